This is an optimization exercise on Yosys and OpenROAD, whose aim is small area, not a production implementation. Where RTL was checked, it was by simulation tests only, not by an equivalence proof against the original. Order is by start time. A run may have started before the one above it ended, and the first run may already hold edits. The series may have gaps, and a smaller design here may also do less where the tests do not look. For runs 1 to 3, only the layout was checked, not whether the RTL still works. The clock cells of runs 5 to 10 come from the design's own scripts or RTL, not from TritonCTS. The clock input has no modelled driver; a real chip could not lean on it and would need a root buffer or a full tree.

### flow/flow/run.sh
#!/bin/bash
set -euo pipefail
here=$PWD
rm -rf scripts_local
cp -r "$FLOW_HOME/scripts" scripts_local
cp flow/abc_area.script scripts_local/abc_area.script
export SCRIPTS_DIR=$here/scripts_local
export BUFFER_PORTS_ARGS="-buffer_cell sky130_fd_sc_hd__buf_1"
bash standard.sh > standard_flow.log 2>&1
### flow/flow/abc_area.script
strash
ifraig
scorr
dc2
strash
&get -n
&st
&dch
&nf -a -R 1000
&put
mfs3 -a
### flow/standard.sh
#!/bin/bash
# synth_recipe.tcl (not shown) runs the flow's synth.tcl, then flattens the netlist and writes it again
# the make line also repeats each setting of config.mk as NAME=value (left out here)
make -C /OpenROAD-flow-scripts/flow DESIGN_CONFIG=/design/flow/config.mk WORK_HOME=/design/flow/orfs CLKGATE_MAP_FILE= SYNTH_SCRIPT=/design/flow/synth_recipe.tcl "${@:-finish}"
### flow/config.mk
export PLATFORM = sky130hd
export DESIGN_NAME = i2c_control
export DESIGN_NICKNAME = i2c_control
export VERILOG_FILES = /design/flow/design.v
export SDC_FILE = /design/flow/constraint.sdc
export NUM_CORES = 4
export LEC_CHECK = 0
export ABC_AREA = 1
export CAP_MARGIN = 20
export CORE_MARGIN = 2
export CORE_UTILIZATION = 40
export SLEW_MARGIN = 20
### flow/constraint.sdc
create_clock -name core_clock -period 10.0 [get_ports {Clk}]
set_input_delay 2.0000 -clock core_clock [delete_from_list [all_inputs] [get_ports {Clk}]]
set_output_delay 2.0000 -clock core_clock [all_outputs]
set_load 0.01 [all_outputs]
### flow/design.v
module i2c_bit_shift(
	Clk,
	ld,
	tick,
	pre,
	post
);
	input Clk;
	input ld;
	output tick;
	output pre;
	output post;
	reg [4:0] D;
	assign tick = (D == 5'b11111);
	assign pre = (D == 5'b01111);
	assign post = (D == 5'b11110);
	always @(posedge Clk)
		if (ld)
			D <= 5'b01111;
		else
			D <= {D[3:0], D[4] ^ D[2]};
endmodule
module i2c_control(
	Clk,
	Rst_n,
	wrreg_req,
	rdreg_req,
	addr,
	addr_mode,
	wrdata,
	rddata,
	device_id,
	RW_Done,
	ack,
	i2c_sclk,
	i2c_sdat_i,
	i2c_sdat_pull
);
	input Clk;
	input Rst_n;
	input wrreg_req;
	input rdreg_req;
	input [15:0]addr;
	input addr_mode;
	input [7:0]wrdata;
	output reg[7:0]rddata;
	input [7:0]device_id;
	output RW_Done;
	output reg ack;
	output reg i2c_sclk;
	input i2c_sdat_i;
	output reg i2c_sdat_pull;
	localparam
		IDLE = 3'd0,
		B0   = 3'd1,    
		B1   = 3'd2,    
		B2   = 3'd3,    
		B3   = 3'd4,    
		B4   = 3'd5,    
		FIN  = 3'd6;
	localparam
		S_ACK = 4'd0,
		S_STO = 4'd1,
		S_GAP = 4'd2,
		S_STA = 4'd7,
		S_D1  = 4'd8;
	reg [2:0] b;
	reg rd;
	reg [3:0] s;
	reg [1:0] q;
	reg [7:0] sr;
	wire tick, pre, post;
	wire idle = (b == IDLE);
	wire fin = (b == FIN);
	wire act = !idle && !fin;
	wire start_ok = idle || (fin && tick);
	wire req = wrreg_req || rdreg_req;
	wire start = start_ok && req;
	wire dslot = s[3];
	wire gap = !s[3] && s[1] && !s[0];
	wire s_sta = !s[3] && s[2];
	wire s_sto = !s[3] && !s[1] && s[0];
	wire s_ack = !s[3] && !s[1] && !s[0];
	wire isB0 = (b == B0);
	wire isB1 = (b == B1);
	wire isB2 = (b == B2);
	wire isB3 = (b == B3);
	wire isB4 = (b == B4);
	wire has_sta = isB0 || (isB3 && rd);
	wire has_sto = (isB3 && !rd) || isB4;
	wire t = tick && !gap;             
	wire slot_end = t && q[1] && q[0];
	wire gap_end = tick && gap && act;
	wire gap1 = act && gap && post;    
	wire gap2 = gap && pre;            
	assign RW_Done = fin && tick;
	i2c_bit_shift i2c_bit_shift(
		.Clk(Clk),
		.ld(start || gap1),
		.tick(tick),
		.pre(pre),
		.post(post)
	);
	always @(posedge Clk or negedge Rst_n)
	if (!Rst_n) begin
		b <= IDLE;
		s <= S_GAP;
		q <= 2'd0;
	end
	else begin
		if (start_ok)
			b <= req ? B0 : IDLE;
		else if (gap1)
			case (b)
				B0: b <= B1;
				B1: b <= addr_mode ? B2 : B3;
				B2: b <= B3;
				B3: b <= rd ? B4 : FIN;
				default: b <= FIN;
			endcase
		q[0] <= q[0] ^ t;
		q[1] <= q[1] ^ (t && q[0]);
		if (gap_end)
			s <= has_sta ? S_STA : S_D1;
		else if (slot_end && s_ack && !has_sto)
			s <= S_GAP;
		else if (slot_end)
			s <= s + 4'd1;
	end
	always @(posedge Clk)
		if (start)
			rd <= !wrreg_req;
	wire ld_dev = gap2 && has_sta;
	wire ld_hi  = gap2 && ((isB1 && addr_mode) || (isB2 && !addr_mode));
	wire ld_lo  = gap2 && ((isB1 && !addr_mode) || (isB2 && addr_mode));
	wire ld_wr  = gap2 && isB3 && !rd;
	wire shift  = t && q[1] && !q[0] && (dslot || (s_ack && !isB4));
	wire hold   = !gap2 && !shift;
	wire sh_in  = (dslot && !isB4) ? sr[7] : i2c_sdat_i;
	wire [7:0] dev = device_id | {7'd0, isB3};
	always @(posedge Clk)
		sr <= ({8{ld_dev}} & dev) | ({8{ld_hi}} & addr[15:8]) | ({8{ld_lo}} & addr[7:0]) |
		      ({8{ld_wr}} & wrdata) | ({8{shift}} & {sr[6:0], sh_in}) | ({8{hold}} & sr);
	always @(posedge Clk or negedge Rst_n)
	if (!Rst_n) begin
		i2c_sclk <= 1'b1;
		i2c_sdat_pull <= 1'b0;
		ack <= 1'b0;
		rddata <= 8'd0;
	end
	else begin
		if (t && q[0])
			i2c_sclk <= !q[1] || s_sto;
		if (gap1)
			i2c_sdat_pull <= !sr[1] && !has_sto;
		else if (t && !q[0] && dslot && !q[1] && !isB4)
			i2c_sdat_pull <= !sr[7];
		else if (t && !q[0] && !dslot && (s_sta || s_sto))
			i2c_sdat_pull <= q[1] ? s_sta : s_sto;
		else if (t && !q[0] && !q[1] && s_ack)
			i2c_sdat_pull <= 1'b0;
		if (start_ok)
			ack <= 1'b0;
		else if (gap1 && !isB4)
			ack <= ack | sr[0];
		if (fin && gap2 && rd)
			rddata <= sr;
	end
endmodule
==> results of run 1 <==
## through the flow
step	std cells	worst slack, ns	hold WS (ns)	instance area (µm²)
detailed placement	278	6.32	0.470	1910
CTS	286	6.59	0.486	2020
finish	286	6.53	0.483	2020
global route	286	6.39	0.508	2020
floorplan	176	6.72	0.430	1640
global placement	277	6.31	0.467	1900
## cells in the mapped netlist (2+ instances only)
cell | instances | share of area [%]
sky130_fd_sc_hd__a21oi_1 | 7 | 2.1
sky130_fd_sc_hd__a222oi_1 | 8 | 4.9
sky130_fd_sc_hd__a22oi_1 | 7 | 3.2
sky130_fd_sc_hd__a31oi_1 | 3 | 1.1
sky130_fd_sc_hd__clkinv_1 | 8 | 1.8
sky130_fd_sc_hd__dfrtp_1 | 18 | 27
sky130_fd_sc_hd__dfstp_2 | 2 | 3.2
sky130_fd_sc_hd__dfxtp_1 | 13 | 16
sky130_fd_sc_hd__ha_1 | 3 | 2.3
sky130_fd_sc_hd__mux2_1 | 9 | 6.2
sky130_fd_sc_hd__nand2_1 | 23 | 5.3
sky130_fd_sc_hd__nand3_1 | 10 | 3.0
sky130_fd_sc_hd__nand3b_1 | 2 | 0.91
sky130_fd_sc_hd__nor2_1 | 18 | 4.1
sky130_fd_sc_hd__nor3_1 | 9 | 2.7
sky130_fd_sc_hd__nor3b_1 | 3 | 1.4
sky130_fd_sc_hd__o21ai_0 | 12 | 3.7
sky130_fd_sc_hd__or2_0 | 2 | 0.76
sky130_fd_sc_hd__or3_1 | 4 | 1.5
## layer usage
metal	GRT usage, %	up-vias	wire length, µm
met1	24.7	737	1880
met2	27.5	35	1880
met5	0	-	0
met3	4.77	8	155
met4	4.00	0	50
li1	-	783	-
## area by class of cell
| class | count | area [µm²] | area share [%] |
|---|---|---|---|
| inverters | 8 | 30.0 | 1.48 |
| well taps | 50 | 62.6 | 3.09 |
| flip-flops and latches | 34 | 793 | 39.2 |
| multi-input cells | 134 | 818 | 40.4 |
| repair buffers | 52 | 210 | 10.4 |
| clock buffers | 8 | 110 | 5.44 |
## cell usage in the layout, fill, tap and decap left out, drive strengths merged, types with 4 or more instances in the layout
cell type and n:
o21ai 12, mux2 9, a222oi 8, clkbuf 8, nor3 9, nand3 10, nand2 23, nor2 18
dfrtp 18, or3 4, buf 52, dfxtp 13, a21oi 7, a22oi 7, clkinv 8
## cells by family after synthesis
group | synth area share, %
and+or+nand+nor | 22.1
AOI/OAI and AO/OA | 18.2
DFF | 48.3
muxes | 6.17
buffers and inverters | 1.83
adders and majority gates | 2.29
xor gates and xnor gates | 1.07
## registers in the layout (all words and copies together) (netlist names)
register / cells
i2c_bit_shift.D: 5
rddata: 8
s: 4
b: 3
i2c_sdat_pull: 1
sr: 8
i2c_sclk: 1
rd: 1
q: 2
ack: 1
## worst register-to-register path: stages (launching register included)
cell and delay (ns):
sky130_fd_sc_hd__dfstp_2 0.58, sky130_fd_sc_hd__nand2_1 0.09, sky130_fd_sc_hd__or3_1 0.46, sky130_fd_sc_hd__nor3_1 0.79, sky130_fd_sc_hd__a22oi_1 0.20, sky130_fd_sc_hd__nand2_1 0.10, sky130_fd_sc_hd__a221o_1 0.10
## final timing paths
check	slack, ns	to
worst max-delay path	6.53	sr[0]
worst min-delay path	0.48	rddata[1]
worst max register to register	7.63	sr[0]
worst min register to register	0.48	rddata[1]
max in group asynchronous	7.91	rddata[3]
min in group asynchronous	1.63	s[2]
==> metrics.yaml, run 1 <==
cts_resized: 0
cts-root-buf: "sky130_fd_sc_hd__clkbuf_8"
clock_transition_at_the_registers_of_the_reported_paths_ns: 0.07
cts.sink_count: 34
critical_path_peak_fanout: 8
layout_worst_path_cycle_share_pct: 34.7
crit_buf_inv: 1
post_drt_wl_per_cell_um: 13.9
grt_remaining_overflow: 0
postSynthNetCount: 217
fin_tns_setup_ns: 0
critical-path-top-cell-by-count: "sky130_fd_sc_hd__nand2_1"
clockBufferDepth: 2
die_area_mm2: 0.00463
synth_edf_count: 1
crit-reg2reg-launch: "s[1]"
drive_above_1_share_pct: 5.51
initial_core_util_pct: 41.3
num_antenna_cells: 0
initial_antenna_violation_count: 0
vias: 1563
worst_slew_pin_slew_ns: 0.929
drtIter0Drc: 136
ys_dominant_reg_cell: "sky130_fd_sc_hd__dfrtp_1"
cts_max_level: 2
firstDrtPassIters: 7
ys_async_sr_fraction_pct: 58.8
critical_path.startpoint: "addr_mode"
crit_slowest_cell: "sky130_fd_sc_hd__nor3_1"
crit_path_cell_trace: "buf_1 -> nand2_1 -> nor3_1 -> a31oi_1 -> nand2_1 -> nor3_1 -> a22oi_1 -> nand2_1 -> a221o_1"
grt_max_degree: 14
dieHeight_um: 68.1
route.detailed.vias_per_inst: 5.47
fin_nets: 276
critical-path-max-stage-delay_ns: 0.77
global_route_wire_length_before_repair_um: 6150
via_count_of_the_first_global_routing_pass: 1345
postCtsSetupBuffers: 0
timing.reg2reg.worst_path_depth: 6
route.final.wire_length_um: 3970
worst-endpoint-arrival_ns: 3.70
syn_inst: 176
die_width_um: 68.1
drc: 0
worst_setup_path_start_kind: "primary input"
required_ns: 10.22
dp_hpwl_um: 3090
finClkSkew_ns: 0.00315
post_synth_instance_area_mm2: 0.00164
hold_class: "reg -> reg"
finalWeightedCongestion: 0.847
grt_util_all_layers_pct: 17.7
synthDistinctLibCells: 34
result_of_the_run: "complete, no violations"
placement_rows: 23
layout.core_utilization_pct: 51.0
yosysWarningCount: 2
worst_slew_margin_rel_pct: 37.6
final.fill_count: 383
rsz0062_at_grt: "false"
hp-start: "rddata[1]"
critical-path-top-delay-family: "simple AND/OR/NAND/NOR gates"
cap_violations: 0
final.min_clock_period_ns: 3.47
worst_setup_path_end_kind: "register"
boundaryPins: 50
synthToLayoutAreaGrowth_pct: 23.3
cts_inserted_buffers: 5
synth.avg_cell_area_um2: 9.33
cts-hold-fix-buffers: 0
report.final.setup_viol: 0
timing.fmax_mhz: 288
insertion_delay_ns: 0.28
drv_slew: 0
clock_tree_from_tritoncts: "yes"
coreArea_mm2: 0.00397
count_of_port_buffers_added_during_placement: 49
hold-path-cell-count: 1
ant_nets: 0
synth_seq_cells: 34
critical_setup_path_class: "in -> reg"
final-hold-violation-count: 0
yosysSeqAreaShare_pct: 48.3
worstSetupPathDepth: 9
Power of run 1 is not shown: the default activity estimate is doubtful for this run.
==> run 2: changes to the inputs <==
==> flow/design.v (replaced) <==
module i2c_bit_shift(
	Clk,
	ld,
	tick,
	pre,
	post
);
	input Clk;
	input ld;
	output tick;
	output pre;
	output post;
	reg [4:0] D;
	assign tick = (D == 5'b11111);
	assign pre = (D == 5'b01111);
	assign post = (D == 5'b11110);
	always @(posedge Clk)
		if (ld)
			D <= 5'b01111;
		else
			D <= {D[3:0], D[4] ^ D[2]};
endmodule
module i2c_control(
	Clk,
	Rst_n,
	wrreg_req,
	rdreg_req,
	addr,
	addr_mode,
	wrdata,
	rddata,
	device_id,
	RW_Done,
	ack,
	i2c_sclk,
	i2c_sdat_i,
	i2c_sdat_pull
);
	input Clk;
	input Rst_n;
	input wrreg_req;
	input rdreg_req;
	input [15:0]addr;
	input addr_mode;
	input [7:0]wrdata;
	output reg[7:0]rddata;
	input [7:0]device_id;
	output RW_Done;
	output reg ack;
	output i2c_sclk;
	input i2c_sdat_i;
	output reg i2c_sdat_pull;
	reg [2:0] b;
	reg rd;
	reg [3:0] s;
	reg [1:0] q;
	reg [7:0] sr;
	wire tick, pre, post;
	wire idle = (!b[2] && !b[1] && !b[0]);
	wire fin = (b[2] && b[1]);
	wire act = (!b[2] && b[1]) || (b[2] && !b[1]) || (b[0]);
	wire start_ok = idle || (fin && tick);
	wire req = wrreg_req || rdreg_req;
	wire start = start_ok && req;
	wire dslot = s[3];
	wire gap = !s[3] && ((!s[2] && s[1]));
	wire gaph = !s[3] && ((s[1] && !s[0]));
	wire gapl = !s[3] && ((!s[2] && s[1] && s[0]));
	wire s_sta = !s[3] && ((s[2]));
	wire s_sto = !s[3] && ((!s[1] && s[0]));
	wire s_ack = !s[3] && ((!s[1] && !s[0]));
	wire isB0 = (!b[2] && !b[1] && b[0]);
	wire isB4 = (b[2] && b[0]);
	wire has_sta = (!b[2] && !b[1] && b[0]) || (b[2] && !b[1] && !b[0] && rd);
	wire has_sto = (b[2] && !b[1] && !rd) || (b[2] && b[0]);
	wire wr_last = (b[2] && !b[1] && !b[0] && !rd);
	wire dev_or1 = (b[2] && !b[1] && !b[0]);
	wire capture = (b[2] && b[1] && rd);
	wire addr_hi = (!b[2] && b[1] && !b[0] && addr_mode) || (b[1] && b[0] && !addr_mode);
	wire addr_lo = (!b[2] && b[1] && !b[0] && !addr_mode) || (b[1] && b[0] && addr_mode);
	wire q0 = (!q[1] && !q[0]);
	wire q2 = (q[1] && !q[0]);
	wire q3 = (q[1] && q[0]);
	wire q_odd = (q[0]);
	wire q_hi = (q[1]);
	wire t = tick && !gap;             
	wire slot_end = t && q3;
	wire gap_end = tick && gap && act;
	wire gap1 = act && gap && post;    
	wire gap2 = gap && pre;            
	assign RW_Done = fin && tick;
	assign i2c_sclk = q_hi || gaph || (isB0 && s_sta);
	i2c_bit_shift i2c_bit_shift(
		.Clk(Clk),
		.ld(start || gap1),
		.tick(tick),
		.pre(pre),
		.post(post)
	);
	always @(posedge Clk or negedge Rst_n)
	if (!Rst_n) begin
		b <= 3'd0;
		s <= 4'd2;
		q <= 2'd0;
	end
	else begin
		if (start_ok)
			b <= req ? 3'd1 : 3'd0;
		else if (gap1)
			case (b)
				3'd1: b <= 3'd2;
				3'd2: b <= addr_mode ? 3'd3 : 3'd4;
				3'd3: b <= 3'd4;
				3'd4: b <= rd ? 3'd5 : 3'd6;
				default: b <= 3'd6;
			endcase
		if (t) begin
			q[1] <= (!q[1] && q[0]) || (q[1] && !q[0]);
			q[0] <= (!q[0]);
		end
		if (gap_end)
			s <= has_sta ? 4'd7 : 4'd8;
		else if (slot_end) begin
			if (dslot)
				s <= (s[2:0] == 3'd7) ? 4'd0 : {1'b1, s[2:0] + 3'd1};
			else if (s_ack)
				s <= has_sto ? 4'd1 : 4'd3;
			else if (s_sto)
				s <= 4'd2;
			else
				s <= 4'd8;
		end
	end
	always @(posedge Clk)
		if (start)
			rd <= !wrreg_req;
	wire ld_dev = gap2 && has_sta;
	wire ld_hi  = gap2 && addr_hi;
	wire ld_lo  = gap2 && addr_lo;
	wire ld_wr  = gap2 && wr_last;
	wire shift  = t && q2 && (dslot || (s_ack && !isB4));
	wire hold   = !gap2 && !shift;
	wire sh_in  = (dslot && !isB4) ? sr[7] : i2c_sdat_i;
	wire [7:0] dev = device_id | {7'd0, dev_or1};
	always @(posedge Clk)
		sr <= ({8{ld_dev}} & dev) | ({8{ld_hi}} & addr[15:8]) | ({8{ld_lo}} & addr[7:0]) |
		      ({8{ld_wr}} & wrdata) | ({8{shift}} & {sr[6:0], sh_in}) | ({8{hold}} & sr);
	always @(posedge Clk or negedge Rst_n)
	if (!Rst_n) begin
		i2c_sdat_pull <= 1'b0;
		ack <= 1'b0;
		rddata <= 8'd0;
	end
	else begin
		if (gapl && post)
			i2c_sdat_pull <= !sr[1];
		else if (t && q0 && dslot)
			i2c_sdat_pull <= !sr[7] && !isB4;
		else if (t && !q_odd && !dslot)
			i2c_sdat_pull <= q_hi ? s_sta : s_sto;
		if (start_ok)
			ack <= 1'b0;
		else if (gap1 && !isB4)
			ack <= ack | sr[0];
		if (capture && gap2)
			rddata <= sr;
	end
endmodule
==> flow/flow/run.sh (replaced) <==
#!/bin/bash
# Own layout flow: the standard flow (standard.sh), with these changes:
#  - the port buffers are buf_1 cells;
#  - clock tree synthesis uses clkbuf_4 cells, large sink clusters and no
#    dummy loads.
# make's output goes to standard_flow.log; ORFS keeps each step's log
# under orfs/logs.
set -euo pipefail
here=$PWD
rm -rf scripts_local
cp -r "$FLOW_HOME/scripts" scripts_local
cp flow/abc_area.script scripts_local/abc_area.script
export SCRIPTS_DIR=$here/scripts_local
export BUFFER_PORTS_ARGS="-buffer_cell sky130_fd_sc_hd__buf_1"
export CTS_ARGS="-sink_clustering_enable -repair_clock_nets -dont_use_dummy_load -root_buf sky130_fd_sc_hd__clkbuf_4 -buf_list sky130_fd_sc_hd__clkbuf_4 -sink_clustering_size 40 -sink_clustering_max_diameter 200"
bash standard.sh > standard_flow.log 2>&1
--- a/flow/config.mk
+++ b/flow/config.mk
@@ -8,5 +8,5 @@
 export ABC_AREA = 1
 export CAP_MARGIN = 20
 export CORE_MARGIN = 2
-export CORE_UTILIZATION = 40
+export CORE_UTILIZATION = 70
 export SLEW_MARGIN = 20
==> run 2 against run 1 <==
Effect of this change: still clean on timing, DRC and antenna; hold slack worse by 0.0049 ns; setup slack worse by 0.30 ns; count of clock-buffer cells in the layout down 3; register-to-register slack worse by 0.78 ns; clock skew up 0.0098 ns; via count up 9.4%; cell count down 6.3%; wire length up 7.0%; sequential share of layout area down 1.0 points; area after synthesis up 6.6%; fmax down 8.0%; flip-flop and latch count down 1; critical endpoint is now i2c_sclk.
==> metrics.yaml, run 2 <==
firstDrtPassIters: 7  # unchanged
critical-path-max-stage-delay_ns: 0.55  # -0.22 ns
clockBufferDepth: 2  # unchanged
synth_seq_cells: 33  # -2.9%
boundaryPins: 50  # unchanged
insertion_delay_ns: 0.33  # +0.05 ns
drv_slew: 0  # unchanged
worst_slew_pin_slew_ns: 0.992  # +0.0634 ns
route.detailed.vias_per_inst: 6.38  # +17%
synth_top_cells_by_area: "sky130_fd_sc_hd__dfrtp_1, sky130_fd_sc_hd__dfxtp_1, sky130_fd_sc_hd__a222oi_1"
yosys-mux-area-fraction_pct: 5.15  # -1.0 points
worstSetupPathDepth: 5  # -4
drc: 0  # unchanged
rsz0062_at_grt: "false"
worst-endpoint-arrival_ns: 1.77  # -1.93 ns
worst_slew_margin_rel_pct: 33.4  # -4.2 points
vias: 1710  # +9.4%
synthToLayoutAreaGrowth_pct: 14.9
critical_setup_path_class: "reg -> out"
yosysSeqAreaShare_pct: 43.8  # -4.5 points
layout_worst_path_cycle_share_pct: 37.7  # +3.0 points
report.final.setup_viol: 0  # unchanged
synthSimpleGateAreaFrac_pct: 15.9  # -6.2 points
ys_dominant_reg_cell: "sky130_fd_sc_hd__dfrtp_1"
cap_violations: 0  # unchanged
fin_nets: 290  # +5.1%
yosys.area_share.adder_pct: 8.58  # +6.3 points
required_ns: 8.00  # -2.22 ns
post_synth_instance_area_mm2: 0.00175  # +6.6%
crit_path_cell_trace: "clkinv_1 -> ha_1 -> a31oi_1 -> o21ai_0 -> buf_1"
multi_input_area_um2: 927  # +13%
yosysWarningCount: 2  # unchanged
clock_tree_from_tritoncts: "yes"
timing.fmax_mhz: 265  # -8.0%
cts-root-buf: "sky130_fd_sc_hd__clkbuf_4"
drive_above_1_share_pct: 2.94  # -2.6 points
synth.most_common_cell: "sky130_fd_sc_hd__nand2_1"
setup_ws_ns: 6.23  # -0.300 ns
cts_max_level: 2  # unchanged
post_drt_wl_per_cell_um: 15.9  # +14%
place_worst_setup_slack_ns: 6.04  # -0.281 ns
die_area_mm2: 0.00292  # -37%
cts_resized: 0  # unchanged
hold-path-cell-count: 1  # unchanged
cts-hold-fix-buffers: 0  # unchanged
area_fraction_in_compound_gates_after_synthesis_pct: 22.4  # +4.2 points
worst_setup_path_end_kind: "primary output"
drtIter0Drc: 145  # +6.6%
crit_slowest_cell: "sky130_fd_sc_hd__dfrtp_1"
coreArea_mm2: 0.00243  # -39%
yosys.area_share.xor_xnor_pct: 1.00  # -0.066 points
syn_inst: 184  # +4.5%
num_antenna_cells: 0  # unchanged
layout_top_registers: "rddata: 8 flops, sr: 8 flops, i2c_bit_shift.D: 5 flops"
register_area_um2: 767  # -3.3%
synth_top_family_by_area: "compound AO/OA/AOI/OAI gates"
worst_setup_path_start_kind: "register"
layout_common_cells: "sky130_fd_sc_hd__buf_1, sky130_fd_sc_hd__nand2_1, sky130_fd_sc_hd__dfrtp_1"
cts_inserted_buffers: 5  # unchanged
post-synth-top-area-cell: "sky130_fd_sc_hd__dfrtp_1"
route.final.wire_length_um: 4250  # +7.0%
crit_buf_inv: 2  # +1
finalWeightedCongestion: 0.908  # +7.2%
via_count_of_the_first_global_routing_pass: 1562  # +16%
critical_path_peak_fanout: 10  # +2
synthDistinctLibCells: 31  # -8.8%
final.fill_count: 159  # -58%
dieHeight_um: 54.0  # -21%
final-hold-violation-count: 0  # unchanged
synth.avg_cell_area_um2: 9.51  # +2.0%
initial_core_util_pct: 72.0  # +31 points
ant_nets: 0  # unchanged
grt_remaining_overflow: 0  # unchanged
dp_hpwl_um: 3200  # +3.5%
initial_antenna_violation_count: 0  # unchanged
ys_async_sr_fraction_pct: 57.6  # -1.2 points
final_common_cell: "sky130_fd_sc_hd__buf_1"
postCtsSetupBuffers: 0  # unchanged
finClkSkew_ns: 0.0130  # +0.00981 ns
count_of_port_buffers_added_during_placement: 49  # unchanged
ys_top_cells_by_count: "sky130_fd_sc_hd__nand2_1, sky130_fd_sc_hd__dfrtp_1, sky130_fd_sc_hd__a222oi_1, sky130_fd_sc_hd__clkinv_1, sky130_fd_sc_hd__nor2_1"
final.min_clock_period_ns: 3.77  # +0.300 ns
postSynthNetCount: 234  # +7.8%
placement_rows: 18  # -22%
grt_util_all_layers_pct: 31.2  # +13 points
grt_max_degree: 20  # +6
hold_class: "reg -> reg"
fin_tns_setup_ns: 0  # unchanged
timing.reg2reg.worst_path_depth: 7  # +1
synth_edf_count: 1  # unchanged
clock_transition_at_the_registers_of_the_reported_paths_ns: 0.09  # +0.02 ns
result_of_the_run: "complete, no violations"
global_route_wire_length_before_repair_um: 6540  # +6.4%
die_width_um: 54.0  # -21%
cts.sink_count: 33  # -2.9%
critical-path-top-delay-family: "flip-flops"
synthDominantCellAreaShare_pct: 25.7  # -1.7 points
[run 2: changes by cell type after synthesis, sizes merged, moves of 5 or more]
cell | before | now
ha | 3 | 12
clkinv | 8 | 15
a22oi | 7 | 2
o21ai | 12 | 6
a222oi | 8 | 15
nand3 | 10 | 4
nor3 | 9 | 4
[run 2: worst register-to-register path: cells and delay by family (launching register included)]
family	cells	cell delay (ns)
AO/OA/AOI/OAI	3	1.62
AND/OR/NAND/NOR	3	0.73
flip-flops	1	0.58
buffers and inverters	1	0.12
[run 2: logic make-up (layout without fill, tap and decap cells)]
kind of cell,Yosys count,in the layout
flip-flops,33,33
buffers and inverters,15,69
adder cells (fa/ha/maj),12,12
multiplexers,8,8
AND/OR/NAND/NOR,62,62
XOR/XNOR,2,2
AO/OA/AOI/OAI,52,52
[run 2: through the flow]
stage                     hold WS [ns]  instances  cell area, µm²  utilization [%]
after floorplan                  0.440        184            1750                -
after global placement           0.451        263            1970             81.1
after detailed placement         0.456        263            1970             81.1
after CTS                        0.483        268            2010             82.6
after global routing             0.513        268            2010             82.7
final                            0.478        268            2010             82.7
[run 2: cell type report]
| cell class | count | area share (%) |
|---|---|---|
| well taps | 30 | 1.87 |
| multi-input cells | 136 | 46.1 |
| repair buffers | 49 | 9.21 |
| inverters | 15 | 2.80 |
| clock buffers | 5 | 1.87 |
| flip-flops and latches | 33 | 38.1 |
[run 2: per-layer routing]
metal | wire length (µm) | vias to the layer above | GRT usage, %
met4 | 34 | 0 | 12.9
met2 | 2120 | 103 | 49.2
met1 | 1710 | 798 | 39.8
met5 | 0 | - | 0
li1 | - | 801 | -
met3 | 386 | 8 | 9.17
[run 2: final timing paths]
kind                                          from                  to  slack, ns
worst max register to register                s[1]               sr[1]       6.85
min in group asynchronous                    Rst_n           rddata[7]       1.60
max in group asynchronous                    Rst_n                s[1]       8.05
worst min-delay path            i2c_bit_shift.D[0]  i2c_bit_shift.D[1]       0.48
worst min register to register  i2c_bit_shift.D[0]  i2c_bit_shift.D[1]       0.48
worst max-delay path                          b[2]            i2c_sclk       6.23
Power of run 2 is not shown: the default activity estimate is doubtful for this run.
==> run 3: changes to the inputs <==
==> flow/flow/run.sh (replaced) <==
#!/bin/bash
set -euo pipefail
here=$PWD
rm -rf scripts_local
cp -r "$FLOW_HOME/scripts" scripts_local
cp flow/abc_area.script scripts_local/abc_area.script
export SCRIPTS_DIR=$here/scripts_local
export BUFFER_PORTS_ARGS="-buffer_cell sky130_fd_sc_hd__buf_1"
bash standard.sh > standard_flow.log 2>&1
==> run 3 against run 2 <==
Effect of this change: synthesized cell count unchanged; global-route usage is 0.23 points higher; critical path type unchanged; highest routed layer unchanged; cell count grew 1.1%; non-clock buffer count did not move; critical path depth is the same; still clean on timing, DRC and antenna.
==> metrics.yaml, run 3 <==
result_of_the_run: "complete, no violations"
worst_slew_pin_slew_ns: 0.988  # -0.00459 ns
die_area_mm2: 0.00292  # unchanged
final.min_clock_period_ns: 3.79  # +0.0224 ns
insertion_delay_ns: 0.34  # about the same
report.final.setup_viol: 0  # unchanged
yosysWarningCount: 2  # unchanged
drv_slew: 0  # unchanged
ys_async_sr_fraction_pct: 57.6  # unchanged
cts_resized: 0  # unchanged
cts_inserted_buffers: 5  # unchanged
final_common_cell: "sky130_fd_sc_hd__buf_1"
clockBufferDepth: 2  # unchanged
drtIter0Drc: 113  # -22%
count_of_port_buffers_added_during_placement: 49  # unchanged
drc: 0  # unchanged
dp_hpwl_um: 3200  # unchanged
synth_seq_cells: 33  # unchanged
cts-hold-fix-buffers: 0  # unchanged
syn_inst: 184  # unchanged
fin_nets: 290  # unchanged
yosysSeqAreaShare_pct: 43.8  # unchanged
dieHeight_um: 54.0  # unchanged
synth.most_common_cell: "sky130_fd_sc_hd__nand2_1"
vias: 1754  # +2.6%
required_ns: 8.00  # about the same
worst_setup_path_start_kind: "register"
postSynthNetCount: 234  # unchanged
final-hold-violation-count: 0  # unchanged
hold_class: "reg -> reg"
grt_util_all_layers_pct: 31.4  # +0.23 points
synthToLayoutAreaGrowth_pct: 15.6
worst_setup_path_end_kind: "primary output"
route.detailed.vias_per_inst: 6.47  # +1.4%
layout_common_cells: "sky130_fd_sc_hd__buf_1, sky130_fd_sc_hd__nand2_1, sky130_fd_sc_hd__dfrtp_1"
crit_buf_inv: 2  # unchanged
timing.critical_path.to: "i2c_sclk"
worstSetupPathDepth: 5  # unchanged
synth_top_cells_by_area: "sky130_fd_sc_hd__dfrtp_1, sky130_fd_sc_hd__dfxtp_1, sky130_fd_sc_hd__a222oi_1"
via_count_of_the_first_global_routing_pass: 1533  # -1.9%
multi_input_area_um2: 927  # unchanged
grt_remaining_overflow: 0  # unchanged
initial_antenna_violation_count: 0  # unchanged
clock_tree_from_tritoncts: "yes"
drive_above_1_share_pct: 3.32  # +0.38 points
die_width_um: 54.0  # unchanged
grt_max_degree: 20  # unchanged
critical-path-max-stage-delay_ns: 0.55  # about the same
route.final.wire_length_um: 4230  # -0.52%
worst-endpoint-arrival_ns: 1.79  # +0.02 ns
crit-reg2reg-launch: "s[1]"
ant_nets: 0  # unchanged
post-synth-top-area-cell: "sky130_fd_sc_hd__dfrtp_1"
firstDrtPassIters: 8  # +1
critical_setup_path_class: "reg -> out"
boundaryPins: 50  # unchanged
clock_transition_at_the_registers_of_the_reported_paths_ns: 0.10  # about the same
finClkSkew_ns: 0.00349  # -0.00946 ns
final.fill_count: 158  # -0.63%
critical_path_peak_fanout: 10  # unchanged
post_drt_wl_per_cell_um: 15.6  # -1.6%
worst_slew_margin_rel_pct: 33.8  # +0.31 points
hold-path-cell-count: 1  # unchanged
ys_top_cells_by_count: "sky130_fd_sc_hd__nand2_1, sky130_fd_sc_hd__dfrtp_1, sky130_fd_sc_hd__a222oi_1, sky130_fd_sc_hd__clkinv_1, sky130_fd_sc_hd__nor2_1"
crit_path_cell_trace: "clkinv_1 -> ha_1 -> a31oi_1 -> o21ai_0 -> buf_1"
synth.avg_cell_area_um2: 9.51  # unchanged
num_antenna_cells: 0  # unchanged
register_to_register_path_setup_slack_ns: 6.84  # about the same
critical-path-top-delay-family: "flip-flops"
cts.sink_count: 33  # unchanged
synthDistinctLibCells: 31  # unchanged
synthDominantCellAreaShare_pct: 25.7  # unchanged
register_area_um2: 767  # unchanged
layout_worst_path_cycle_share_pct: 37.9  # +0.22 points
global_route_wire_length_before_repair_um: 6560  # +0.31%
ys_dominant_reg_cell: "sky130_fd_sc_hd__dfrtp_1"
cts-root-buf: "sky130_fd_sc_hd__clkbuf_4"
rsz0062_at_grt: "false"
timing.reg2reg.worst_path_depth: 7  # unchanged
initial_core_util_pct: 72.0  # unchanged
coreArea_mm2: 0.00243  # unchanged
cts_max_level: 2  # unchanged
finalWeightedCongestion: 0.908  # unchanged
fin_tns_setup_ns: 0  # unchanged
critical_path.startpoint: "b[2]"
post_synth_instance_area_mm2: 0.00175  # unchanged
placement_rows: 18  # unchanged
crit_slowest_cell: "sky130_fd_sc_hd__dfrtp_1"
timing.fmax_mhz: 264  # -0.59%
layout_top_registers: "rddata: 8 flops, sr: 8 flops, i2c_bit_shift.D: 5 flops"
synth_edf_count: 1  # unchanged
cap_violations: 0  # unchanged
critical_path.reg2reg.endpoint: "sr[1]"
postCtsSetupBuffers: 0  # unchanged
==> run 3: cell counts after synthesis <==
Identical to the previous run, type by type.
==> run 3: worst min path at each step <==
stage	end	slack, ns	startpoint
2_1_floorplan	i2c_bit_shift.D[1]	0.44	i2c_bit_shift.D[0]
3_3_place_gp	i2c_bit_shift.D[1]	0.45	i2c_bit_shift.D[0]
3_5_place_dp	i2c_bit_shift.D[1]	0.46	i2c_bit_shift.D[0]
4_1_cts	i2c_bit_shift.D[1]	0.48	i2c_bit_shift.D[0]
5_1_grt	i2c_bit_shift.D[1]	0.51	i2c_bit_shift.D[0]
6_report	i2c_bit_shift.D[1]	0.48	i2c_bit_shift.D[0]
==> run 3: cell type report <==
| type | count | area share [%] |
|---|---|---|
| multi-input cells | 136 | 45.8 |
| flip-flops and latches | 33 | 37.9 |
| repair buffers | 49 | 9.15 |
| inverters | 15 | 2.78 |
| clock buffers | 7 | 2.23 |
| well taps | 30 | 1.86 |
| clock inverters | 1 | 0.247 |
==> run 3: worst register-to-register path, cell delays in order, from the launching register on <==
cell                       delay (ns)
sky130_fd_sc_hd__dfstp_2         0.58
sky130_fd_sc_hd__clkinv_1        0.12
sky130_fd_sc_hd__nor3_1          0.40
sky130_fd_sc_hd__nand3_1         0.24
sky130_fd_sc_hd__a211oi_1        0.82
sky130_fd_sc_hd__a211oi_1        0.35
sky130_fd_sc_hd__a222oi_1        0.45
sky130_fd_sc_hd__nand2_1         0.08
==> run 3: metrics by stage <==
step	setup slack, ns	hold slack (ns)	cells	cell area, µm²	util (%)
6_report	6.21	0.480	271	2020	83.2
5_1_grt	6.07	0.515	271	2020	83.2
4_1_cts	6.22	0.485	271	2020	83.1
3_5_place_dp	6.04	0.456	263	1970	81.1
3_3_place_gp	6.12	0.451	263	1970	81.1
2_1_floorplan	6.50	0.440	184	1750	-
==> run 3: cell families after synthesis <==
kind of cell	Yosys count	synth area share, %
buffers and inverters	15	3.22
XOR/XNOR	2	1.00
AND/OR/NAND/NOR	62	15.9
flip-flops	33	43.8
multiplexers	8	5.15
adder cells (fa/ha/maj)	12	8.58
AO/OA/AOI/OAI	52	22.4
==> run 3: metal layers <==
layer,routed length (µm),vias to the layer above,global-route usage (%)
met1,1770,829,40.9
li1,-,809,-
met4,65,0,15.8
met2,2060,104,49.2
met3,335,12,6.67
met5,0,-,0
Power of run 3 is not shown: the default activity estimate is doubtful for this run.
==> run 4: changes to the inputs <==
--- a/flow/design.v
+++ b/flow/design.v
@@ -69,15 +69,16 @@
 	wire s_sta = !s[3] && ((s[2]));
 	wire s_sto = !s[3] && ((!s[1] && s[0]));
 	wire s_ack = !s[3] && ((!s[1] && !s[0]));
-	wire isB0 = (!b[2] && !b[1] && b[0]);
+	wire isB0 = (!b[2] && !b[1]);
 	wire isB4 = (b[2] && b[0]);
-	wire has_sta = (!b[2] && !b[1] && b[0]) || (b[2] && !b[1] && !b[0] && rd);
-	wire has_sto = (b[2] && !b[1] && !rd) || (b[2] && b[0]);
-	wire wr_last = (b[2] && !b[1] && !b[0] && !rd);
-	wire dev_or1 = (b[2] && !b[1] && !b[0]);
+	wire has_sta = (!b[2] && !b[1]) || (b[2] && !b[0] && rd);
+	wire has_sto = (b[2] && b[0]) || (b[2] && !rd);
+	wire sel_dev = (!b[2] && !b[1]) || (b[2] && rd);
+	wire wr_last = (b[2] && !rd);
+	wire dev_or1 = (b[2]);
 	wire capture = (b[2] && b[1] && rd);
-	wire addr_hi = (!b[2] && b[1] && !b[0] && addr_mode) || (b[1] && b[0] && !addr_mode);
-	wire addr_lo = (!b[2] && b[1] && !b[0] && !addr_mode) || (b[1] && b[0] && addr_mode);
+	wire addr_hi = (!b[2] && !b[0] && addr_mode) || (b[1] && b[0] && !addr_mode);
+	wire addr_lo = (!b[2] && !b[0] && !addr_mode) || (b[1] && b[0] && addr_mode);
 	wire q0 = (!q[1] && !q[0]);
 	wire q2 = (q[1] && !q[0]);
 	wire q3 = (q[1] && q[0]);
@@ -85,14 +86,14 @@
 	wire q_hi = (q[1]);
 	wire t = tick && !gap;             
 	wire slot_end = t && q3;
-	wire gap_end = tick && gap && act;
+	wire gap_end = tick && gap && act;    
 	wire gap1 = act && gap && post;    
 	wire gap2 = gap && pre;            
 	assign RW_Done = fin && tick;
 	assign i2c_sclk = q_hi || gaph || (isB0 && s_sta);
 	i2c_bit_shift i2c_bit_shift(
 		.Clk(Clk),
-		.ld(start || gap1),
+		.ld(start_ok || gap1),
 		.tick(tick),
 		.pre(pre),
 		.post(post)
@@ -134,7 +135,7 @@
 	always @(posedge Clk)
 		if (start)
 			rd <= !wrreg_req;
-	wire ld_dev = gap2 && has_sta;
+	wire ld_dev = gap2 && sel_dev;
 	wire ld_hi  = gap2 && addr_hi;
 	wire ld_lo  = gap2 && addr_lo;
 	wire ld_wr  = gap2 && wr_last;
==> flow/flow/run.sh (replaced) <==
#!/bin/bash
# Own layout flow: the standard flow (standard.sh), with these changes:
#  - the port buffers are buf_1 cells;
#  - clock tree synthesis uses clkbuf_4 cells, large sink clusters and no
#    dummy loads.
# make's output goes to standard_flow.log; ORFS keeps each step's log
# under orfs/logs.
set -euo pipefail
here=$PWD
rm -rf scripts_local
cp -r "$FLOW_HOME/scripts" scripts_local
cp flow/abc_area.script scripts_local/abc_area.script
export SCRIPTS_DIR=$here/scripts_local
export BUFFER_PORTS_ARGS="-buffer_cell sky130_fd_sc_hd__buf_1"
export CTS_ARGS="-sink_clustering_enable -repair_clock_nets -dont_use_dummy_load -root_buf sky130_fd_sc_hd__clkbuf_4 -buf_list sky130_fd_sc_hd__clkbuf_4 -sink_clustering_size 40 -sink_clustering_max_diameter 200"
bash standard.sh ADDER_MAP_FILE= finish > standard_flow.log 2>&1
==> flow/flow/abc_area.script (replaced) <==
strash
ifraig
dc2
strash
&get -n
&st
&dch
&nf -a -R 1000
&put
--- a/flow/config.mk
+++ b/flow/config.mk
@@ -8,5 +8,5 @@
 export ABC_AREA = 1
 export CAP_MARGIN = 20
 export CORE_MARGIN = 2
-export CORE_UTILIZATION = 70
+export CORE_UTILIZATION = 45
 export SLEW_MARGIN = 20
==> run 4 against run 3 <==
Effect of this change: wire length fell by 8.5%; non-clock buffer count unchanged; first-iteration DRC count rose by 53%; cell area shrank 8.5%; flip-flop and latch count did not move; synthesized cell count decreased by 12%; fmax up 8.9%; global-route usage down 11 points; sequential share of layout area up 3.5 points.
==> metrics.yaml, run 4 <==
multi_input_area_um2: 785  # -15%
timing.reg2reg.worst_path_depth: 7  # unchanged
final_common_cell: "sky130_fd_sc_hd__buf_1"
synth.avg_cell_area_um2: 9.69  # +1.9%
cap_violations: 0  # unchanged
ys_dominant_reg_cell: "sky130_fd_sc_hd__dfrtp_1"
synthSimpleGateAreaFrac_pct: 20.2  # +4.3 points
clock_tree_from_tritoncts: "yes"
crit_path_cell_trace: "clkinv_1 -> a31oi_1 -> o21ai_0 -> buf_1"
synthToLayoutAreaGrowth_pct: 17.8
ys_top_cells_by_count: "sky130_fd_sc_hd__nand2_1, sky130_fd_sc_hd__dfrtp_1, sky130_fd_sc_hd__nor2_1, sky130_fd_sc_hd__a222oi_1, sky130_fd_sc_hd__dfxtp_1"
layout_worst_path_cycle_share_pct: 34.8  # -3.1 points
route.final.wire_length_um: 3870  # -8.5%
die_width_um: 63.1  # +17%
synthDominantCellAreaShare_pct: 28.7  # +3.0 points
worst_slew_pin_slew_ns: 1.01  # +0.0184 ns
final_area_mm2: 0.00185  # -8.5%
firstDrtPassIters: 6  # -2
count_of_port_buffers_added_during_placement: 49  # unchanged
dp_hpwl_um: 2950  # -7.7%
hold_class: "reg -> reg"
layout.core_utilization_pct: 55.5  # -28 points
post-synth-top-area-cell: "sky130_fd_sc_hd__dfrtp_1"
cts_inserted_buffers: 5  # unchanged
worst_setup_path_end_kind: "primary output"
ys_async_sr_fraction_pct: 57.6  # unchanged
postCtsSetupBuffers: 0  # unchanged
syn_inst: 162  # -12%
cts-hold-fix-buffers: 0  # unchanged
coreArea_mm2: 0.00334  # +37%
area_fraction_in_compound_gates_after_synthesis_pct: 22.4  # about the same
hold-path-cell-count: 1  # unchanged
rsz0062_at_grt: "false"
fin_nets: 256  # -12%
grt_util_all_layers_pct: 20.3  # -11 points
crit_slowest_cell: "sky130_fd_sc_hd__dfrtp_1"
critical_path_peak_fanout: 10  # unchanged
critical_setup_path_class: "reg -> out"
layout_common_cells: "sky130_fd_sc_hd__buf_1, sky130_fd_sc_hd__nand2_1, sky130_fd_sc_hd__dfrtp_1"
yosys.area_share.adder_pct: 0  # -8.6 points
critical-path-max-stage-delay_ns: 0.52  # -0.03 ns
num_antenna_cells: 0  # unchanged
finClkSkew_ns: 0.00898  # +0.00549 ns
drc: 0  # unchanged
worst_slew_margin_rel_pct: 32.8  # -0.97 points
yosysWarningCount: 2  # unchanged
vias: 1524  # -13%
synth_seq_cells: 33  # unchanged
postSynthNetCount: 200  # -15%
clockBufferDepth: 2  # unchanged
drtIter0Drc: 173  # +53%
ant_nets: 0  # unchanged
boundaryPins: 50  # unchanged
insertion_delay_ns: 0.32  # -0.02 ns
synth_top_cells_by_area: "sky130_fd_sc_hd__dfrtp_1, sky130_fd_sc_hd__dfxtp_1, sky130_fd_sc_hd__a222oi_1"
route.detailed.vias_per_inst: 5.82  # -10%
worst-endpoint-arrival_ns: 1.48  # -0.31 ns
grt_max_degree: 20  # unchanged
result_of_the_run: "complete, no violations"
grt_remaining_overflow: 0  # unchanged
placedInstanceArea_mm2: 0.00181  # -8.1%
initial_antenna_violation_count: 0  # unchanged
cts_max_level: 2  # unchanged
fin_tns_setup_ns: 0  # unchanged
worst_setup_path_start_kind: "register"
cts-root-buf: "sky130_fd_sc_hd__clkbuf_4"
cts_resized: 0  # unchanged
die_area_mm2: 0.00398  # +36%
post_synth_instance_area_mm2: 0.00157  # -10%
yosysSeqAreaShare_pct: 48.8  # +5.0 points
layout_top_registers: "rddata: 8 flops, sr: 8 flops, i2c_bit_shift.D: 5 flops"
initial_core_util_pct: 47.1  # -25 points
cts.sink_count: 33  # unchanged
timing.fmax_mhz: 287  # +8.9%
synth.most_common_cell: "sky130_fd_sc_hd__nand2_1"
drive_above_1_share_pct: 3.24  # -0.079 points
synth_edf_count: 1  # unchanged
dieHeight_um: 63.1  # +17%
placement_rows: 21  # +3
final_worst_hold_slack_ns: 0.493  # +0.0127 ns
clock_transition_at_the_registers_of_the_reported_paths_ns: 0.09  # about the same
yosys-mux-area-fraction_pct: 5.74  # +0.59 points
yosys.area_share.xor_xnor_pct: 1.67  # +0.67 points
final.min_clock_period_ns: 3.48  # -0.310 ns
post_drt_wl_per_cell_um: 14.8  # -5.4%
drv_slew: 0  # unchanged
global_route_wire_length_before_repair_um: 6380  # -2.7%
report.final.setup_viol: 0  # unchanged
synthDistinctLibCells: 34  # +9.7%
finalWeightedCongestion: 0.832  # -8.4%
register_to_register_path_setup_slack_ns: 7.50  # +0.66 ns
final-hold-violation-count: 0  # unchanged
final.fill_count: 338  # +110%
required_ns: 8.00  # about the same
register_area_um2: 767  # unchanged
synth_top_family_by_area: "compound AO/OA/AOI/OAI gates"
via_count_of_the_first_global_routing_pass: 1384  # -9.7%
## run 4: changes by cell type after synthesis, moves of 4 or more
| cell | before | now |
|---|---|---|
| sky130_fd_sc_hd__o22a_1 | 0 | 4 |
| sky130_fd_sc_hd__clkinv_1 | 15 | 5 |
| sky130_fd_sc_hd__nand2_1 | 25 | 21 |
| sky130_fd_sc_hd__and3_1 | 4 | 0 |
| sky130_fd_sc_hd__ha_1 | 12 | 0 |
| sky130_fd_sc_hd__a221oi_1 | 4 | 0 |
## run 4: per-layer routing
layer / global-route usage, % / wire length (µm) / share of wire (%)
met2: 32.2 / 1870 / 48
met3: 5.36 / 220 / 5.7
met1: 26.9 / 1730 / 45
met5: 0 / 0 / 0
met4: 6.67 / 42 / 1.1
## run 4: final timing paths
| check | from | to |
|---|---|---|
| min in group asynchronous | Rst_n | rddata[7] |
| max in group asynchronous | Rst_n | s[1] |
| setup / recovery | s[3] | i2c_sclk |
| hold / removal | rddata[1] | rddata[1] |
| hold reg to reg | rddata[1] | rddata[1] |
| setup reg to reg | s[3] | sr[3] |
## run 4: critical path: cells and delay by family (launching register included)
kind / cells / cell delay [ns]
AO/OA/AOI/OAI: 2 / 0.28
buffers and inverters: 2 / 0.37
flip-flops: 1 / 0.52
## run 4: cell type report
cell class / count / area share, %
clock buffers: 5 / 2.03
inverters: 5 / 1.01
multi-input cells: 124 / 42.4
flip-flops and latches: 33 / 41.4
well taps: 46 / 3.11
repair buffers: 49 / 10.0
## run 4: logic make-up (layout without fill, tap and decap cells)
group,Yosys count,count (layout)
buffers and inverters,5,59
AOI/OAI and AO/OA,45,45
xor gates and xnor gates,3,3
muxes,8,8
DFF,33,33
and+or+nand+nor,68,68
## run 4: through the flow
stage	instances	setup WS, ns
after detailed placement	257	6.53
final	262	6.52
after global routing	262	6.34
after CTS	262	6.51
after floorplan	162	7.06
after global placement	257	6.62
Power of run 4 is not shown: the default activity estimate is doubtful for this run.
==> run 5: changes to the inputs <==
==> flow/flow/run.sh (replaced) <==
#!/bin/bash
# Own layout flow: the standard flow (standard.sh), with these changes:
#  - the port buffers are buf_1 cells;
#  - the clock tree is two clkbuf_8 cells driven by the clock port, each
#    driving half of the registers (flow/manual_cts.tcl, in place of
#    clock_tree_synthesis in the CTS step; the rest of the step, with its
#    legalisation and timing repair, is unchanged).
# make's output goes to standard_flow.log; ORFS keeps each step's log
# under orfs/logs.
set -euo pipefail
here=$PWD
rm -rf scripts_local
cp -r "$FLOW_HOME/scripts" scripts_local
cp flow/abc_area.script scripts_local/abc_area.script
sed -i "s|^log_cmd clock_tree_synthesis {\*}\$cts_args|source $here/flow/manual_cts.tcl|" scripts_local/cts.tcl
grep -q "manual_cts.tcl" scripts_local/cts.tcl
export SCRIPTS_DIR=$here/scripts_local
export BUFFER_PORTS_ARGS="-buffer_cell sky130_fd_sc_hd__buf_1"
export MCTS_CELL=sky130_fd_sc_hd__clkbuf_8
export MCTS_GROUPS=2
bash standard.sh ADDER_MAP_FILE= finish > standard_flow.log 2>&1
==> flow/flow/manual_cts.tcl (new file) <==
# Clock tree made by hand: the clock port drives $ncts clock buffers
# ($::env(MCTS_CELL)), each placed at the centre of a group of registers
# and driving that group. Groups come from splitting the registers by
# position (k-d split on x, then y).
set mcts_cell $::env(MCTS_CELL)
set mcts_groups $::env(MCTS_GROUPS)
set block [ord::get_db_block]
set clk_net [$block findNet Clk]
set sinks {}
foreach it [$clk_net getITerms] {
  set bb [[$it getInst] getBBox]
  lappend sinks [list $it [expr {([$bb xMin] + [$bb xMax]) / 2}] [expr {([$bb yMin] + [$bb yMax]) / 2}]]
}
proc mcts_split { sinks n axis } {
  if { $n <= 1 } { return [list $sinks] }
  set idx [expr { $axis == 0 ? 1 : 2 }]
  set sorted [lsort -integer -index $idx $sinks]
  set n1 [expr { $n / 2 }]
  set k [expr { ([llength $sorted] * $n1) / $n }]
  set a [lrange $sorted 0 [expr { $k - 1 }]]
  set b [lrange $sorted $k end]
  return [concat [mcts_split $a $n1 [expr {1 - $axis}]] [mcts_split $b [expr { $n - $n1 }] [expr {1 - $axis}]]]
}
set master [[ord::get_db] findMaster $mcts_cell]
set gi 0
foreach group [mcts_split $sinks $mcts_groups 0] {
  set sx 0; set sy 0
  foreach s $group { set sx [expr { $sx + [lindex $s 1] }]; set sy [expr { $sy + [lindex $s 2] }] }
  set x [expr { $sx / [llength $group] }]
  set y [expr { $sy / [llength $group] }]
  set inst [odb::dbInst_create $block $master "clkbuf_m_$gi"]
  set net [odb::dbNet_create $block "clknet_m_$gi"]
  $net setSigType CLOCK
  foreach s $group { set it [lindex $s 0]; $it disconnect; $it connect $net }
  [$inst findITerm A] connect $clk_net
  [$inst findITerm X] connect $net
  $inst setLocation $x $y
  $inst setPlacementStatus PLACED
  puts "manual CTS: $mcts_cell clkbuf_m_$gi drives [llength $group] registers"
  incr gi
}
==> run 5 against run 4 <==
Effect of this change: clock skew decreased by 0.0050 ns; critical path depth unchanged; area after synthesis unchanged; register-to-register slack about the same; hold slack improved by 0.0023 ns; fmax increased by 4.7%; cell count decreased by 1.1%; critical endpoint unchanged; setup slack improved by 0.16 ns; still clean on timing, DRC and antenna; flip-flop and latch count unchanged; cell area decreased by 0.54%; die area unchanged; via count decreased by 0.26%; highest routed layer unchanged.
==> metrics.yaml, run 5 <==
result_of_the_run: "complete, no violations"
dieHeight_um: 63.1  # unchanged
layout_worst_path_cycle_share_pct: 33.3  # -1.6 points
hold_class: "reg -> reg"
critical_path.startpoint: "s[3]"
ys_dominant_reg_cell: "sky130_fd_sc_hd__dfrtp_1"
drtIter0Drc: 149  # -14%
worst_slew_pin_slew_ns: 1.02  # +0.0120 ns
drc: 0  # unchanged
firstDrtPassIters: 7  # +1
placement_rows: 21  # unchanged
worst_setup_path_start_kind: "register"
synthToLayoutAreaGrowth_pct: 17.2
grt_util_all_layers_pct: 18.7  # -1.6 points
route.detailed.vias_per_inst: 5.87  # +0.89%
clock_transition_at_the_registers_of_the_reported_paths_ns: 0.10  # about the same
ant_nets: 0  # unchanged
worst_setup_path_end_kind: "primary output"
layout_top_registers: "rddata: 8 flops, sr: 8 flops, i2c_bit_shift.D: 5 flops"
ys_top_cells_by_count: "sky130_fd_sc_hd__nand2_1, sky130_fd_sc_hd__dfrtp_1, sky130_fd_sc_hd__nor2_1, sky130_fd_sc_hd__a222oi_1, sky130_fd_sc_hd__dfxtp_1"
placedInstanceArea_mm2: 0.00181  # unchanged
required_ns: 8.00  # about the same
synth_top_cells_by_area: "sky130_fd_sc_hd__dfrtp_1, sky130_fd_sc_hd__dfxtp_1, sky130_fd_sc_hd__a222oi_1"
synth.most_common_cell: "sky130_fd_sc_hd__nand2_1"
synthDistinctLibCells: 34  # unchanged
cts-hold-fix-buffers: 0  # unchanged
crit-reg2reg-launch: "s[3]"
global_route_wire_length_before_repair_um: 6310  # -1.2%
grt_remaining_overflow: 0  # unchanged
yosysSeqAreaShare_pct: 48.8  # unchanged
report.final.setup_viol: 0  # unchanged
final-hold-violation-count: 0  # unchanged
vias: 1520  # -0.26%
critical_path_peak_fanout: 10  # unchanged
synth_seq_cells: 33  # unchanged
post_drt_wl_per_cell_um: 14.8  # about the same
ys_async_sr_fraction_pct: 57.6  # unchanged
worst-endpoint-arrival_ns: 1.33  # -0.15 ns
final_worst_hold_slack_ns: 0.495  # +0.00232 ns
boundaryPins: 50  # unchanged
fin_tns_setup_ns: 0  # unchanged
postSynthNetCount: 200  # unchanged
die_width_um: 63.1  # unchanged
num_antenna_cells: 0  # unchanged
drv_slew: 0  # unchanged
layout_common_cells: "sky130_fd_sc_hd__buf_1, sky130_fd_sc_hd__nand2_1, sky130_fd_sc_hd__dfrtp_1"
worst_slew_margin_rel_pct: 32.0  # -0.80 points
syn_inst: 162  # unchanged
post-synth-top-area-cell: "sky130_fd_sc_hd__dfrtp_1"
insertion_delay_ns: 0.16  # -0.16 ns
timing.fmax_mhz: 301  # +4.7%
finalWeightedCongestion: 0.832  # unchanged
route.final.wire_length_um: 3830  # -1.1%
final_area_mm2: 0.00184  # -0.54%
synthDominantCellAreaShare_pct: 28.7  # unchanged
drive_above_1_share_pct: 1.88  # -1.4 points
count_of_port_buffers_added_during_placement: 49  # unchanged
synth_edf_count: 1  # unchanged
initial_antenna_violation_count: 0  # unchanged
postCtsSetupBuffers: 0  # unchanged
yosysWarningCount: 2  # unchanged
initial_core_util_pct: 47.1  # unchanged
layout.core_utilization_pct: 55.2  # -0.30 points
coreArea_mm2: 0.00334  # unchanged
fin_nets: 253  # -1.2%
grt_max_degree: 20  # unchanged
cts_resized: 0  # unchanged
via_count_of_the_first_global_routing_pass: 1362  # -1.6%
post_synth_instance_area_mm2: 0.00157  # unchanged
final.min_clock_period_ns: 3.33  # -0.157 ns
cap_violations: 0  # unchanged
rsz0062_at_grt: "false"
die_area_mm2: 0.00398  # unchanged
final_common_cell: "sky130_fd_sc_hd__buf_1"
synth.avg_cell_area_um2: 9.69  # unchanged
hp-start: "rddata[1]"
finClkSkew_ns: 0.00402  # -0.00496 ns
critical_setup_path_class: "reg -> out"
dp_hpwl_um: 2950  # unchanged
-- run 5: critical path, cell delays in order, from the launching register on --
cell,delay [ns]
sky130_fd_sc_hd__dfrtp_1,0.52
sky130_fd_sc_hd__clkinv_1,0.22
sky130_fd_sc_hd__a31oi_1,0.19
sky130_fd_sc_hd__o21ai_0,0.10
sky130_fd_sc_hd__buf_1,0.14
-- run 5: path summary, 6_finish.rpt --
| kind | endpoint | slack, ns | depth (start not counted) |
|---|---|---|---|
| max | i2c_sclk | 6.67 | 4 |
| min | rddata[1] | 0.50 | 1 |
| max reg2reg | sr[0] | 7.51 | 7 |
| min reg2reg | rddata[1] | 0.50 | 1 |
| max in group asynchronous | s[1] | 7.86 | 1 |
| min in group asynchronous | s[2] | 1.79 | 1 |
-- run 5: per-stage QoR --
step | setup WS [ns] | std cells
after floorplan | 7.06 | 162
after global placement | 6.62 | 257
after detailed placement | 6.53 | 257
after CTS | 6.55 | 259
after global routing | 6.50 | 259
final | 6.67 | 259
-- run 5: layer usage --
| layer | up-vias | wire length [µm] | track usage (%) |
|---|---|---|---|
| li1 | 728 | - | - |
| met1 | 735 | 1740 | 26.7 |
| met2 | 48 | 1860 | 32.4 |
| met3 | 9 | 177 | 1.07 |
| met4 | 0 | 48 | 1.94 |
| met5 | - | 0 | 0 |
-- run 5: area by class of cell --
cell class / count / area, µm²
Buffer: 2 / 27.5
Fill cell: 337 / 1500
Inverter: 5 / 18.8
Multi-Input combinational cell: 124 / 785
Sequential cell: 33 / 767
Tap cell: 46 / 57.6
Timing Repair Buffer: 49 / 185
-- run 5: cells by family after synthesis --
family                 after synthesis  share of synthesized area, %
XOR/XNOR                             3                          1.67
multiplexers                         8                          5.74
AND/OR/NAND/NOR                     68                          20.2
flip-flops                          33                          48.8
AO/OA/AOI/OAI                       45                          22.4
buffers and inverters                5                          1.20
Power of run 5 is not shown: the default activity estimate is doubtful for this run.
==> run 6: changes to the inputs <==
--- a/flow/design.v
+++ b/flow/design.v
@@ -56,9 +56,9 @@
 	reg [1:0] q;
 	reg [7:0] sr;
 	wire tick, pre, post;
-	wire idle = (!b[2] && !b[1] && !b[0]);
-	wire fin = (b[2] && b[1]);
-	wire act = (!b[2] && b[1]) || (b[2] && !b[1]) || (b[0]);
+	wire idle = (b[2] && b[1] && !b[0]);
+	wire fin = (b[2] && !b[1] && b[0]);
+	wire act = (!b[2]) || (!b[1] && !b[0]) || (b[1] && b[0]);
 	wire start_ok = idle || (fin && tick);
 	wire req = wrreg_req || rdreg_req;
 	wire start = start_ok && req;
@@ -69,16 +69,16 @@
 	wire s_sta = !s[3] && ((s[2]));
 	wire s_sto = !s[3] && ((!s[1] && s[0]));
 	wire s_ack = !s[3] && ((!s[1] && !s[0]));
-	wire isB0 = (!b[2] && !b[1]);
-	wire isB4 = (b[2] && b[0]);
-	wire has_sta = (!b[2] && !b[1]) || (b[2] && !b[0] && rd);
-	wire has_sto = (b[2] && b[0]) || (b[2] && !rd);
-	wire sel_dev = (!b[2] && !b[1]) || (b[2] && rd);
-	wire wr_last = (b[2] && !rd);
-	wire dev_or1 = (b[2]);
-	wire capture = (b[2] && b[1] && rd);
-	wire addr_hi = (!b[2] && !b[0] && addr_mode) || (b[1] && b[0] && !addr_mode);
-	wire addr_lo = (!b[2] && !b[0] && !addr_mode) || (b[1] && b[0] && addr_mode);
+	wire isB0 = (b[2] && !b[1]);
+	wire isB4 = (b[2] && b[1]);
+	wire has_sta = (!b[2] && b[0] && rd) || (b[2] && !b[1]);
+	wire has_sto = (b[2] && b[1]) || (b[0] && !rd);
+	wire sel_dev = (b[2]) || (b[0] && rd);
+	wire wr_last = (b[0] && !rd);
+	wire dev_or1 = (!b[2]);
+	wire capture = (b[2] && !b[1] && b[0] && rd);
+	wire addr_hi = (!b[2] && !b[1] && !b[0] && !addr_mode) || (b[1] && addr_mode);
+	wire addr_lo = (!b[2] && !b[1] && !b[0] && addr_mode) || (b[1] && !addr_mode);
 	wire q0 = (!q[1] && !q[0]);
 	wire q2 = (q[1] && !q[0]);
 	wire q3 = (q[1] && q[0]);
@@ -86,8 +86,8 @@
 	wire q_hi = (q[1]);
 	wire t = tick && !gap;             
 	wire slot_end = t && q3;
-	wire gap_end = tick && gap && act;    
-	wire gap1 = act && gap && post;    
+	wire gap_end = tick && gap && !fin;    
+	wire gap1 = gap && post;    
 	wire gap2 = gap && pre;            
 	assign RW_Done = fin && tick;
 	assign i2c_sclk = q_hi || gaph || (isB0 && s_sta);
@@ -100,20 +100,20 @@
 	);
 	always @(posedge Clk or negedge Rst_n)
 	if (!Rst_n) begin
-		b <= 3'd0;
+		b <= 3'd6;
 		s <= 4'd2;
 		q <= 2'd0;
 	end
 	else begin
 		if (start_ok)
-			b <= req ? 3'd1 : 3'd0;
+			b <= req ? 3'd4 : 3'd6;
 		else if (gap1)
 			case (b)
-				3'd1: b <= 3'd2;
-				3'd2: b <= addr_mode ? 3'd3 : 3'd4;
-				3'd3: b <= 3'd4;
-				3'd4: b <= rd ? 3'd5 : 3'd6;
-				default: b <= 3'd6;
+				3'd4: b <= 3'd2;
+				3'd2: b <= addr_mode ? 3'd0 : 3'd1;
+				3'd0: b <= 3'd1;
+				3'd1: b <= rd ? 3'd7 : 3'd5;
+				default: b <= 3'd5;
 			endcase
 		if (t) begin
 			q[1] <= (!q[1] && q[0]) || (q[1] && !q[0]);
@@ -163,7 +163,7 @@
 			ack <= 1'b0;
 		else if (gap1 && !isB4)
 			ack <= ack | sr[0];
-		if (capture && gap2)
+		if (capture && pre)
 			rddata <= sr;
 	end
 endmodule
==> run 6 against run 5 <==
Effect of this change: setup slack got worse by 0.054 ns; synthesized cell count decreased by 1.9%; global-route usage grew 0.57 points.
==> metrics.yaml, run 6 <==
vias: 1478  # -2.8%
hold_class: "reg -> reg"
dp_hpwl_um: 2900  # -2.0%
yosys.area_share.xor_xnor_pct: 1.69  # +0.019 points
yosysSeqAreaShare_pct: 49.6  # +0.71 points
critical_setup_path_class: "reg -> out"
cap_violations: 0  # unchanged
route.detailed.vias_per_inst: 5.75  # -2.0%
grt_remaining_overflow: 0  # unchanged
result_of_the_run: "complete, no violations"
yosysWarningCount: 2  # unchanged
initial_core_util_pct: 46.5  # -0.52 points
crit_path_cell_trace: "nand2_1 -> nor3_1 -> buf_1"
die_width_um: 62.7  # -0.52%
ant_nets: 0  # unchanged
synthDominantCellAreaShare_pct: 25.8  # -2.9 points
clock_transition_at_the_registers_of_the_reported_paths_ns: 0.10  # about the same
ys_dominant_reg_cell: "sky130_fd_sc_hd__dfrtp_1"
layout_worst_path_cycle_share_pct: 33.8  # +0.54 points
firstDrtPassIters: 6  # -1
multi_input_area_um2: 768  # -2.1%
synth.avg_cell_area_um2: 9.77  # +0.75%
ys_top_cells_by_count: "sky130_fd_sc_hd__nand2_1, sky130_fd_sc_hd__nor2_1, sky130_fd_sc_hd__dfrtp_1, sky130_fd_sc_hd__a222oi_1, sky130_fd_sc_hd__dfxtp_1"
layout_top_registers: "rddata: 8 flops, sr: 8 flops, i2c_bit_shift.D: 5 flops"
fin_nets: 251  # -0.79%
final-instance-count-excl-fill: 257  # -0.77%
synthDistinctLibCells: 38  # +12%
drc: 0  # unchanged
crit_slowest_cell: "sky130_fd_sc_hd__dfstp_2"
timing.fmax_mhz: 296  # -1.6%
synth_top_cells_by_area: "sky130_fd_sc_hd__dfrtp_1, sky130_fd_sc_hd__dfxtp_1, sky130_fd_sc_hd__a222oi_1"
area_fraction_in_compound_gates_after_synthesis_pct: 21.9  # -0.47 points
insertion_delay_ns: 0.16  # about the same
final.fill_count: 356  # +5.6%
postSynthNetCount: 197  # -1.5%
route.final.wire_length_um: 3920  # +2.5%
initial_antenna_violation_count: 0  # unchanged
required_ns: 8.00  # about the same
post-synth-top-area-cell: "sky130_fd_sc_hd__dfrtp_1"
cts-hold-fix-buffers: 0  # unchanged
cts_resized: 0  # unchanged
yosys.area_share.adder_pct: 0  # unchanged
post_drt_wl_per_cell_um: 15.3  # +3.3%
register_area_um2: 769  # +0.33%
final-hold-violation-count: 0  # unchanged
worst-endpoint-arrival_ns: 1.38  # +0.05 ns
num_antenna_cells: 0  # unchanged
critical-path-max-stage-delay_ns: 0.65  # +0.13 ns
syn_inst: 159  # -1.9%
synth_top_family_by_area: "compound AO/OA/AOI/OAI gates"
count_of_port_buffers_added_during_placement: 49  # unchanged
ys_async_sr_fraction_pct: 57.6  # unchanged
fin_tns_setup_ns: 0  # unchanged
finalWeightedCongestion: 0.846  # +1.6%
rsz0062_at_grt: "false"
dieHeight_um: 62.7  # -0.52%
final.min_clock_period_ns: 3.38  # +0.0543 ns
layout.core_utilization_pct: 54.9  # -0.30 points
worst_slew_pin_slew_ns: 0.645  # -0.373 ns
worst_setup_path_end_kind: "primary output"
grt_max_degree: 20  # unchanged
critical_path_peak_fanout: 11  # +1
post_synth_instance_area_mm2: 0.00155  # -1.1%
crit_buf_inv: 1  # -1
synthSimpleGateAreaFrac_pct: 20.1  # -0.095 points
via_count_of_the_first_global_routing_pass: 1282  # -5.9%
die_area_mm2: 0.00394  # -1.0%
synth_edf_count: 1  # unchanged
yosys-mux-area-fraction_pct: 5.80  # +0.065 points
worst_slew_margin_rel_pct: 56.9  # +25 points
drv_slew: 0  # unchanged
drive_above_1_share_pct: 3.32  # +1.4 points
placement_rows: 21  # unchanged
finClkSkew_ns: 0.0102  # +0.00620 ns
grt_util_all_layers_pct: 19.3  # +0.57 points
report.final.setup_viol: 0  # unchanged
synth_seq_cells: 33  # unchanged
final_common_cell: "sky130_fd_sc_hd__buf_1"
critical-path-top-delay-family: "flip-flops"
boundaryPins: 50  # unchanged
postCtsSetupBuffers: 0  # unchanged
placed_cells_incl_taps: 255  # -0.78%
synthToLayoutAreaGrowth_pct: 17.9
drtIter0Drc: 196  # +32%
worst_setup_path_start_kind: "register"
layout_common_cells: "sky130_fd_sc_hd__buf_1, sky130_fd_sc_hd__nand2_1, sky130_fd_sc_hd__nor2_1"
synth.most_common_cell: "sky130_fd_sc_hd__nand2_1"
coreArea_mm2: 0.00334  # unchanged
global_route_wire_length_before_repair_um: 6230  # -1.2%
==> run 6: per-stage QoR <==
| step | instance area (µm²) | hold WS [ns] | setup slack [ns] |
|---|---|---|---|
| 2_1_floorplan | 1550 | 0.431 | 6.94 |
| 3_3_place_gp | 1800 | 0.465 | 6.83 |
| 3_5_place_dp | 1800 | 0.474 | 6.81 |
| 4_1_cts | 1830 | 0.474 | 6.80 |
| 5_1_grt | 1830 | 0.512 | 6.49 |
| 6_report | 1830 | 0.493 | 6.62 |
==> run 6: per-layer routing <==
metal	global-route usage, %	vias up	wire length (µm)
met1	28.2	702	1840
met5	0	-	0
met2	32.4	41	1890
li1	-	731	-
met3	1.80	4	171
met4	1.67	0	19
==> run 6: worst register-to-register path: cells and delay by family (launching register included) <==
| kind | cells | cell delay, ns |
|---|---|---|
| buffers and inverters | 1 | 0.21 |
| AND/OR/NAND/NOR | 4 | 0.74 |
| AO/OA/AOI/OAI | 3 | 1.03 |
| flip-flops | 1 | 0.49 |
==> run 6: path summary, 6_finish.rpt <==
path | startpoint | endpoint | slack (ns) | depth (start not counted)
min reg2reg | rddata[3] | rddata[3] | 0.49 | 1
max reg2reg | s[3] | sr[1] | 7.42 | 8
min in group asynchronous | Rst_n | i2c_sdat_pull | 1.79 | 1
max | b[2] | RW_Done | 6.62 | 3
min | rddata[3] | rddata[3] | 0.49 | 1
max in group asynchronous | Rst_n | b[1] | 7.84 | 1
==> run 6: logic make-up after synthesis <==
kind of cell / Yosys count
AOI/OAI and AO/OA: 43
xor gates and xnor gates: 3
buffers and inverters: 4
DFF: 33
muxes: 8
and+or+nand+nor: 68
==> run 6: cell type report <==
| cell class | count | share of cell area [%] |
|---|---|---|
| Multi-Input combinational cell | 122 | 42.0 |
| Buffer | 2 | 1.50 |
| Sequential cell | 33 | 42.0 |
| Tap cell | 46 | 3.14 |
| Inverter | 4 | 0.820 |
| Timing Repair Buffer | 50 | 10.5 |
Power of run 6 is not shown: the default activity estimate is doubtful for this run.
==> run 7: changes to the inputs <==
--- a/flow/config.mk
+++ b/flow/config.mk
@@ -6,7 +6,7 @@
 export NUM_CORES = 4
 export LEC_CHECK = 0
 export ABC_AREA = 1
-export CAP_MARGIN = 20
+export CAP_MARGIN = 0
 export CORE_MARGIN = 2
 export CORE_UTILIZATION = 45
-export SLEW_MARGIN = 20
+export SLEW_MARGIN = 0
==> run 7 against run 6 <==
Effect of this change: sequential share of layout area is essentially flat; first-iteration DRC count unchanged; setup slack about the same; area after synthesis unchanged; die area unchanged; critical path depth unchanged; largest cell class unchanged; register-to-register slack better by 0.02 ns; synthesized cell count unchanged; utilization is essentially flat.
==> metrics.yaml, run 7 <==
yosys.area_share.adder_pct: 0  # unchanged
synthSimpleGateAreaFrac_pct: 20.1  # unchanged
register_to_register_path_setup_slack_ns: 7.44  # +0.02 ns
drive_above_1_share_pct: 2.84  # -0.47 points
drv_slew: 0  # unchanged
crit_buf_inv: 1  # unchanged
route.detailed.vias_per_inst: 5.75  # unchanged
critical_path_peak_fanout: 11  # unchanged
synthDistinctLibCells: 38  # unchanged
vias: 1478  # unchanged
synth_top_family_by_area: "compound AO/OA/AOI/OAI gates"
synth_seq_cells: 33  # unchanged
ys_dominant_reg_cell: "sky130_fd_sc_hd__dfrtp_1"
grt_remaining_overflow: 0  # unchanged
num_antenna_cells: 0  # unchanged
area_fraction_in_compound_gates_after_synthesis_pct: 21.9  # unchanged
ys_top_cells_by_count: "sky130_fd_sc_hd__nand2_1, sky130_fd_sc_hd__nor2_1, sky130_fd_sc_hd__dfrtp_1, sky130_fd_sc_hd__a222oi_1, sky130_fd_sc_hd__dfxtp_1"
crit-reg2reg-launch: "s[3]"
finClkSkew_ns: 0.0100  # -0.000209 ns
setup_ws_ns: 6.62  # -0.0000200 ns
synth_top_cells_by_area: "sky130_fd_sc_hd__dfrtp_1, sky130_fd_sc_hd__dfxtp_1, sky130_fd_sc_hd__a222oi_1"
hold_class: "reg -> reg"
route.final.wire_length_um: 3900  # -0.59%
post_drt_wl_per_cell_um: 15.2  # -0.59%
final.min_clock_period_ns: 3.38  # +0.0000200 ns
crit_path_cell_trace: "nand2_1 -> nor3_1 -> buf_1"
insertion_delay_ns: 0.16  # about the same
yosys.area_share.xor_xnor_pct: 1.69  # unchanged
worst_slew_margin_rel_pct: 27.7  # -29 points
place_worst_setup_slack_ns: 6.81  # unchanged
post_synth_instance_area_mm2: 0.00155  # unchanged
synthDominantCellAreaShare_pct: 25.8  # unchanged
dieHeight_um: 62.7  # unchanged
cap_violations: 0  # unchanged
final-hold-violation-count: 0  # unchanged
worst_slew_pin_slew_ns: 1.08  # +0.440 ns
multi_input_area_um2: 768  # unchanged
grt_util_all_layers_pct: 19.3  # unchanged
result_of_the_run: "complete, no violations"
cts-hold-fix-buffers: 0  # unchanged
firstDrtPassIters: 5  # -1
final-instance-count-excl-fill: 257  # unchanged
dp_hpwl_um: 2900  # unchanged
synth.avg_cell_area_um2: 9.77  # unchanged
cts_resized: 0  # unchanged
placement_rows: 21  # unchanged
register_area_um2: 769  # unchanged
timing.reg2reg.worst_path_depth: 8  # unchanged
drtIter0Drc: 196  # unchanged
initial_antenna_violation_count: 0  # unchanged
yosys-mux-area-fraction_pct: 5.80  # unchanged
worst_setup_path_start_kind: "register"
drc: 0  # unchanged
fin_nets: 251  # unchanged
final.fill_count: 357  # +0.28%
layout_common_cells: "sky130_fd_sc_hd__buf_1, sky130_fd_sc_hd__nand2_1, sky130_fd_sc_hd__nor2_1"
syn_inst: 159  # unchanged
timing.fmax_mhz: 296  # about the same
rsz0062_at_grt: "false"
hp-start: "rddata[3]"
grt_max_degree: 20  # unchanged
report.final.setup_viol: 0  # unchanged
die_area_mm2: 0.00394  # unchanged
critical_path.reg2reg.endpoint: "sr[3]"
critical-path-max-stage-delay_ns: 0.65  # about the same
layout_top_registers: "rddata: 8 flops, sr: 8 flops, i2c_bit_shift.D: 5 flops"
via_count_of_the_first_global_routing_pass: 1282  # unchanged
yosysWarningCount: 2  # unchanged
layout_worst_path_cycle_share_pct: 33.8  # about the same
fin_tns_setup_ns: 0  # unchanged
postSynthNetCount: 197  # unchanged
ant_nets: 0  # unchanged
initial_core_util_pct: 46.5  # unchanged
placed_cells_incl_taps: 255  # unchanged
coreArea_mm2: 0.00334  # unchanged
crit_slowest_cell: "sky130_fd_sc_hd__dfstp_2"
final_common_cell: "sky130_fd_sc_hd__buf_1"
die_width_um: 62.7  # unchanged
yosysSeqAreaShare_pct: 49.6  # unchanged
synthToLayoutAreaGrowth_pct: 17.8  # about the same
boundaryPins: 50  # unchanged
hold-path-cell-count: 1  # unchanged
count_of_port_buffers_added_during_placement: 49  # unchanged
critical_setup_path_class: "reg -> out"
synth_edf_count: 1  # unchanged
required_ns: 8.00  # about the same
worst_setup_path_end_kind: "primary output"
finalWeightedCongestion: 0.846  # unchanged
critical-path-top-delay-family: "flip-flops"
layout.core_utilization_pct: 54.8  # about the same
post-synth-top-area-cell: "sky130_fd_sc_hd__dfrtp_1"
ys_async_sr_fraction_pct: 57.6  # unchanged
worst-endpoint-arrival_ns: 1.38  # about the same
hold-path-endpoint: "rddata[3]"
global_route_wire_length_before_repair_um: 6230  # unchanged
clock_transition_at_the_registers_of_the_reported_paths_ns: 0.10  # about the same
postCtsSetupBuffers: 0  # unchanged
synth.most_common_cell: "sky130_fd_sc_hd__nand2_1"
run 7: cell counts after synthesis:
Identical to the previous run, type by type.
run 7: worst max path at each step:
stage / startpoint / end / slack (ns) / cells past startpoint
2_1_floorplan: b[2] / RW_Done / 6.94 / 2
3_3_place_gp: b[2] / RW_Done / 6.83 / 3
3_5_place_dp: b[2] / RW_Done / 6.81 / 3
4_1_cts: b[2] / RW_Done / 6.80 / 3
5_1_grt: b[2] / RW_Done / 6.49 / 3
6_report: b[2] / RW_Done / 6.62 / 3
run 7: final cells by class:
type	instances	area share (%)
Multi-Input combinational cell	122	42.0
Buffer	2	1.50
Timing Repair Buffer	50	10.5
Sequential cell	33	42.1
Tap cell	46	3.15
Inverter	4	0.821
run 7: worst reg2reg max path, cell delays in order (launching register included):
cell                       delay, ns
sky130_fd_sc_hd__dfrtp_1        0.49
sky130_fd_sc_hd__clkinv_1       0.21
sky130_fd_sc_hd__nand2_1        0.20
sky130_fd_sc_hd__nor2_1         0.10
sky130_fd_sc_hd__nor3_1         0.34
sky130_fd_sc_hd__o211a_1        0.40
sky130_fd_sc_hd__a21oi_1        0.22
sky130_fd_sc_hd__a222oi_1       0.40
sky130_fd_sc_hd__nand2_1        0.09
run 7: kinds of logic after synthesis:
| family | Yosys count |
|---|---|
| AO/OA/AOI/OAI | 43 |
| buffers and inverters | 4 |
| XOR/XNOR | 3 |
| flip-flops | 33 |
| multiplexers | 8 |
| AND/OR/NAND/NOR | 68 |
run 7: metal layers:
metal  share of wire, %  vias up  GRT usage, %
li1                   -      732             -
met1                 46      701          28.2
met2                 49       41          32.4
met3                4.8        4          1.80
met4               0.49        0          1.67
met5                  0        -             0
run 7: stage by stage:
| stage | hold slack, ns | area [µm²] |
|---|---|---|
| after floorplan | 0.431 | 1550 |
| after global placement | 0.465 | 1800 |
| after detailed placement | 0.474 | 1800 |
| after CTS | 0.474 | 1830 |
| after global routing | 0.512 | 1830 |
| final | 0.493 | 1830 |
Power of run 7 is not shown: the default activity estimate is doubtful for this run.
==> run 8: changes to the inputs <==
--- a/flow/config.mk
+++ b/flow/config.mk
@@ -9,4 +9,5 @@
 export CAP_MARGIN = 0
 export CORE_MARGIN = 2
 export CORE_UTILIZATION = 45
+export GPL_TIMING_DRIVEN = 0
 export SLEW_MARGIN = 0
==> run 8 against run 7 <==
Effect of this change: still clean; synthesized cell count unchanged; sequential share of layout area up 0.17 points; first-iteration DRC count down 8.2%; via count up 0.27%; cell count down 0.39%; global-route usage down 0.28 points; setup slack worse by 0.029 ns; hold slack worse by 0.0030 ns; cell area down 0.41%; fmax down 0.85%; area after synthesis unchanged; wire length down 2.6%; critical path type unchanged; critical endpoint unchanged; largest cell class unchanged.
==> metrics.yaml, run 8 <==
cts-hold-fix-buffers: 0  # unchanged
critical_setup_path_class: "reg -> out"
register_area_um2: 769  # unchanged
hold-path-endpoint: "i2c_bit_shift.D[1]"
syn_inst: 159  # unchanged
initial_antenna_violation_count: 0  # unchanged
synth_seq_cells: 33  # unchanged
ys_async_sr_fraction_pct: 57.6  # unchanged
ant_nets: 0  # unchanged
hold-path-cell-count: 1  # unchanged
hold_class: "reg -> reg"
cap_violations: 0  # unchanged
drc: 0  # unchanged
crit_slowest_cell: "sky130_fd_sc_hd__dfstp_2"
via_count_of_the_first_global_routing_pass: 1245  # -2.9%
drtIter0Drc: 180  # -8.2%
coreArea_mm2: 0.00334  # unchanged
timing.reg2reg.worst_path_depth: 6  # -2
final.fill_count: 331  # -7.3%
grt_remaining_overflow: 0  # unchanged
synthToLayoutAreaGrowth_pct: 17.3
rsz0062_at_grt: "false"
post-synth-top-area-cell: "sky130_fd_sc_hd__dfrtp_1"
dieHeight_um: 62.7  # unchanged
route.final.wire_length_um: 3800  # -2.6%
drv_slew: 0  # unchanged
synthDominantCellAreaShare_pct: 25.8  # unchanged
critical_path_peak_fanout: 11  # unchanged
yosysSeqAreaShare_pct: 49.6  # unchanged
postCtsSetupBuffers: 0  # unchanged
multi_input_area_um2: 768  # unchanged
fin_nets: 250  # -0.40%
worst_setup_path_start_kind: "register"
hp-start: "i2c_bit_shift.D[0]"
firstDrtPassIters: 7  # +2
synth.most_common_cell: "sky130_fd_sc_hd__nand2_1"
worst_slew_pin_slew_ns: 1.16  # +0.0796 ns
post_drt_wl_per_cell_um: 14.8  # -2.2%
global_route_wire_length_before_repair_um: 6200  # -0.55%
ys_top_cells_by_count: "sky130_fd_sc_hd__nand2_1, sky130_fd_sc_hd__nor2_1, sky130_fd_sc_hd__dfrtp_1, sky130_fd_sc_hd__a222oi_1, sky130_fd_sc_hd__dfxtp_1"
grt_util_all_layers_pct: 19.0  # -0.28 points
postSynthNetCount: 197  # unchanged
cts_resized: 0  # unchanged
num_antenna_cells: 0  # unchanged
die_width_um: 62.7  # unchanged
grt_max_degree: 20  # unchanged
worst_setup_path_end_kind: "primary output"
placement_rows: 21  # unchanged
count_of_port_buffers_added_during_placement: 49  # unchanged
drive_above_1_share_pct: 2.38  # -0.46 points
register_to_register_path_setup_slack_ns: 7.36  # -0.08 ns
synth_top_cells_by_area: "sky130_fd_sc_hd__dfrtp_1, sky130_fd_sc_hd__dfxtp_1, sky130_fd_sc_hd__a222oi_1"
dp_hpwl_um: 2810  # -3.1%
ys_dominant_reg_cell: "sky130_fd_sc_hd__dfrtp_1"
final_common_cell: "sky130_fd_sc_hd__buf_1"
fin_tns_setup_ns: 0  # unchanged
vias: 1482  # +0.27%
timing.fmax_mhz: 293  # -0.85%
report.final.setup_viol: 0  # unchanged
layout_worst_path_cycle_share_pct: 34.1  # +0.29 points
finClkSkew_ns: 0.0102  # +0.000233 ns
synth.avg_cell_area_um2: 9.77  # unchanged
worst-endpoint-arrival_ns: 1.41  # +0.03 ns
critical-path-top-delay-family: "flip-flops"
die_area_mm2: 0.00394  # unchanged
synthDistinctLibCells: 38  # unchanged
crit-reg2reg-launch: "s[3]"
critical_path.reg2reg.endpoint: "b[1]"
clock_transition_at_the_registers_of_the_reported_paths_ns: 0.09  # about the same
finalWeightedCongestion: 0.816  # -3.5%
worst_slew_margin_rel_pct: 21.7  # -6.0 points
boundaryPins: 50  # unchanged
crit_buf_inv: 1  # unchanged
post_synth_instance_area_mm2: 0.00155  # unchanged
final.min_clock_period_ns: 3.41  # +0.0291 ns
insertion_delay_ns: 0.16  # about the same
yosysWarningCount: 2  # unchanged
result_of_the_run: "complete, no violations"
route.detailed.vias_per_inst: 5.79  # +0.66%
final-hold-violation-count: 0  # unchanged
initial_core_util_pct: 46.5  # unchanged
layout_top_registers: "rddata: 8 flops, sr: 8 flops, i2c_bit_shift.D: 5 flops"
synth_edf_count: 1  # unchanged
crit_path_cell_trace: "nand2_1 -> nor3_1 -> buf_1"
critical-path-max-stage-delay_ns: 0.65  # about the same
layout_common_cells: "sky130_fd_sc_hd__buf_1, sky130_fd_sc_hd__nand2_1, sky130_fd_sc_hd__nor2_1"
required_ns: 8.00  # about the same
## run 8: logic make-up (layout without fill, tap and decap cells)
logic type | count (synthesis) | in the layout | share of synthesized area (%)
and+or+nand+nor | 68 | 68 | 20.1
muxes | 8 | 8 | 5.80
xor gates and xnor gates | 3 | 3 | 1.69
DFF | 33 | 33 | 49.6
AOI/OAI and AO/OA | 43 | 43 | 21.9
buffers and inverters | 4 | 55 | 0.967
## run 8: layout make-up
cell class	count	share of cell area [%]
flip-flops and latches	33	42.2
multi-input cells	122	42.2
repair buffers	49	10.1
well taps	46	3.16
plain buffers	2	1.51
inverters	4	0.824
## run 8: stage by stage
stage / utilization, % / worst slack, ns / instances / instance area [µm²] / hold WS (ns)
finish: 54.6 / 6.59 / 256 / 1820 / 0.490
global route: 54.6 / 6.44 / 256 / 1820 / 0.520
CTS: 54.6 / 6.75 / 256 / 1820 / 0.471
detailed placement: 53.8 / 6.76 / 254 / 1790 / 0.467
global placement: 53.8 / 6.79 / 254 / 1790 / 0.465
floorplan: - / 6.94 / 159 / 1550 / 0.431
## run 8: worst reg2reg max path: stages (launching register included)
cell and delay (ns):
sky130_fd_sc_hd__dfrtp_1 0.49, sky130_fd_sc_hd__clkinv_1 0.15, sky130_fd_sc_hd__nand2_1 0.13, sky130_fd_sc_hd__nor4_1 0.96
sky130_fd_sc_hd__nor2_1 0.26, sky130_fd_sc_hd__a2111oi_0 0.42, sky130_fd_sc_hd__a221o_1 0.18
## run 8: routing by layer
metal | GRT usage, % | wire length (µm) | vias up
met1 | 29.5 | 1690 | 698
met5 | 0 | 0 | -
met2 | 30.2 | 1800 | 60
met4 | 1.11 | 29 | 0
li1 | - | - | 721
met3 | 1.80 | 281 | 3
## run 8: worst max-delay path by stage
stage | from | to | slack [ns] | cells past startpoint
3_3_place_gp | b[2] | RW_Done | 6.79 | 3
4_1_cts | addr_mode | sr[0] | 6.75 | 6
3_5_place_dp | addr_mode | sr[0] | 6.76 | 6
5_1_grt | b[2] | RW_Done | 6.44 | 3
6_report | b[2] | RW_Done | 6.59 | 3
2_1_floorplan | b[2] | RW_Done | 6.94 | 2
Power of run 8 is not shown: the default activity estimate is doubtful for this run.
==> run 9: changes to the inputs <==
==> flow/flow/run.sh (replaced) <==
#!/bin/bash
# Own layout flow: the standard flow (standard.sh), with these changes:
#  - the port buffers are buf_1 cells;
#  - the clock tree is three clkbuf_4 cells driven by the clock port, each
#    driving a third of the registers, grouped by position
#    (flow/manual_cts.tcl, in place of clock_tree_synthesis in the CTS step;
#    the rest of the step, with its legalisation and timing repair, is
#    unchanged);
set -euo pipefail
here=$PWD
rm -rf scripts_local
cp -r "$FLOW_HOME/scripts" scripts_local
cp flow/abc_area.script scripts_local/abc_area.script
sed -i "s|^log_cmd clock_tree_synthesis {\*}\$cts_args|source $here/flow/manual_cts.tcl|" scripts_local/cts.tcl
grep -q "manual_cts.tcl" scripts_local/cts.tcl
export SCRIPTS_DIR=$here/scripts_local
export BUFFER_PORTS_ARGS="-buffer_cell sky130_fd_sc_hd__buf_1"
export MCTS_CELL=sky130_fd_sc_hd__clkbuf_4
export MCTS_GROUPS=3
bash standard.sh ADDER_MAP_FILE= finish > standard_flow.log 2>&1
==> run 9 against run 8 <==
Effect of this change: wire length shrank 0.45%; sequential share of layout area is 0.12 points higher; clock skew hardly changed; still clean on timing, DRC and antenna; hold slack worse by 0.0017 ns; first-iteration DRC count is 10% higher; area after synthesis unchanged; fmax is 0.32% lower; critical path depth is the same; flip-flop and latch count stayed put; global-route usage shrank 0.12 points; cell count rose by 0.39%; utilization decreased by 0.15 points.
==> metrics.yaml, run 9 <==
result_of_the_run: "complete, no violations"
route.detailed.vias_per_inst: 5.69  # -1.7%
worst_slew_pin_slew_ns: 1.10  # -0.0595 ns
final_worst_hold_slack_ns: 0.488  # -0.00170 ns
final.fill_count: 334  # +0.91%
final_common_cell: "sky130_fd_sc_hd__buf_1"
final-hold-violation-count: 0  # unchanged
ys_async_sr_fraction_pct: 57.6  # unchanged
cts-hold-fix-buffers: 0  # unchanged
hold_class: "reg -> reg"
initial_core_util_pct: 46.5  # unchanged
worst_slew_margin_rel_pct: 25.7  # +4.0 points
synth.most_common_cell: "sky130_fd_sc_hd__nand2_1"
register_to_register_path_setup_slack_ns: 7.41  # +0.05 ns
final.min_clock_period_ns: 3.42  # +0.0110 ns
synth_seq_cells: 33  # unchanged
crit-reg2reg-launch: "s[3]"
coreArea_mm2: 0.00334  # unchanged
critical_path.reg2reg.endpoint: "b[1]"
dieHeight_um: 62.7  # unchanged
critical_path_peak_fanout: 11  # unchanged
routed-wl-met3_um: 250  # -11%
ant_nets: 0  # unchanged
grt_remaining_overflow: 0  # unchanged
post_synth_instance_area_mm2: 0.00155  # unchanged
insertion_delay_ns: 0.17  # about the same
die_width_um: 62.7  # unchanged
worst-endpoint-arrival_ns: 1.42  # about the same
ys_dominant_reg_cell: "sky130_fd_sc_hd__dfrtp_1"
postSynthNetCount: 197  # unchanged
initial_antenna_violation_count: 0  # unchanged
layout_worst_path_cycle_share_pct: 34.2  # +0.11 points
report.final.setup_viol: 0  # unchanged
crit_buf_inv: 1  # unchanged
synth_top_cells_by_area: "sky130_fd_sc_hd__dfrtp_1, sky130_fd_sc_hd__dfxtp_1, sky130_fd_sc_hd__a222oi_1"
critical-path-max-stage-delay_ns: 0.65  # about the same
firstDrtPassIters: 6  # -1
critical_setup_path_class: "reg -> out"
drv_slew: 0  # unchanged
rsz0062_at_grt: "false"
yosysSeqAreaShare_pct: 49.6  # unchanged
worst_setup_path_start_kind: "register"
synthToLayoutAreaGrowth_pct: 17.0
postCtsSetupBuffers: 0  # unchanged
post_drt_wl_per_cell_um: 14.7  # -0.83%
synth.avg_cell_area_um2: 9.77  # unchanged
synthDominantCellAreaShare_pct: 25.8  # unchanged
cts_resized: 0  # unchanged
post-synth-top-area-cell: "sky130_fd_sc_hd__dfrtp_1"
synth_edf_count: 1  # unchanged
topRoutingLayerUsed: "met4"
route.final.wire_length_um: 3780  # -0.45%
drc: 0  # unchanged
drive_above_1_share_pct: 2.84  # +0.46 points
die_area_mm2: 0.00394  # unchanged
met1_length_um: 1690  # about the same
hold-path-cell-count: 1  # unchanged
finClkSkew_ns: 0.0102  # -0.0000232 ns
finalWeightedCongestion: 0.816  # unchanged
drtIter0Drc: 198  # +10%
grt_max_degree: 20  # unchanged
syn_inst: 159  # unchanged
worstSetupPathDepth: 3  # unchanged
fin_tns_setup_ns: 0  # unchanged
ys_top_cells_by_count: "sky130_fd_sc_hd__nand2_1, sky130_fd_sc_hd__nor2_1, sky130_fd_sc_hd__dfrtp_1, sky130_fd_sc_hd__a222oi_1, sky130_fd_sc_hd__dfxtp_1"
layout_common_cells: "sky130_fd_sc_hd__buf_1, sky130_fd_sc_hd__nand2_1, sky130_fd_sc_hd__nor2_1"
fin_nets: 251  # +0.40%
dp_hpwl_um: 2810  # unchanged
hold-path-endpoint: "i2c_bit_shift.D[1]"
yosysWarningCount: 2  # unchanged
via_count_of_the_first_global_routing_pass: 1259  # +1.1%
layout_top_registers: "rddata: 8 flops, sr: 8 flops, i2c_bit_shift.D: 5 flops"
num_antenna_cells: 0  # unchanged
boundaryPins: 50  # unchanged
timing.fmax_mhz: 292  # -0.32%
cap_violations: 0  # unchanged
global_route_wire_length_before_repair_um: 6170  # -0.45%
timing.reg2reg.worst_path_depth: 6  # unchanged
met2RoutedLength_um: 1820  # +1.4%
count_of_port_buffers_added_during_placement: 49  # unchanged
grt_util_all_layers_pct: 18.9  # -0.12 points
worst_setup_path_end_kind: "primary output"
synthDistinctLibCells: 38  # unchanged
vias: 1462  # -1.3%
required_ns: 8.00  # about the same
crit_slowest_cell: "sky130_fd_sc_hd__dfstp_2"
critical-path-top-delay-family: "flip-flops"
clock_transition_at_the_registers_of_the_reported_paths_ns: 0.10  # about the same
hp-start: "i2c_bit_shift.D[0]"
placement_rows: 21  # unchanged
crit_path_cell_trace: "nand2_1 -> nor3_1 -> buf_1"
-- run 9: kinds of logic (layout without fill, tap and decap cells) --
| group | count (synthesis) | after routing | synth area share, % |
|---|---|---|---|
| simple gates | 68 | 68 | 20.1 |
| compound gates | 43 | 43 | 21.9 |
| flops | 33 | 33 | 49.6 |
| xor+xnor | 3 | 3 | 1.69 |
| mux | 8 | 8 | 5.80 |
| buf+inv | 4 | 56 | 0.967 |
-- run 9: how the worst max path moves through the flow --
| stage | from | end | slack (ns) |
|---|---|---|---|
| after global routing | b[2] | RW_Done | 6.42 |
| after detailed placement | addr_mode | sr[0] | 6.76 |
| after global placement | b[2] | RW_Done | 6.79 |
| after floorplan | b[2] | RW_Done | 6.94 |
| final | b[2] | RW_Done | 6.58 |
| after CTS | addr_mode | sr[0] | 6.75 |
-- run 9: per-layer routing --
metal / track usage (%) / vias to the layer above
met2: 30.2 / 56
li1: - / 727
met5: 0 / -
met1: 29.0 / 677
met4: 1.39 / 0
met3: 1.80 / 2
-- run 9: layout make-up --
class	count	area, µm²	area share [%]
sequential	33	769	42.4
timing repair buffer	49	184	10.1
multi-input combinational	122	768	42.3
tap	46	57.6	3.17
inverter	4	15.0	0.826
buffer	3	22.5	1.24
-- run 9: stage by stage --
step	instance area (µm²)	util [%]	setup WS [ns]	std cells
2_1_floorplan	1550	-	6.94	159
6_report	1820	54.4	6.58	257
3_5_place_dp	1790	53.8	6.76	254
5_1_grt	1820	54.4	6.42	257
3_3_place_gp	1790	53.8	6.79	254
4_1_cts	1820	54.4	6.75	257
Power of run 9 is not shown: the default activity estimate is doubtful for this run.
==> run 10: changes to the inputs <==
--- a/flow/flow/manual_cts.tcl
+++ b/flow/flow/manual_cts.tcl
@@ -1,7 +1,7 @@
-# Clock tree made by hand: the clock port drives $ncts clock buffers
-# ($::env(MCTS_CELL)), each placed at the centre of a group of registers
-# and driving that group. Groups come from splitting the registers by
-# position (k-d split on x, then y).
+# Clock tree made by hand: the clock port drives MCTS_GROUPS clock buffers
+# of cell MCTS_CELL (both set in run.sh), each placed at the centre of a
+# group of registers and driving that group. The groups split the
+# registers by position (alternately by x and by y), into equal sizes.
 set mcts_cell $::env(MCTS_CELL)
 set mcts_groups $::env(MCTS_GROUPS)
 set block [ord::get_db_block]
==> run 10 against run 9 <==
Effect of this change: highest routed layer unchanged; still clean; first-iteration DRC count is the same; sequential share of layout area did not move; setup slack did not move; cell area unchanged; critical path type unchanged; flip-flop and latch count is the same.
==> metrics.yaml, run 10 <==
synthDistinctLibCells: 38  # unchanged
hold_class: "reg -> reg"
postSynthNetCount: 197  # unchanged
result_of_the_run: "complete, no violations"
post_drt_wl_per_cell_um: 14.7  # unchanged
vias: 1462  # unchanged
worst-endpoint-arrival_ns: 1.42  # about the same
worst_slew_pin_slew_ns: 1.10  # unchanged
yosysWarningCount: 2  # unchanged
required_ns: 8.00  # about the same
final-instance-count-excl-fill: 257  # unchanged
synth_top_cells_by_area: "sky130_fd_sc_hd__dfrtp_1, sky130_fd_sc_hd__dfxtp_1, sky130_fd_sc_hd__a222oi_1"
crit-reg2reg-launch: "s[3]"
layout_common_cells: "sky130_fd_sc_hd__buf_1, sky130_fd_sc_hd__nand2_1, sky130_fd_sc_hd__nor2_1"
register_to_register_path_setup_slack_ns: 7.41  # about the same
clock_transition_at_the_registers_of_the_reported_paths_ns: 0.10  # about the same
syn_inst: 159  # unchanged
post_synth_instance_area_mm2: 0.00155  # unchanged
grt_util_all_layers_pct: 18.9  # unchanged
ant_nets: 0  # unchanged
count_of_port_buffers_added_during_placement: 49  # unchanged
num_antenna_cells: 0  # unchanged
initial_antenna_violation_count: 0  # unchanged
finClkSkew_ns: 0.0102  # unchanged
via_count_of_the_first_global_routing_pass: 1259  # unchanged
route.final.wire_length_um: 3780  # unchanged
synthToLayoutAreaGrowth_pct: 17.0  # unchanged
synth_seq_cells: 33  # unchanged
cap_violations: 0  # unchanged
coreArea_mm2: 0.00334  # unchanged
worst_setup_path_start_kind: "register"
ys_top_cells_by_count: "sky130_fd_sc_hd__nand2_1, sky130_fd_sc_hd__nor2_1, sky130_fd_sc_hd__dfrtp_1, sky130_fd_sc_hd__a222oi_1, sky130_fd_sc_hd__dfxtp_1"
critical_path.startpoint: "b[2]"
critical_setup_path_class: "reg -> out"
synth_edf_count: 1  # unchanged
fin_tns_setup_ns: 0  # unchanged
critical_path_peak_fanout: 11  # unchanged
route.detailed.vias_per_inst: 5.69  # unchanged
ys_async_sr_fraction_pct: 57.6  # unchanged
critical_path.reg2reg.endpoint: "b[1]"
dieHeight_um: 62.7  # unchanged
initial_core_util_pct: 46.5  # unchanged
cts-hold-fix-buffers: 0  # unchanged
rsz0062_at_grt: "false"
cts_resized: 0  # unchanged
boundaryPins: 50  # unchanged
hp-start: "i2c_bit_shift.D[0]"
hold-path-endpoint: "i2c_bit_shift.D[1]"
synth.most_common_cell: "sky130_fd_sc_hd__nand2_1"
die_width_um: 62.7  # unchanged
finalWeightedCongestion: 0.816  # unchanged
fin_nets: 251  # unchanged
timing.fmax_mhz: 292  # unchanged
grt_max_degree: 20  # unchanged
grt_remaining_overflow: 0  # unchanged
synthDominantCellAreaShare_pct: 25.8  # unchanged
final.min_clock_period_ns: 3.42  # unchanged
dp_hpwl_um: 2810  # unchanged
layout_top_registers: "rddata: 8 flops, sr: 8 flops, i2c_bit_shift.D: 5 flops"
drc: 0  # unchanged
die_area_mm2: 0.00394  # unchanged
yosysSeqAreaShare_pct: 49.6  # unchanged
post-synth-top-area-cell: "sky130_fd_sc_hd__dfrtp_1"
placement_rows: 21  # unchanged
drtIter0Drc: 198  # unchanged
firstDrtPassIters: 6  # unchanged
timing.reg2reg.worst_path_depth: 6  # unchanged
placed_cells_incl_taps: 254  # unchanged
drv_slew: 0  # unchanged
hold-path-cell-count: 1  # unchanged
postCtsSetupBuffers: 0  # unchanged
worst_slew_margin_rel_pct: 25.7  # unchanged
drive_above_1_share_pct: 2.84  # unchanged
worst_setup_path_end_kind: "primary output"
synth.avg_cell_area_um2: 9.77  # unchanged
global_route_wire_length_before_repair_um: 6170  # unchanged
final_common_cell: "sky130_fd_sc_hd__buf_1"
report.final.setup_viol: 0  # unchanged
ys_dominant_reg_cell: "sky130_fd_sc_hd__dfrtp_1"
layout_worst_path_cycle_share_pct: 34.2  # unchanged
final-hold-violation-count: 0  # unchanged
insertion_delay_ns: 0.17  # about the same
run 10: critical path, stage by stage (launching register included):
cell	delay (ns)
sky130_fd_sc_hd__dfstp_2	0.65
sky130_fd_sc_hd__nand2_1	0.09
sky130_fd_sc_hd__nor3_1	0.33
sky130_fd_sc_hd__buf_1	0.19
run 10: kinds of logic (layout without fill, tap and decap cells):
family,count (synthesis),after routing,synth area share [%]
DFF,33,33,49.6
buffers and inverters,4,56,0.967
AOI/OAI and AO/OA,43,43,21.9
muxes,8,8,5.80
xor gates and xnor gates,3,3,1.69
and+or+nand+nor,68,68,20.1
run 10: through the flow:
step / area [µm²] / worst slack, ns / utilization, % / hold WS [ns]
3_5_place_dp: 1790 / 6.76 / 53.8 / 0.467
2_1_floorplan: 1550 / 6.94 / - / 0.431
4_1_cts: 1820 / 6.75 / 54.4 / 0.471
5_1_grt: 1820 / 6.42 / 54.4 / 0.523
3_3_place_gp: 1790 / 6.79 / 53.8 / 0.465
6_report: 1820 / 6.58 / 54.4 / 0.488
run 10: how the worst max path moves through the flow:
stage	to	slack (ns)	cells after the start
floorplan	RW_Done	6.94	2
global placement	RW_Done	6.79	3
detailed placement	sr[0]	6.76	6
CTS	sr[0]	6.75	6
global route	RW_Done	6.42	3
finish	RW_Done	6.58	3
run 10: cell type report:
cell class	count	area, µm²
repair buffers	49	184
inverters	4	15.0
multi-input cells	122	768
flip-flops and latches	33	769
fillers	334	1520
well taps	46	57.6
plain buffers	3	22.5
run 10: routing by layer:
layer / routed length (µm) / GRT usage (%) / up-vias
li1: - / - / 727
met1: 1690 / 29.0 / 677
met2: 1820 / 30.2 / 56
met3: 250 / 1.80 / 2
met4: 16 / 1.39 / 0
met5: 0 / 0 / -
Power of run 10 is not shown: the default activity estimate is doubtful for this run.

re-timing with driven ports:
The flow's constraints put no driver on any port. The routed layouts listed below were extracted and timed again, unchanged, in two steps.
Step 1 (the two cells are an assumption about what drives the block):
set clk [get_ports {Clk}]
set_driving_cell -lib_cell sky130_fd_sc_hd__clkbuf_16 $clk
set_driving_cell -lib_cell sky130_fd_sc_hd__buf_2 [delete_from_list [all_inputs] $clk]
Step 2 moves the port delays by t, midway between the first and last clock arrival at a register: inputs arrive t later, outputs are due t later. That takes back most of the time a late clock gives input paths.
Slacks: no drivers / after step 1 / after step 2; pairs: no drivers / after step 1.
run	t (ns)	slack for setup (ns)	worst setup path at the end
run 1	0.301	6.528 / 6.535 / 6.233	input to register
run 2	0.346	6.228 / 6.207 / 5.965	input to register
run 3	0.362	6.206 / 6.184 / 5.953	input to register
run 4	0.343	6.516 / 6.492 / 6.509	input to register
run 5	0.191	6.673 / 6.635 / 6.492	input to register
run 6	0.188	6.618 / 6.583 / 6.771	register to output
run 7	0.189	6.618 / 6.582 / 6.771	register to output
run 8	0.193	6.589 / 6.551 / 6.719	input to register
run 9	0.201	6.578 / 6.543 / 6.721	input to register
run 10	0.201	6.578 / 6.543 / 6.721	input to register
After both steps every run listed still meets setup and hold. The setup slack of run 1, which loses most, moves by +0.007 ns with the drivers and by -0.295 ns with both steps.
